Source: an optimization exercise on an open RTL-to-GDS flow (aim: small area). Production flows keep margins and buffers that such runs may drop. The RTL was checked by simulation tests, not by an equivalence proof against the original design. The runs stand in the order in which they began. Some may have run side by side, so a run need not build on the results above it, and the first need not be the original design. The series may have gaps, and a smaller design here may also do less where the tests do not look. Power figures rest on the tool's default switching activity, not on a simulated workload.

File: flow/run.sh
#!/bin/bash
# synth_recipe.tcl (not shown) runs the flow's synth.tcl, then flattens the netlist and writes it again
# the make line also repeats each setting of config.mk as NAME=value (left out here)
make -C /OpenROAD-flow-scripts/flow DESIGN_CONFIG=/design/flow/config.mk WORK_HOME=/design/flow/orfs CLKGATE_MAP_FILE= SYNTH_SCRIPT=/design/flow/synth_recipe.tcl finish
File: flow/config.mk
export PLATFORM = sky130hd
export DESIGN_NAME = ATM_TOP
export DESIGN_NICKNAME = ATM_TOP
export VERILOG_FILES = /design/flow/design.v
export SDC_FILE = /design/flow/constraint.sdc
export NUM_CORES = 4
export LEC_CHECK = 0
export CAP_MARGIN = 20
export CORE_MARGIN = 2
export CORE_UTILIZATION = 40
export SLEW_MARGIN = 20
File: flow/constraint.sdc
create_clock -name core_clock -period 6.0 [get_ports {clk}]
set_input_delay 1.2000 -clock core_clock [delete_from_list [all_inputs] [get_ports {clk}]]
set_output_delay 1.2000 -clock core_clock [all_outputs]
set_load 0.01 [all_outputs]
File: flow/design.v
module timer (
    input wire           clk,
    input wire           rst,
    input wire           start,
    input wire           restart,
    input wire [31:0]    threshold,
    output reg           time_out
);
reg [31:0] counter;
always @(posedge clk or negedge rst) 
begin
    if (!rst) 
    begin
        counter  <= 'b0;
        time_out <= 1'b0;
    end 
    else if (start) 
    begin
        if(!restart)
        begin
            counter <= counter + 'b1;
        end
        else
        begin
            counter <= 'b0;
        end
        if (counter == threshold) 
        begin
            time_out <= 1'b1;
            counter  <= 'd0 ;
        end
        else
        begin
            time_out <= 1'b0;
        end
    end
    else
    begin
        counter <= 'd0;
    end
end
endmodule
module card_handling #(parameter    C_WIDTH   = 6,
                                    P_WIDTH   = 16,
                                    B_WIDTH   = 20,
                                    USERS_NUM = 10)
(
    input wire                  clk,
    input wire                  rst,
    input wire [C_WIDTH-1:0]    card_number,
    input wire                  card_in,
    input wire                  card_out,
    input wire                  operation_done,
    input wire [B_WIDTH-1:0]    updated_balance,
    output reg [P_WIDTH-1:0]    password,
    output reg [B_WIDTH-1:0]    balance,
    output reg                  pass_en     
);
reg [P_WIDTH-1:0] password_rom ;
always @(*)
begin
    case (card_number)
    'd0    : password_rom = 'b0011_0011_0111_0000 ;
    'd1    : password_rom = 'b0011_0101_0000_0110 ;
    'd2    : password_rom = 'b0100_0000_0111_0110 ;
    'd3    : password_rom = 'b0011_0011_0111_0000 ;
    'd4    : password_rom = 'b0101_0010_1001_1000 ;
    'd5    : password_rom = 'b0110_0110_0011_1001 ;
    'd6    : password_rom = 'b0010_0010_1000_0100 ;
    'd7    : password_rom = 'b1001_0001_0010_0101 ;
    'd8    : password_rom = 'b1000_0110_0101_0111 ;
    'd9    : password_rom = 'b0101_0111_1001_0001 ;
    default: password_rom = 'b0 ;
    endcase
end
reg [B_WIDTH*USERS_NUM-1:0] balance_memory ;
reg [B_WIDTH-1:0]           balance_rd ;
localparam [B_WIDTH*USERS_NUM-1:0] BALANCE_INIT = {
    20'd15000 , 20'd40000 , 20'd25000 , 20'd20000 , 20'd4000   ,
    20'd100000, 20'd200000, 20'd10000 , 20'd50000 , 20'd2200   } ;
genvar i ;
generate
for (i = 0 ; i < USERS_NUM ; i = i + 1)
begin : g_balance
    always @(posedge clk or negedge rst) 
    begin
        if (!rst) 
        begin
            balance_memory[i*B_WIDTH +: B_WIDTH] <= BALANCE_INIT[i*B_WIDTH +: B_WIDTH] ;
        end
        else if((card_number == i) && (card_out || operation_done))
        begin
            balance_memory[i*B_WIDTH +: B_WIDTH] <= updated_balance ;
        end
    end
end
endgenerate
integer k ;
always @(*)
begin
    balance_rd = 'b0 ;
    for (k = 0 ; k < USERS_NUM ; k = k + 1)
    begin
        if (card_number == k)
        begin
            balance_rd = balance_memory[k*B_WIDTH +: B_WIDTH] ;
        end
    end
end
always @(posedge clk or negedge rst) 
begin
    if (!rst) 
    begin
        password <= 'b0 ;
        balance  <= 'b0 ;
    end 
    else 
    begin
        if(card_number < USERS_NUM)
        begin
            if(card_in)
            begin
                password <= password_rom ;
                balance  <= balance_rd  ;
            end
        end
        else
        begin
            password <= 'b0 ;
            balance  <= 'b0 ;
        end
    end
end
always @(posedge clk or negedge rst) 
begin
    if(!rst)
    begin
        pass_en <= 1'b0 ;
    end
    else if(card_number < USERS_NUM)
    begin
        pass_en <= card_in ;
    end
    else begin
    end
end
endmodule
module user_interface #(parameter  	P_WIDTH = 16,
                            		B_WIDTH = 20 )
(
    input wire                      clk,
    input wire                      rst,
	input wire                      card_in,
    input wire                      button_0,
    input wire                      button_1,
    input wire                      button_2,
    input wire                      button_3,
    input wire                      button_4,
    input wire                      button_5,
    input wire                      button_6,
    input wire                      button_7,
    input wire                      button_8,
    input wire                      button_9,
    input wire                      enter_button,
    input wire                      cancel_button,
	input wire                      multiple_100_button,
    input wire                      multiple_1000_button,
    input wire                      withdraw_button,
    input wire                      deposit_button,
    input wire                      show_balance,
    input wire                      another_service,
    input wire                      English_button,
    input wire                      Arabic_button,
	output reg     [B_WIDTH-1:0]    entry_value,  
    output reg     [P_WIDTH-1:0]    in_password,  
	output reg     [1:0]            operation,
	output reg     [1:0]	        language
);
reg  [1:0]  count ; 
reg  [3:0]  temp1, temp2, temp3, temp4 ;
reg     [P_WIDTH-1:0]    in_password_temp;
reg     [B_WIDTH-1:0]    entry_value_temp;
reg                 withdraw_hold, withdraw_100_hold, withdraw_1000_hold ;
reg                 withdraw_hold_reg, withdraw_100_hold_reg, withdraw_1000_hold_reg ;
always @(posedge clk or negedge rst) 
begin
	if(!rst)
	begin
		withdraw_hold_reg      <= 1'b0;
		withdraw_100_hold_reg  <= 1'b0;
		withdraw_1000_hold_reg <= 1'b0;
	end
	else
	begin
		withdraw_hold_reg      <= withdraw_hold ;
		withdraw_100_hold_reg  <= withdraw_100_hold ;
		withdraw_1000_hold_reg <= withdraw_1000_hold ;
	end
end
always @(posedge clk or negedge rst) 
begin
	if(!rst)
	begin
		in_password     <= 'b0;
		entry_value  <= 'b0;
	end
	else
	begin
		in_password     <= in_password_temp ;
		entry_value     <= entry_value_temp ;
	end
end
always @(*) 
begin
	if(withdraw_button || deposit_button)
	begin
		entry_value_temp = entry_value ;
		withdraw_hold       = 1'b1; 
		withdraw_100_hold   = 1'b0;
		withdraw_1000_hold  = 1'b0;
	end
	else if(withdraw_hold_reg)
	begin
		entry_value_temp   = entry_value ;
		withdraw_hold      = withdraw_hold_reg ;
		withdraw_100_hold  = withdraw_100_hold_reg ;
		withdraw_1000_hold = withdraw_1000_hold_reg ;
		  if(multiple_100_button)
		begin
			entry_value_temp = entry_value ;
			withdraw_100_hold   = 1'b1;
			withdraw_hold       = 1'b1;
			withdraw_1000_hold  = 1'b0;
		end
		else if(withdraw_100_hold_reg)
		begin
			if(button_1)
			begin
				entry_value_temp = 'd100;
				withdraw_100_hold   = 1'b0;
				withdraw_hold       = 1'b0;
				withdraw_1000_hold  = 1'b0;
			end
			else if(button_2)
			begin
				entry_value_temp = 'd200 ;
				withdraw_100_hold   = 1'b0;
				withdraw_hold       = 1'b0;
				withdraw_1000_hold  = 1'b0;
			end
			else if(button_3)
			begin
				entry_value_temp = 'd300 ;
				withdraw_100_hold   = 1'b0;
				withdraw_hold       = 1'b0;
				withdraw_1000_hold  = 1'b0;
			end
			else if(button_4)
			begin
				entry_value_temp = 'd400 ;
				withdraw_100_hold   = 1'b0;
				withdraw_hold       = 1'b0;
				withdraw_1000_hold  = 1'b0;
			end
			else if(button_5)
			begin
				entry_value_temp      = 'd500 ;
				withdraw_100_hold   = 1'b0;
				withdraw_hold       = 1'b0;
				withdraw_1000_hold  = 1'b0;
			end
			else if(button_6)
			begin
				entry_value_temp      = 'd600 ;
				withdraw_100_hold   = 1'b0;
				withdraw_hold       = 1'b0;
				withdraw_1000_hold  = 1'b0;
			end
			else if(button_7)
			begin
				entry_value_temp      = 'd700 ;
				withdraw_100_hold   = 1'b0;
				withdraw_hold       = 1'b0;
				withdraw_1000_hold  = 1'b0;
			end
			else if(button_8)
			begin
				entry_value_temp      = 'd800 ;
				withdraw_100_hold   = 1'b0;
				withdraw_hold       = 1'b0;
				withdraw_1000_hold  = 1'b0;
			end
			else if(button_9)
			begin
				entry_value_temp      = 'd900 ;
				withdraw_100_hold   = 1'b0;
				withdraw_hold       = 1'b0;
				withdraw_1000_hold  = 1'b0;
			end
			else
			begin
				entry_value_temp = entry_value ;
				withdraw_100_hold   = 1'b1;
				withdraw_hold       = 1'b1;
				withdraw_1000_hold  = 1'b0;
			end
		end
		else if(multiple_1000_button)
		begin
			entry_value_temp = entry_value ;
			withdraw_hold      = 1'b1;
			withdraw_100_hold  = 1'b0;
			withdraw_1000_hold = 1'b1;
		end
		else if(withdraw_1000_hold_reg)
		begin
			if(button_1)
			begin
				entry_value_temp = 'd1000 ;
				withdraw_hold      = 1'b0;
				withdraw_100_hold  = 1'b0;
				withdraw_1000_hold = 1'b0;
			end
			else if(button_2)
			begin
				entry_value_temp = 'd2000 ;
				withdraw_hold      = 1'b0;
				withdraw_100_hold  = 1'b0;
				withdraw_1000_hold = 1'b0;
			end
			else if(button_3)
			begin
				entry_value_temp = 'd3000 ;
				withdraw_hold      = 1'b0;
				withdraw_100_hold  = 1'b0;
				withdraw_1000_hold = 1'b0;
			end
			else if(button_4)
			begin
				entry_value_temp = 'd4000 ;
				withdraw_hold      = 1'b0;
				withdraw_100_hold  = 1'b0;
				withdraw_1000_hold = 1'b0;
			end
			else if(button_5)
			begin
				entry_value_temp = 'd5000 ;
				withdraw_hold      = 1'b0;
				withdraw_100_hold  = 1'b0;
				withdraw_1000_hold = 1'b0;
			end
			else if(button_6)
			begin
				entry_value_temp = 'd6000 ;
				withdraw_hold      = 1'b0;
				withdraw_100_hold  = 1'b0;
				withdraw_1000_hold = 1'b0;
			end
			else if(button_7)
			begin
				entry_value_temp = 'd7000 ;
				withdraw_hold      = 1'b0;
				withdraw_100_hold  = 1'b0;
				withdraw_1000_hold = 1'b0;
			end
			else if(button_8)
			begin
				entry_value_temp = 'd8000 ;
				withdraw_hold      = 1'b0;
				withdraw_100_hold  = 1'b0;
				withdraw_1000_hold = 1'b0;
			end
			else if(button_9)
			begin
				entry_value_temp = 'd9000 ;
				withdraw_hold      = 1'b0;
				withdraw_100_hold  = 1'b0;
				withdraw_1000_hold = 1'b0;
			end
			else
			begin
				entry_value_temp = entry_value ;
				withdraw_hold      = 1'b1;
				withdraw_100_hold  = 1'b0;
				withdraw_1000_hold = 1'b1;
			end
		end 
	end
	else
	begin
		entry_value_temp = entry_value ;
		withdraw_hold      = 1'b0;
		withdraw_100_hold  = 1'b0;
		withdraw_1000_hold = 1'b0;
	end
end
always @(*) 
begin
	if(withdraw_button)
	begin
		operation = 2'b00 ;
	end
	else if(deposit_button)
	begin
		operation = 2'b01 ;
	end
	else if(show_balance)
	begin
		operation = 2'b10 ;
	end
	else
	begin
		operation = 2'b11 ;  
	end
end
always @(posedge clk or negedge rst) 
begin
    if(!rst)
    begin
        count <= 'b0;
		temp1 <= 'd0;
		temp2 <= 'd0;
		temp3 <= 'd0;
		temp4 <= 'd0;
    end
    else if(card_in)
	begin
		count <= 'b0 ;
	end
	else
    begin
        if(button_0)
        begin
		  if(count == 'd0)
		  begin
		   temp1 <= 'd0;
		   count <= count + 1'b1 ;
		  end
		  else if(count == 'd1)
		  begin
		   temp2 <= 'd0;
		   count <= count + 1'b1 ;
		  end
		  else if(count == 'd2)
		  begin
		   temp3 <= 'd0;
		   count <= count + 1'b1 ;
		  end
		  else
		  begin
		   temp4 <= 'd0;
		   count <= 1'b0 ;
		  end
        end
        else if (button_1) 
        begin
		  if(count == 'd0)
		  begin
		   temp1 <= 'd1;
		   count <= count + 1'b1 ;
		  end
		  else if(count == 'd1)
		  begin
		   temp2 <= 'd1;
		   count <= count + 1'b1 ;
		  end
		  else if(count == 'd2)
		  begin
		   temp3 <= 'd1;
		   count <= count + 1'b1 ;
		  end
		  else
		  begin
		   temp4 <= 'd1;
		   count <= 1'b0 ;
		  end
        end
        else if (button_2) 
        begin
		 if(count == 'd0)
		  begin
		   temp1 <= 'd2;
		   count <= count + 1'b1 ;
		  end
		  else if(count == 'd1)
		  begin
		   temp2 <= 'd2;
		   count <= count + 1'b1 ;
		  end
		  else if(count == 'd2)
		  begin
		   temp3 <= 'd2;
		   count <= count + 1'b1 ;
		  end
		  else
		  begin
		   temp4 <= 'd2;
		   count <= 1'b0 ;
		  end
        end
        else if (button_3) 
        begin
		 if(count == 'd0)
		  begin
		   temp1 <= 'd3;
		   count <= count + 1'b1 ;
		  end
		  else if(count == 'd1)
		  begin
		   temp2 <= 'd3;
		   count <= count + 1'b1 ;
		  end
		  else if(count == 'd2)
		  begin
		   temp3 <= 'd3;
		   count <= count + 1'b1 ;
		  end
		  else
		  begin
		   temp4 <= 'd3;
		   count <= 1'b0 ;
		  end
        end
        else if (button_4) 
        begin
		  if(count == 'd0)
		  begin
		   temp1 <= 'd4;
		   count <= count + 1'b1 ;
		  end
		  else if(count == 'd1)
		  begin
		   temp2 <= 'd4;
		   count <= count + 1'b1 ;
		  end
		  else if(count == 'd2)
		  begin
		   temp3 <= 'd4;
		   count <= count + 1'b1 ;
		  end
		  else
		  begin
		   temp4 <= 'd4;
		   count <= 1'b0 ;
		  end
        end
        else if (button_5) 
        begin
           if(count == 'd0)
		  begin
		   temp1 <= 'd5;
		   count <= count + 1'b1 ;
		  end
		  else if(count == 'd1)
		  begin
		   temp2 <= 'd5;
		   count <= count + 1'b1 ;
		  end
		  else if(count == 'd2)
		  begin
		   temp3 <= 'd5;
		   count <= count + 1'b1 ;
		  end
		  else
		  begin
		   temp4 <= 'd5;
		   count <= 1'b0 ;
		  end 
        end
        else if (button_6) 
        begin
		 if(count == 'd0)
		  begin
		   temp1 <= 'd6;
		   count <= count + 1'b1 ;
		  end
		  else if(count == 'd1)
		  begin
		   temp2 <= 'd6;
		   count <= count + 1'b1 ;
		  end
		  else if(count == 'd2)
		  begin
		   temp3 <= 'd6;
		   count <= count + 1'b1 ;
		  end
		  else
		  begin
		   temp4 <= 'd6;
		   count <= 1'b0 ;
		  end 
        end
        else if (button_7) 
        begin
            if(count == 'd0)
		  begin
		   temp1 <= 'd7;
		   count <= count + 1'b1 ;
		  end
		  else if(count == 'd1)
		  begin
		   temp2 <= 'd7;
		   count <= count + 1'b1 ;
		  end
		  else if(count == 'd2)
		  begin
		   temp3 <= 'd7;
		   count <= count + 1'b1 ;
		  end
		  else
		  begin
		   temp4 <= 'd7;
		   count <= 1'b0 ;
		  end 
        end
        else if (button_8) 
        begin
            if(count == 'd0)
		  begin
		   temp1 <= 'd8;
		   count <= count + 1'b1 ;
		  end
		  else if(count == 'd1)
		  begin
		   temp2 <= 'd8;
		   count <= count + 1'b1 ;
		  end
		  else if(count == 'd2)
		  begin
		   temp3 <= 'd8;
		   count <= count + 1'b1 ;
		  end
		  else
		  begin
		   temp4 <= 'd8;
		   count <= 1'b0 ;
		  end 
        end
        else if (button_9) 
        begin
            if(count == 'd0)
		  begin
		   temp1 <= 'd9;
		   count <= count + 1'b1 ;
		  end
		  else if(count == 'd1)
		  begin
		   temp2 <= 'd9;
		   count <= count + 1'b1 ;
		  end
		  else if(count == 'd2)
		  begin
		   temp3 <= 'd9;
		   count <= count + 1'b1 ;
		  end
		  else
		  begin
		   temp4 <= 'd9;
		   count <= 1'b0 ;
		  end 
        end
    end
end
always @(*) begin
    if(enter_button ) 
	begin
		in_password_temp = {temp1, temp2, temp3, temp4} ;
	end
	else
	begin
		in_password_temp = in_password ;
	end
end
always @(*) 
begin
	if(English_button)
	begin
		language = 2'b01;
	end	
	else if(Arabic_button)
	begin
		language = 2'b10;
	end
	else
	begin
		language = 2'b00;   
	end
end
endmodule
module ATM_FSM #(parameter  P_WIDTH = 16,
                            B_WIDTH = 20 )
(
    input wire              clk,
    input wire              rst,
    input wire                       time_out,
    input wire     [P_WIDTH-1:0]     user_password,
    input wire     [B_WIDTH-1:0]     current_balance,
    input wire                       pass_en,
    input wire     [P_WIDTH-1:0]     in_password,
    input wire                       enter_button,
    input wire                       cancel_button,
    input wire                       correction_button,
    input wire                       another_service,
    input wire     [1:0]             language,       
    input wire     [1:0]             operation,      
    input wire     [B_WIDTH-1:0]     actual_deposit_value,
    input wire     [B_WIDTH-1:0]     entry_value,
    output reg     [B_WIDTH-1:0]     updated_balance,
    output reg                       wrong_password,
    output reg                       operation_done,  
    output reg                       error,  
    output reg                       start_timer,  
    output wire                      restart_timer,  
    output reg                       card_out
);
localparam          IDLE             = 4'b0000 ,
                    LANGUAGE         = 4'b0001 ,
                    WRITE_PASS       = 4'b0010 ,
                    CHECK_PASS       = 4'b0011 ,
                    OPERATION        = 4'b0100 ,
                    WRITE_WITHDRAW   = 4'b0101 ,
                    WITHDRAW         = 4'b0110 ,
                    WRITE_DEPOSIT    = 4'b0111 ,
                    DEPOSIT          = 4'b1000 ,
                    BALANCE          = 4'b1001 ;
reg      [3:0]      current_state ,
                    next_state ;
reg      [B_WIDTH-1:0]     updated_balance_comb ;
reg      [1:0]    error_count ;
reg      [1:0]    error_count_reg ;
always @(posedge clk or negedge rst) 
begin
    if(!rst)
    begin
        error_count_reg <= 'b0 ;
    end
    else
    begin
        error_count_reg <= error_count ;
    end
end
reg                        op_done_reg ;
always @(posedge clk or negedge rst) 
begin
    if(!rst)
    begin
        op_done_reg <= 1'b0 ;
    end
    else
    begin
        op_done_reg <= operation_done && ((current_state == WITHDRAW) || (current_state == DEPOSIT)) ;
    end
end
always @(posedge clk or negedge rst) 
begin
    if(!rst)
    begin
        updated_balance <= 'b0 ;
    end
    else
    begin
        if(pass_en)
        begin
            updated_balance <= current_balance ;
        end
        else
        begin
            updated_balance <= updated_balance_comb ;
        end
    end   
end
always @ (posedge clk or negedge rst)
begin
    if(!rst)
    begin
        current_state <= IDLE ;
    end
    else
    begin
        current_state <= next_state ;
    end
end
always @ (*)
begin
    error_count = error_count_reg;
    case (current_state)
    IDLE : begin
        error_count = 'b0;
        if(pass_en)
        begin
            next_state = LANGUAGE ;
        end
        else
        begin
            next_state = IDLE ;
        end
    end
    LANGUAGE : begin
        if(time_out || cancel_button)  
        begin
            next_state = IDLE ;
        end
        else
        begin
            if(language == 2'b01 || language == 2'b10)
            begin
                next_state = WRITE_PASS ;
            end
            else
            begin
                next_state = LANGUAGE ;
            end
        end
    end
    WRITE_PASS : begin
        error_count = error_count_reg;
        if(time_out || cancel_button)
        begin
            next_state = IDLE ;
        end
        else if(enter_button)
        begin
            next_state = CHECK_PASS ;
        end
        else
        begin
            next_state = WRITE_PASS ;
        end
    end
    CHECK_PASS : begin
        if(wrong_password)  
        begin
            if(error_count_reg == 2'b10)
            begin
                error_count = 2'b0;
                next_state = IDLE ;
            end
            else
            begin
                error_count = error_count_reg + 'b1 ;
                next_state = WRITE_PASS ;
            end    
        end
        else
        begin
            error_count = 2'b0;
            next_state = OPERATION ;
        end
    end
    OPERATION : begin
        if(time_out || cancel_button)  
        begin
            next_state = IDLE ;
        end
        else
        begin
            if(operation == 2'b00)
            begin
                next_state = WRITE_WITHDRAW ;
            end
            else if(operation == 2'b01)
            begin
                next_state = WRITE_DEPOSIT ;
            end
            else if(operation == 2'b10)
            begin
                next_state = BALANCE ;
            end
            else
            begin
                next_state = OPERATION ;
            end
        end
    end
    WRITE_WITHDRAW : begin
         error_count = error_count_reg;
        if(time_out || cancel_button)
        begin
            next_state = IDLE ;
        end
        else
        begin
            if(enter_button)
            begin
                next_state = WITHDRAW ;
            end
            else 
            begin
                next_state = WRITE_WITHDRAW ;
            end
        end
    end
    WITHDRAW : begin
        if(operation_done)
        begin
            error_count = 2'b0;
            if(time_out || cancel_button)
            begin
                next_state = IDLE ;
            end
            else
            begin
                if(another_service)
                begin
                    next_state = OPERATION ;
                end
                else
                begin
                    next_state = WITHDRAW ;
                end
            end
        end
        else  
        begin
            if(error_count_reg == 2'b10)
            begin
                error_count = 2'b0;
                next_state = IDLE ;
            end
            else
            begin
                error_count = error_count_reg + 'b1 ;
                next_state = WRITE_WITHDRAW ;
            end
        end
    end
    WRITE_DEPOSIT : begin
         error_count = error_count_reg;
        if(time_out || cancel_button)
        begin
            next_state = IDLE ;
        end
        else
        begin
            if(enter_button)
            begin
                next_state = DEPOSIT ;
            end
            else
            begin
                next_state = WRITE_DEPOSIT ;
            end
        end
    end
    DEPOSIT : begin
        if(operation_done)
        begin
            error_count = 2'b0;
            if(time_out || cancel_button)
            begin
                next_state = IDLE ;
            end
            else
            begin
                if(another_service)
                begin
                    next_state = OPERATION ;
                end
                else
                begin
                    next_state = DEPOSIT ;
                end
            end 
        end
        else  
        begin
            if(error_count_reg == 2'b10)
            begin
                error_count = 2'b0;
                next_state = IDLE ;
            end
            else
            begin
                error_count = error_count_reg + 'b1 ;
                next_state = WRITE_DEPOSIT ;
            end
        end
    end
    BALANCE : begin
        if(time_out || cancel_button)
        begin
            next_state = IDLE ;
        end
        else
        begin
            if(another_service)
            begin
                next_state = OPERATION ;
            end
            else
            begin
                next_state = BALANCE ;
            end
        end
    end
    default : begin
        next_state = IDLE ;
    end
    endcase
end
always @ (*)
begin
    case (current_state)
    IDLE : begin
        wrong_password = 1'b0 ;
        operation_done = 1'b0 ;
        error = 1'b0 ;
        updated_balance_comb = updated_balance ; 
        start_timer = 1'b0 ;
        card_out = 1'b0 ;
    end
    LANGUAGE : begin
        wrong_password = 1'b0 ;
        operation_done = 1'b0 ;
        error = 1'b0 ;
        updated_balance_comb = updated_balance ; 
        start_timer = 1'b1 ;
        if(time_out || cancel_button) 
        begin
            card_out = 1'b1 ;
        end
        else
        begin
            card_out = 1'b0 ;
        end  
    end
    WRITE_PASS : begin
        wrong_password = 1'b0 ;
        operation_done = 1'b0 ;
        error = 1'b0 ;
        updated_balance_comb = updated_balance ; 
        start_timer = 1'b1 ;
        if(time_out || cancel_button) 
        begin
            card_out = 1'b1 ;
        end
        else
        begin
            card_out = 1'b0 ;
        end  
    end
    CHECK_PASS : begin
        operation_done = 1'b0 ;
        updated_balance_comb = updated_balance ; 
        start_timer = 1'b0 ;
        card_out = 1'b0 ;
        if(in_password == user_password)
        begin
            wrong_password = 1'b0 ;
            error = 1'b0 ;
        end
        else
        begin
            wrong_password = 1'b1 ;
            error = 1'b1 ;
        end
    end
    OPERATION : begin
        wrong_password = 1'b0 ;
        operation_done = 1'b0 ;
        error = 1'b0 ;
        updated_balance_comb = updated_balance ;
        start_timer = 1'b1 ;
        if(time_out || cancel_button) 
        begin
            card_out = 1'b1 ;
        end
        else
        begin
            card_out = 1'b0 ;
        end  
    end
    WRITE_WITHDRAW : begin
        wrong_password = 1'b0 ;
        operation_done = 1'b0 ;
        error = 1'b0 ;
        updated_balance_comb = updated_balance ; 
        start_timer = 1'b1 ;
        if(time_out || cancel_button) 
        begin
            card_out = 1'b1 ;
        end
        else
        begin
            card_out = 1'b0 ;
        end  
    end
    WITHDRAW : begin
        wrong_password = 1'b0 ;
        start_timer = 1'b1 ;
        if(!op_done_reg)  
        begin
            if(entry_value > current_balance)
            begin
                error = 1'b1 ;
                updated_balance_comb = updated_balance ;
                operation_done = 1'b0 ;
            end
            else
            begin
                error = 1'b0 ;
                updated_balance_comb = updated_balance - entry_value ;
                operation_done = 1'b1 ;
            end
        end
        else
        begin
            error = 1'b0 ;
            updated_balance_comb = updated_balance ;
            operation_done = 1'b1 ;
        end 
        if(time_out || cancel_button) 
        begin
            card_out = 1'b1 ;
        end
        else
        begin
            card_out = 1'b0 ;
        end  
    end
    WRITE_DEPOSIT : begin
        wrong_password = 1'b0 ;
        operation_done = 1'b0 ;
        error = 1'b0 ;
        updated_balance_comb = updated_balance ; 
        start_timer = 1'b1 ;
        if(time_out || cancel_button) 
        begin
            card_out = 1'b1 ;
        end
        else
        begin
            card_out = 1'b0 ;
        end  
    end
    DEPOSIT : begin
        wrong_password = 1'b0 ;
        start_timer = 1'b1 ;
        if(!op_done_reg)  
        begin
            if(entry_value == actual_deposit_value)
            begin
                error = 1'b0 ;
                updated_balance_comb = updated_balance + actual_deposit_value ;
                operation_done = 1'b1 ;
            end
            else
            begin
                error = 1'b1 ;
                updated_balance_comb = updated_balance ;
                operation_done = 1'b0 ;
            end
        end
        else
        begin
            error = 1'b0 ;
            updated_balance_comb = updated_balance ;
            operation_done = 1'b1 ;
        end
        if(time_out || cancel_button) 
        begin
            card_out = 1'b1 ;
        end
        else
        begin
            card_out = 1'b0 ;
        end   
    end
    BALANCE : begin
        wrong_password = 1'b0 ;
        operation_done = 1'b1 ;
        error = 1'b0 ;
        updated_balance_comb = updated_balance ; 
        start_timer = 1'b1 ;
        if(time_out || cancel_button) 
        begin
            card_out = 1'b1 ;
        end
        else
        begin
            card_out = 1'b0 ;
        end  
    end
    default : begin
        wrong_password = 1'b0 ;
        operation_done = 1'b0 ;
        error = 1'b0 ;
        updated_balance_comb = updated_balance ; 
        start_timer = 1'b0 ;
        card_out = 1'b0 ;
    end
    endcase
end
assign restart_timer = another_service || enter_button || (language == 2'b01) || (language == 2'b10) || (operation == 2'b00) || (operation == 2'b01) || (operation == 2'b10);
endmodule
module ATM_TOP #(parameter  P_WIDTH = 16,
                            B_WIDTH = 20, 
							C_WIDTH = 6)
( 
    input   wire                    clk,
    input   wire                    rst,
	input wire [C_WIDTH-1:0]         card_number,
	input wire                       card_in,
    input wire                      button_0,
    input wire                      button_1,
    input wire                      button_2,
    input wire                      button_3,
    input wire                      button_4,
    input wire                      button_5,
    input wire                      button_6,
    input wire                      button_7,
    input wire                      button_8,
    input wire                      button_9,
    input wire                      enter_button,
    input wire                      cancel_button,
    input wire                      withdraw_button,
    input wire                      deposit_button,
    input wire                      show_balance,
	input wire                      another_service,
    input wire                      English_button,
    input wire                      Arabic_button,
	input wire                      multiple_100_button,
    input wire                      multiple_1000_button,
    input wire     [B_WIDTH-1:0]     actual_deposit_value,
	input wire [31:0]                threshold,
	output wire	                         card_out,
	output wire  [B_WIDTH-1:0]     updated_balance,  
	output wire                    operation_done, 
	output wire                    error,
	output wire                    wrong_password
	);
wire  [B_WIDTH-1:0]         entry_value;
wire  [P_WIDTH-1:0]         password; 
wire  [B_WIDTH-1:0]         balance; 
wire                        pass_en; 
wire  [P_WIDTH-1:0]         in_password ;  
wire  [1:0]                 operation ;  
wire                         time_out ;  
wire                         start_timer ;  
wire                         restart_timer;  
wire     [1:0]               language ;
card_handling U0_card_handling (
    .clk(clk),
    .rst(rst),
    .card_number(card_number),
    .card_in(card_in),
	.card_out(card_out),
	.updated_balance(updated_balance),
    .password(password),
    .balance(balance),
	.operation_done(operation_done),
    .pass_en(pass_en)
);
user_interface U0_user_interface (
    .clk(clk),
    .rst(rst),
    .button_0(button_0),
	.button_1(button_1),
	.button_2(button_2),
	.button_3(button_3),
	.button_4(button_4),
	.button_5(button_5),
	.button_6(button_6),
	.button_7(button_7),
	.button_8(button_8),
	.button_9(button_9),
    .card_in(card_in),
	.multiple_100_button(multiple_100_button),
	.multiple_1000_button(multiple_1000_button),
    .enter_button(enter_button),
    .cancel_button(cancel_button),
    .withdraw_button(withdraw_button),
    .deposit_button(deposit_button),
	.show_balance(show_balance),
	.another_service(another_service),
	.English_button(English_button),
	.Arabic_button(Arabic_button),
	.entry_value(entry_value),
	.in_password(in_password),
	.operation(operation),
	.language(language)
);
timer U0_timer (
    .clk(clk),
    .rst(rst),
	.restart(restart_timer),
    .start(start_timer),
    .threshold(threshold),
    .time_out(time_out)
);
ATM_FSM U0_ATM_FSM (
    .clk(clk),
    .rst(rst),
    .time_out(time_out),
    .user_password(password),
    .current_balance(balance),
    .pass_en(pass_en),
	.card_out(card_out),
    .in_password(in_password),
    .enter_button(enter_button),
	.cancel_button(cancel_button),
	.correction_button(1'b0),
	.another_service(another_service),
	.language(language),
	.operation(operation),
	.entry_value(entry_value),
	.actual_deposit_value(actual_deposit_value),
	.updated_balance(updated_balance),
	.wrong_password(wrong_password),
	.operation_done(operation_done),
	.error(error),
	.start_timer(start_timer),
	.restart_timer(restart_timer)
);
endmodule
==> flow_metrics.tcl, run 1 <==
set metrics [dict create \
    synthCells 1750 \
    io_pins 105 \
    timing_worst_setup_path_type "in2out" \
    synth_ff_type "dfrtp_1" \
    antenna_left 0 \
    routedWlPerCell_microns 20.63 \
    grt_max_degree 118 \
    layout_setup_ws_ns 1.213 \
    tns_ns 0 \
    drive_above_1_share 0.1671 \
    h-tree-depth 2 \
    cts_buffer_depth 3 \
    worst_path_most_repeated_cell "clkdlybuf4s50_1" \
    syn_to_final_growth_pct 15.55 \
    drtIter0Drc 1103 \
    hold_path_class "reg2reg" \
    gr-total-overflow 0 \
    route.detailed.drc 0 \
    p_leak_nw 9.558 \
    cp.arrival_ns 3.59 \
    clock_latency_ns 0.58 \
    fp.dieW_microns 219.9 \
    synth_seq_area_share 0.4668 \
    cts_buffers 39 \
    yosysWarningCount 4 \
    core-area_sq_um 46260 \
    synth-async-reset-ratio 1.000 \
    dpl.hpwl_mm 35.41 \
    ir_drop_v 0.0002422 \
    finalCritPeriodShare 0.7978 \
    grt_pass1_vias 14231 \
    setup_viol 0 \
    path_max_fanout 4 \
    maxSlewViolCount 0 \
    vias 14051 \
    cp-end-kind "output port" \
    ys_types 83 \
    ctsResizeCount 0 \
    status "complete, no violations" \
    worst_slew_pin_slew_ns 1.065 \
    track_usage 0.2115 \
    post_cts_buffers 0 \
    drv_cap 0 \
    initial_core_util 0.4031 \
    synth_edf_count 0 \
    grt_pass1_wl_mm 80.73 \
    io_buffers 104 \
    max_stage_delay_ns 0.49 \
    rsz0062_at_grt "false" \
    antenna_found_initial 0 \
    place.gp.congestion 0.8818 \
    clk_pin_slew_ns 0.06 \
    synth_area_sq_um 18650 \
    clock_skew_ns 0.02537 \
    dp_slack_ns 1.266 \
    clock_sinks 345 \
    critPathBufInv 3 \
    cp_slowest_cell "clkdlybuf4s50_1" \
    crit_family "buffers and inverters" \
    fmax_ghz 0.2089 \
    antennaDiodeCount 0 \
    crit_chain "clkdlybuf4s50_1 -> nor4_1 -> nand2_1 -> nor4_4 -> nor2_1 -> a21o_1 -> a21oi_1 -> inv_1 -> clkdlybuf4s50_1" \
    slew_headroom 0.2902 \
    cp-start-kind "input pin" \
    finalHoldViolCount 0 \
    cts_root_buf "clkbuf_16" \
    synth_seq_cells 345 \
    powerDensity_nw_per_um2 305.6 \
    dr.pass1.iters 5 \
    min_period_ns 4.787 \
    regMostFlops "U0_card_handling.balance_memory" \
    avgSynthCellArea_sq_um 10.66 \
    routed_wl_mm 50.30 \
    die_area_sq_um 48360 \
    cp.required_ns 4.80 \
    cts_hold_buf 0 \
    largestRegisters "U0_card_handling.balance_memory: 200 flops, U0_timer.counter: 32 flops" \
    cts_tree "yes" \
    die_h_microns 219.9 \
    largest_reg_flops 200 \
    via_per_inst 5.763 \
    layout.nets 1927 \
    rows 79 \
]
-- power breakdown --
part | switching, mW | internal [mW] | total, mW
Clock | 0.999 | 1.62 | 2.62
Sequential | 0.265 | 2.57 | 2.83
Combinational | 0.604 | 0.533 | 1.14
Total | 1.87 | 4.72 | 6.59
-- stage by stage --
stage	power (mW)	instance area (sq um)	utilization	hold slack, ns	instances
2_1_floorplan	3.555	18650	-	0.4498	1750
3_3_place_gp	3.955	20120	0.4348	0.4679	2367
3_5_place_dp	4.000	20140	0.4354	0.4673	2368
4_1_cts	6.635	21540	0.4657	0.4882	2438
5_1_grt	6.897	21550	0.4658	0.5023	2438
6_report	6.585	21550	0.4658	0.4829	2438
-- kinds of logic after synthesis --
logic type | after synthesis | share of synthesized area
compound gates | 392 | 0.1428
xor+xnor | 104 | 0.04885
fa+ha+maj | 44 | 0.02993
buf+inv | 166 | 0.04033
flops | 345 | 0.4668
mux | 247 | 0.1522
simple gates | 452 | 0.1192
-- Yosys cell counts, types with 8 or more instances --
cell type,n,share of area
inv_1,45,0.0091
nor2b_1,10,0.0034
nor3_1,35,0.0094
ha_1,43,0.029
dfrtp_1,289,0.39
nor4_1,20,0.0067
dfstp_2,56,0.079
a21oi_1,78,0.021
a21o_1,8,0.0032
o21a_1,14,0.0056
and3_1,19,0.0064
buf_6,13,0.0079
mux2_2,105,0.063
a211o_1,8,0.0038
o22ai_1,22,0.0074
nand2_1,111,0.022
clkbuf_1,81,0.016
xor2_1,33,0.016
o21ai_0,85,0.023
mux2i_1,15,0.0081
o221ai_1,9,0.0042
o211ai_1,23,0.0093
a22oi_1,8,0.0032
o31ai_1,12,0.0048
mux2_1,107,0.065
a2111oi_0,10,0.0047
mux2_4,20,0.016
buf_2,19,0.0051
and2_1,10,0.0034
nor2_1,151,0.030
nand4_1,28,0.0094
a221oi_1,38,0.018
xnor2_1,71,0.033
nand3_1,23,0.0062
-- cell type report --
| type | count | area (sq um) |
|---|---|---|
| Sequential cell | 345 | 8703 |
| Clock buffer | 54 | 1082 |
| Inverter | 45 | 168.9 |
| Tap cell | 607 | 759.5 |
| Multi-Input combinational cell | 1239 | 9246 |
| Fill cell | 4314 | 24710 |
| Clock inverter | 16 | 317.8 |
| Timing Repair Buffer | 132 | 1267 |
-- final timing paths --
kind                                                  start  depth (start not counted)  slack (ns)                                   to
worst max-delay path               actual_deposit_value[18]                          9        1.21                                error
worst min-delay path             U0_user_interface.temp3[2]                          1        0.48           U0_user_interface.temp3[2]
worst max register to register  U0_ATM_FSM.current_state[1]                         13        1.58       U0_ATM_FSM.updated_balance[18]
worst min register to register   U0_user_interface.temp3[2]                          1        0.48           U0_user_interface.temp3[2]
max in group asynchronous                               rst                          2        4.23  U0_card_handling.balance_memory[31]
min in group asynchronous                               rst                          1        0.61           U0_user_interface.temp2[1]
-- routing by layer --
| metal | track usage | vias to the layer above | share of wire |
|---|---|---|---|
| li1 | - | 6470 | - |
| met4 | 0.05123 | 0 | 0.019 |
| met3 | 0.03271 | 76 | 0.058 |
| met5 | 0 | - | 0 |
| met2 | 0.3463 | 405 | 0.47 |
| met1 | 0.2937 | 7100 | 0.46 |
-- cells in the final DEF (no fill, tap or decap), drive strengths merged, types with 22 or more instances in the layout --
| master | instances |
|---|---|
| dfrtp | 289 |
| mux2 | 232 |
| nor2 | 151 |
| nand2 | 111 |
| clkdlybuf4s50 | 102 |
| o21ai | 95 |
| a21oi | 79 |
| xnor2 | 71 |
| dfstp | 56 |
| clkbuf | 54 |
| inv | 46 |
| ha | 43 |
| a221oi | 38 |
| nor3 | 35 |
| xor2 | 33 |
| buf | 30 |
| nand4 | 28 |
| nand3 | 23 |
| o211ai | 23 |
| o22ai | 22 |
| nor4 | 22 |
==> inputs of run 2 (changes only) <==
==> flow/design.v (replaced) <==
module timer (
    input  wire          clk,
    input  wire          rst,
    input  wire          start,
    input  wire          restart,
    input  wire [31:0]   threshold,
    output reg           time_out
);
reg  [31:0] counter;
wire        hit = (counter == threshold);
always @(posedge clk)
    counter <= (start && !restart && !hit) ? counter + 32'd1 : 32'd0;
always @(posedge clk or negedge rst)
    if (!rst)
        time_out <= 1'b0;
    else if (start)
        time_out <= hit;
endmodule
module card_handling (
    input  wire          clk,
    input  wire          rst,
    input  wire [5:0]    card_number,
    input  wire          card_in,
    input  wire          write_en,           
    input  wire [19:2]   updated_balance,
    output reg  [15:0]   password_next,      
    output reg  [19:2]   balance,
    output reg           pass_en
);
wire valid = (card_number < 6'd10);
reg  [3:0] pin_idx;
wire [3:0] pin_idx_next = valid ? (card_in ? card_number[3:0] : pin_idx) : 4'd15;
always @(posedge clk)
    pin_idx <= pin_idx_next;
always @(*)
begin
    case (pin_idx_next)
    4'd0   : password_next = 16'h3370;
    4'd1   : password_next = 16'h3506;
    4'd2   : password_next = 16'h4076;
    4'd3   : password_next = 16'h3370;
    4'd4   : password_next = 16'h5298;
    4'd5   : password_next = 16'h6639;
    4'd6   : password_next = 16'h2284;
    4'd7   : password_next = 16'h9125;
    4'd8   : password_next = 16'h8657;
    4'd9   : password_next = 16'h5791;
    default: password_next = 16'h0000;
    endcase
end
localparam [20*10-1:0] BALANCE_INIT = {
    20'd15000 , 20'd40000 , 20'd25000 , 20'd20000 , 20'd4000   ,
    20'd100000, 20'd200000, 20'd10000 , 20'd50000 , 20'd2200   } ;
reg [19:2] mem [0:9];
genvar i;
generate
for (i = 0; i < 10; i = i + 1)
begin : g_balance
    always @(posedge clk or negedge rst)
        if (!rst)
            mem[i] <= BALANCE_INIT[i*20+2 +: 18];
        else if ((card_number == i) && write_en)
            mem[i] <= updated_balance;
end
endgenerate
wire [19:2] balance_rd = card_number[3] ? (card_number[0] ? mem[9] : mem[8])
                                        : mem[card_number[2:0]];
always @(posedge clk)
    if (!valid)
        balance <= 18'd0;
    else if (card_in)
        balance <= balance_rd;
always @(posedge clk or negedge rst)
    if (!rst)
        pass_en <= 1'b0;
    else if (valid)
        pass_en <= card_in;
endmodule
module user_interface (
    input  wire          clk,
    input  wire          rst,
    input  wire          card_in,
    input  wire [9:0]    digit,
    input  wire          withdraw_button,
    input  wire          deposit_button,
    input  wire          multiple_100_button,
    input  wire          multiple_1000_button,
    input  wire [15:0]   password_next,
    output reg           pin_ok,            
    output reg           entry_big,         
    output reg  [3:0]    entry_digit
);
reg [3:0] pin_digit;
integer k;
always @(*)
begin
    pin_digit = 4'd0;
    for (k = 9; k >= 0; k = k - 1)
        if (digit[k]) pin_digit = k;
end
reg [3:0] amt_digit;
always @(*)
begin
    amt_digit = 4'd0;
    for (k = 9; k >= 1; k = k - 1)
        if (digit[k]) amt_digit = k;
end
wire amt_any = |digit[9:1];
reg [1:0] count;
reg [3:0] temp1, temp2, temp3, temp4;
always @(posedge clk or negedge rst)
begin
    if (!rst) begin
        count <= 2'd0;
        temp1 <= 4'd0; temp2 <= 4'd0; temp3 <= 4'd0; temp4 <= 4'd0;
    end
    else if (card_in)
        count <= 2'd0;
    else if (|digit) begin
        case (count)
        2'd0: temp1 <= pin_digit;
        2'd1: temp2 <= pin_digit;
        2'd2: temp3 <= pin_digit;
        2'd3: temp4 <= pin_digit;
        endcase
        count <= count + 2'd1;
    end
end
always @(posedge clk)
    pin_ok <= ({temp1, temp2, temp3, temp4} == password_next);
localparam H_NONE = 2'd0, H_WAIT = 2'd1, H_100 = 2'd2, H_1000 = 2'd3;
reg [1:0] hold;
always @(posedge clk or negedge rst)
begin
    if (!rst) begin
        hold        <= H_NONE;
        entry_big   <= 1'b0;
        entry_digit <= 4'd0;
    end
    else if (withdraw_button || deposit_button)
        hold <= H_WAIT;
    else if (hold != H_NONE) begin
        if (multiple_100_button)
            hold <= H_100;
        else if (hold == H_100) begin
            if (amt_any) begin
                hold        <= H_NONE;
                entry_big   <= 1'b0;
                entry_digit <= amt_digit;
            end
        end
        else if (multiple_1000_button)
            hold <= H_1000;
        else if (hold == H_1000) begin
            if (amt_any) begin
                hold        <= H_NONE;
                entry_big   <= 1'b1;
                entry_digit <= amt_digit;
            end
        end
    end
end
endmodule
module ATM_FSM (
    input  wire          clk,
    input  wire          rst,
    input  wire          time_out,
    input  wire [19:2]   current_balance,
    input  wire          pass_en,
    input  wire          pin_ok,
    input  wire          enter_button,
    input  wire          cancel_button,
    input  wire          another_service,
    input  wire          language_key,       
    input  wire          withdraw_button,
    input  wire          deposit_button,
    input  wire          show_balance,
    input  wire          entry_big,
    input  wire [3:0]    entry_digit,
    input  wire [19:0]   actual_deposit_value,
    output reg  [19:2]   updated_balance,
    output wire          wrong_password,
    output wire          operation_done,
    output wire          error,
    output wire          start_timer,
    output wire          card_out
);
localparam [3:0]    IDLE             = 4'd0 ,
                    LANGUAGE         = 4'd1 ,
                    WRITE_PASS       = 4'd2 ,
                    CHECK_PASS       = 4'd3 ,
                    OPERATION        = 4'd4 ,
                    WRITE_WITHDRAW   = 4'd5 ,
                    WITHDRAW         = 4'd6 ,
                    WRITE_DEPOSIT    = 4'd7 ,
                    DEPOSIT          = 4'd8 ,
                    BALANCE          = 4'd9 ;
reg [3:0] state, next_state;
reg [1:0] error_count, error_count_next;
reg       op_done_reg;
reg [13:2] entry;
always @(*)
begin
    case ({entry_big, entry_digit})
    5'h01: entry = 100  >> 2;
    5'h02: entry = 200  >> 2;
    5'h03: entry = 300  >> 2;
    5'h04: entry = 400  >> 2;
    5'h05: entry = 500  >> 2;
    5'h06: entry = 600  >> 2;
    5'h07: entry = 700  >> 2;
    5'h08: entry = 800  >> 2;
    5'h09: entry = 900  >> 2;
    5'h11: entry = 1000 >> 2;
    5'h12: entry = 2000 >> 2;
    5'h13: entry = 3000 >> 2;
    5'h14: entry = 4000 >> 2;
    5'h15: entry = 5000 >> 2;
    5'h16: entry = 6000 >> 2;
    5'h17: entry = 7000 >> 2;
    5'h18: entry = 8000 >> 2;
    5'h19: entry = 9000 >> 2;
    default: entry = 12'd0;
    endcase
end
wire st_withdraw = (state == WITHDRAW);
wire st_deposit  = (state == DEPOSIT);
wire st_check    = (state == CHECK_PASS);
wire st_balance  = (state == BALANCE);
wire over = (current_balance[19:14] != 6'd0) ? 1'b0 : (entry > current_balance[13:2]);
wire dep_ok = (actual_deposit_value == {6'd0, entry, 2'b00});
wire op_ok = st_withdraw ? !over : dep_ok;
wire op_fresh = (st_withdraw || st_deposit) && !op_done_reg;
assign operation_done = st_balance || ((st_withdraw || st_deposit) && (op_done_reg || op_ok));
assign error          = (st_check && !pin_ok) || (op_fresh && !op_ok);
assign wrong_password = st_check && !pin_ok;
assign start_timer = (state != IDLE) && (state != CHECK_PASS) && (state <= BALANCE);
wire   abort       = time_out || cancel_button;
assign card_out    = start_timer && abort;
wire        do_op  = op_fresh && op_ok;
wire        sub    = st_withdraw;
wire [19:2] addend = do_op ? (sub ? ~{6'd0, entry} : {6'd0, entry}) : 18'd0;
wire [19:2] sum    = updated_balance + addend + {17'd0, do_op && sub};
always @(posedge clk or negedge rst)
    if (!rst)
        updated_balance <= 18'd0;
    else if (pass_en)
        updated_balance <= current_balance;
    else
        updated_balance <= sum;
always @(posedge clk or negedge rst)
    if (!rst) begin
        state       <= IDLE;
        error_count <= 2'd0;
        op_done_reg <= 1'b0;
    end
    else begin
        state       <= next_state;
        error_count <= error_count_next;
        op_done_reg <= operation_done && (st_withdraw || st_deposit);
    end
always @(*)
begin
    next_state       = state;
    error_count_next = error_count;
    case (state)
    IDLE: begin
        error_count_next = 2'd0;
        if (pass_en) next_state = LANGUAGE;
    end
    LANGUAGE: begin
        if (abort) next_state = IDLE;
        else if (language_key) next_state = WRITE_PASS;
    end
    WRITE_PASS: begin
        if (abort) next_state = IDLE;
        else if (enter_button) next_state = CHECK_PASS;
    end
    CHECK_PASS: begin
        if (!pin_ok) begin
            if (error_count == 2'd2) begin
                error_count_next = 2'd0;
                next_state = IDLE;
            end
            else begin
                error_count_next = error_count + 2'd1;
                next_state = WRITE_PASS;
            end
        end
        else begin
            error_count_next = 2'd0;
            next_state = OPERATION;
        end
    end
    OPERATION: begin
        if (abort) next_state = IDLE;
        else if (withdraw_button) next_state = WRITE_WITHDRAW;
        else if (deposit_button) next_state = WRITE_DEPOSIT;
        else if (show_balance) next_state = BALANCE;
    end
    WRITE_WITHDRAW: begin
        if (abort) next_state = IDLE;
        else if (enter_button) next_state = WITHDRAW;
    end
    WRITE_DEPOSIT: begin
        if (abort) next_state = IDLE;
        else if (enter_button) next_state = DEPOSIT;
    end
    WITHDRAW, DEPOSIT: begin
        if (operation_done) begin
            error_count_next = 2'd0;
            if (abort) next_state = IDLE;
            else if (another_service) next_state = OPERATION;
        end
        else begin
            if (error_count == 2'd2) begin
                error_count_next = 2'd0;
                next_state = IDLE;
            end
            else begin
                error_count_next = error_count + 2'd1;
                next_state = st_withdraw ? WRITE_WITHDRAW : WRITE_DEPOSIT;
            end
        end
    end
    BALANCE: begin
        if (abort) next_state = IDLE;
        else if (another_service) next_state = OPERATION;
    end
    default: next_state = IDLE;
    endcase
end
endmodule
module ATM_TOP #(parameter  P_WIDTH = 16,
                            B_WIDTH = 20,
                            C_WIDTH = 6)
(
    input  wire                     clk,
    input  wire                     rst,
    input  wire [C_WIDTH-1:0]       card_number,
    input  wire                     card_in,
    input  wire                     button_0,
    input  wire                     button_1,
    input  wire                     button_2,
    input  wire                     button_3,
    input  wire                     button_4,
    input  wire                     button_5,
    input  wire                     button_6,
    input  wire                     button_7,
    input  wire                     button_8,
    input  wire                     button_9,
    input  wire                     enter_button,
    input  wire                     cancel_button,
    input  wire                     withdraw_button,
    input  wire                     deposit_button,
    input  wire                     show_balance,
    input  wire                     another_service,
    input  wire                     English_button,
    input  wire                     Arabic_button,
    input  wire                     multiple_100_button,
    input  wire                     multiple_1000_button,
    input  wire [B_WIDTH-1:0]       actual_deposit_value,
    input  wire [31:0]              threshold,
    output wire                     card_out,
    output wire [B_WIDTH-1:0]       updated_balance,
    output wire                     operation_done,
    output wire                     error,
    output wire                     wrong_password
);
wire [19:2] ub;
wire [19:2] balance;
wire [15:0] password_next;
wire        pass_en, pin_ok, entry_big, time_out, start_timer;
wire [3:0]  entry_digit;
assign updated_balance = {ub, 2'b00};
wire restart_timer = another_service || enter_button || English_button || Arabic_button ||
                     withdraw_button || deposit_button || show_balance;
card_handling U0_card_handling (
    .clk(clk), .rst(rst),
    .card_number(card_number), .card_in(card_in),
    .write_en(card_out || operation_done),
    .updated_balance(ub),
    .password_next(password_next),
    .balance(balance),
    .pass_en(pass_en)
);
user_interface U0_user_interface (
    .clk(clk), .rst(rst),
    .card_in(card_in),
    .digit({button_9, button_8, button_7, button_6, button_5,
            button_4, button_3, button_2, button_1, button_0}),
    .withdraw_button(withdraw_button),
    .deposit_button(deposit_button),
    .multiple_100_button(multiple_100_button),
    .multiple_1000_button(multiple_1000_button),
    .password_next(password_next),
    .pin_ok(pin_ok),
    .entry_big(entry_big),
    .entry_digit(entry_digit)
);
timer U0_timer (
    .clk(clk), .rst(rst),
    .start(start_timer),
    .restart(restart_timer),
    .threshold(threshold),
    .time_out(time_out)
);
ATM_FSM U0_ATM_FSM (
    .clk(clk), .rst(rst),
    .time_out(time_out),
    .current_balance(balance),
    .pass_en(pass_en),
    .pin_ok(pin_ok),
    .enter_button(enter_button),
    .cancel_button(cancel_button),
    .another_service(another_service),
    .language_key(English_button || Arabic_button),
    .withdraw_button(withdraw_button),
    .deposit_button(deposit_button),
    .show_balance(show_balance),
    .entry_big(entry_big),
    .entry_digit(entry_digit),
    .actual_deposit_value(actual_deposit_value),
    .updated_balance(ub),
    .wrong_password(wrong_password),
    .operation_done(operation_done),
    .error(error),
    .start_timer(start_timer),
    .card_out(card_out)
);
endmodule
==> run 2 against run 1 <==
Against the previous run: final area shrank 12%; sequential power fell by 19%; first-iteration DRC count down 29%; critical endpoint is now U0_ATM_FSM.updated_balance[18].
==> flow_metrics.tcl, run 2 <==
set metrics [dict create \
    busiest_layer "met2" \
    grt_util_met3 0.03579 \
    cts_root_buf "clkbuf_16" \
    placed_cell_area_sq_um 17860 \
    drv_cap 0 \
    via_per_inst 5.503 \
    synth_seq_cells 287 \
    fin_util 0.4658 \
    powerDensity_nw_per_um2 289.2 \
    clock_sinks 287 \
    critPathCapture "U0_ATM_FSM.updated_balance[18]" \
    dr.pass1.iters 5 \
    cp-end-kind "flop" \
    cts_buffer_depth 3 \
    post_cts_buffers 0 \
    final_cells 2190 \
    slew_headroom 0.3804 \
    track_usage 0.2021 \
    maxSlewViolCount 0 \
    finalCritPeriodShare 0.9300 \
    grt_use_met2 0.3338 \
    fmax_ghz 0.1792 \
    grt_pass1_wl_mm 68.10 \
    vias 12051 \
    finalInstanceArea_sq_um 18970 \
    synth_edf_count 0 \
    cp.required_ns 6.45 \
    route.detailed.drc 0 \
    synth_ff_type "dfrtp_1" \
    status "complete, no violations" \
    routed_wl_mm 42.13 \
    power.switching_mw 1.624 \
    io_pins 105 \
    r2r_end "U0_ATM_FSM.updated_balance[18]" \
    seq_power_share 0.417 \
    cts_hold_buf 0 \
    initial_core_util 0.4040 \
    clk_pin_slew_ns 0.06 \
    cts_tree "yes" \
    setup_viol 0 \
    rows 74 \
    place_inst 2126 \
    synth-async-reset-ratio 0.8084 \
    h-tree-depth 2 \
    io_buffers 102 \
    synth_mux_area_frac 0.1979 \
    avgSynthCellArea_sq_um 10.61 \
    clock_latency_ns 0.53 \
    layout_commonest_cell "dfrtp_1" \
    die_h_microns 206.8 \
    cp.arrival_ns 6.03 \
    gr-total-overflow 0 \
    grt_pass1_vias 12312 \
    min_period_ns 5.580 \
    hold_path_class "reg2reg" \
    grt_max_degree 141 \
    netlist.area_leader.share 0.2676 \
    synth_top_family_by_area "multiplexers" \
    drtIter0Drc 779 \
    synth_seq_area_share 0.4239 \
    seqCellArea_sq_um 6978 \
    p_int_mw 3.863 \
    p_leak_nw 8.270 \
    drive_above_1_share 0.1996 \
    regMostFlops "U0_card_handling.mem" \
    rsz0062_at_grt "false" \
    synth_compound_area_frac 0.1124 \
    post-synth-top-count-cell "dfrtp_1" \
    comb_power_share 0.213 \
    synthCells 1551 \
    routedWlPerCell_microns 19.24 \
    synth.largest_area_cell "dfrtp_1" \
    die_area_sq_um 42780 \
    synth_simple_gate_area_share 0.1263 \
    antenna_left 0 \
    core-area_sq_um 40740 \
    fp.dieW_microns 206.8 \
    switching_share 0.2960 \
    multi_input_area_sq_um 8743 \
    synth_xor_area_frac 0.05588 \
    layout.nets 1760 \
    crit_path_start "U0_user_interface.entry_digit[1]" \
    dpl.hpwl_mm 29.10 \
    syn_to_final_growth_pct 15.29 \
    rr_startpoint "U0_user_interface.entry_digit[1]" \
    place.gp.congestion 0.8700 \
    synth_adder_area_share 0.03740 \
    antennaDiodeCount 0 \
    worst-r2r-cell-count 24 \
    antenna_found_initial 4 \
    finalHoldViolCount 0 \
    timing_worst_setup_path_type "reg2reg" \
    cp-start-kind "flop" \
    path_max_fanout 5 \
    clock_skew_ns 0.03204 \
    largestRegisters "U0_card_handling.mem: 180 flops, U0_timer.counter: 32 flops" \
    tns_ns 0 \
    synth_area_leaders "dfrtp_1 27%, dfstp_2 8.9%, mux2_2 8.3%" \
    worst_slew_pin_slew_ns 0.9209 \
    groute.layer.met1.usage 0.2721 \
    p_clk_frac 0.370 \
    synth_area_sq_um 16460 \
    cts_buffers 35 \
    largest_reg_flops 180 \
    reg2reg_slack_ns 0.42 \
    ir_drop_v 0.0001791 \
    yosysWarningCount 5 \
    fillers 3776 \
    layout_common_cells "175 x dfrtp_1, 121 x mux2_2, 117 x nor2_1" \
    ys_types 89 \
    synth_common_cells "176 x dfrtp_1, 121 x mux2_2, 118 x nor2_1, 94 x nand2_1, 88 x o21ai_0" \
]
==> run 2: cell types whose count changed after synthesis, moves of 33 or more <==
cell      delta
nor2_1      -33
clkbuf_1    -41
dfrtp_1    -113
dfxtp_1     +55
xnor2_1     -35
mux2_1      -37
xor2_1      +36
==> run 2: cell type report <==
class	instances	area share
clock buffer	61	0.05618
clock inverter	3	0.001846
inverter	54	0.01068
multi-input combinational	1116	0.4608
sequential	287	0.3678
tap	532	0.03508
timing repair buffer	137	0.06766
==> run 2: per-layer routing <==
metal	share of wire	vias to the layer above
li1	-	5715
met1	0.45	6013
met3	0.045	70
met5	0.00057	-
met4	0.024	4
met2	0.48	249
==> run 2: repair_timing <==
item,CTS,global route
endpoints found under the hold margin,0,0
endpoints found under the setup margin,0,1
gates resized for setup,0,6
==> run 2: worst min path at each step <==
stage                                     endpoint  cells past startpoint  slack, ns                         start
global route           U0_card_handling.mem[4][18]                      1       0.50   U0_card_handling.mem[4][18]
CTS                  U0_ATM_FSM.updated_balance[9]                      2       0.48   U0_card_handling.balance[9]
detailed placement     U0_card_handling.mem[0][16]                      1       0.47   U0_card_handling.mem[0][16]
global placement    U0_ATM_FSM.updated_balance[13]                      2       0.46  U0_card_handling.balance[13]
finish              U0_ATM_FSM.updated_balance[11]                      2       0.48  U0_card_handling.balance[11]
floorplan            U0_ATM_FSM.updated_balance[2]                      2       0.44   U0_card_handling.balance[2]
==> run 2: worst max-delay path, cell delays in order, from the launching register on <==
cell      delay (ns)
dfrtp_1         0.37
inv_1           0.18
ha_1            0.28
nand2b_1        0.18
a21oi_1         0.16
nor2_1          0.06
nor2_2          0.14
ha_1            0.27
a21oi_1         0.19
o21ai_0         0.10
a2111o_1        0.40
o21a_1          0.22
o21a_1          0.20
or3_1           0.36
fa_1            0.42
inv_1           0.08
fa_1            0.20
a21o_1          0.13
a21oi_1         0.09
o21ai_1         0.22
o211ai_1        0.19
a41oi_2         0.24
a21oi_1         0.12
or4b_2          0.61
nand3_1         0.09
==> run 2: kinds of logic after synthesis <==
group                    Yosys count
adder cells (fa/ha/maj)           48
AO/OA/AOI/OAI                    283
flip-flops                       287
buffers and inverters            149
multiplexers                     274
XOR/XNOR                         105
other                              1
AND/OR/NAND/NOR                  404
==> run 2: power groups by stage <==
stage	clock, mW	combinational [mW]	sequential [mW]
after floorplan	0	0.872	2.21
after global placement	0	1.16	2.31
after detailed placement	0	1.17	2.32
after CTS	2.08	1.17	2.28
after global routing	2.18	1.30	2.31
final	2.03	1.17	2.29
==> run 2: stage by stage <==
step	hold WS [ns]	setup WS (ns)	power, mW
final	0.4776	0.4200	5.487
after global routing	0.5007	0.02354	5.788
after global placement	0.4616	0.05008	3.468
after detailed placement	0.4695	0.009691	3.484
after floorplan	0.4404	0.6596	3.082
after CTS	0.4776	0.2039	5.533
==> inputs of run 3 (changes only) <==
--- a/flow/config.mk
+++ b/flow/config.mk
@@ -7,5 +7,8 @@
 export LEC_CHECK = 0
+export ABC_AREA = 1
 export CAP_MARGIN = 20
 export CORE_MARGIN = 2
-export CORE_UTILIZATION = 40
+export CORE_UTILIZATION = 65
+export CTS_BUF_LIST = sky130_fd_sc_hd__clkbuf_4 sky130_fd_sc_hd__clkbuf_8
+export CTS_CLUSTER_SIZE = 30
 export SLEW_MARGIN = 20
==> run 3 against run 2 <==
Against the previous run: still clean; combinational power shrank 9%; sequential power is 2% lower; final cell count is 18% higher; worst hold slack worse by 0.017 ns; sequential share of layout area is 1.1 points higher; largest cell class unchanged; largest power group unchanged.
==> flow_metrics.tcl, run 3 <==
set metrics [dict create \
    io_buffers 102 \
    dpl.hpwl_mm 31.23 \
    dr.pass1.iters 6 \
    ir_drop_v 0.0002620 \
    cp-end-kind "output port" \
    cts_hold_buf 0 \
    synth_simple_gate_area_share 0.3220 \
    netlist.area_leader.share 0.2710 \
    synth_area_sq_um 16250 \
    synth_adder_area_share 0.03788 \
    clk_pin_slew_ns 0.06 \
    antenna_left 0 \
    cts_root_buf "clkbuf_8" \
    drtIter0Drc 1347 \
    route.detailed.drc 0 \
    synth_common_cells "689 x nand2_1, 216 x nand3_1, 176 x dfrtp_1, 157 x inv_1, 154 x nor2_1" \
    routedWlPerCell_microns 18.05 \
    synth.largest_area_cell "dfrtp_1" \
    grt_util_met3 0.09270 \
    finalPower_mw 5.264 \
    largest_reg_flops 180 \
    largestRegisters "U0_card_handling.mem: 180 flops, U0_timer.counter: 32 flops" \
    layout_commonest_cell "nand2_1" \
    vias 15245 \
    timing_worst_setup_path_type "reg2out" \
    cts_tree "yes" \
    min_period_ns 5.146 \
    max_stage_delay_ns 0.61 \
    syn_to_final_growth_pct 13.44 \
    cp.arrival_ns 3.95 \
    ctsResizeCount 0 \
    layout_common_cells "689 x nand2_1, 216 x nand3_1, 176 x dfrtp_1" \
    busiest_layer "met2" \
    ys_types 60 \
    h-tree-depth 2 \
    grt_pass1_vias 14403 \
    place.gp.congestion 0.9096 \
    synth_mux_area_frac 0 \
    regMostFlops "U0_card_handling.mem" \
    cp.required_ns 4.80 \
    cts_buffer_depth 3 \
    track_usage 0.3550 \
    grt_use_met2 0.5559 \
    routed_wl_mm 46.75 \
    cts_buffers 48 \
    cp_slowest_cell "clkdlybuf4s50_1" \
    initial_core_util 0.6643 \
    hp-start "U0_card_handling.mem[9][12]" \
    crit_family "simple AND/OR/NAND/NOR gates" \
    finalHoldViolCount 0 \
    fmax_ghz 0.1943 \
    finalInstanceArea_sq_um 18430 \
    io_pins 105 \
    layout_setup_ws_ns 0.8540 \
    maxSlewViolCount 0 \
    status "complete, no violations" \
    tns_ns 0 \
    grt_max_degree 132 \
    clock_skew_ns 0.03132 \
    crit_path_start "U0_user_interface.entry_digit[1]" \
    setup_viol 0 \
    worst_slew_pin_slew_ns 1.040 \
    drive_above_1_share 0.1130 \
    path_max_fanout 9 \
    rr_startpoint "U0_user_interface.entry_digit[1]" \
    rows 57 \
    post-synth-top-count-cell "nand2_1" \
    cp-start-kind "flop" \
    antenna_found_initial 0 \
    dp_slack_ns 0.8646 \
    place_inst 2498 \
    die_area_sq_um 26280 \
    synth_edf_count 0 \
    p_leak_nw 8.754 \
    crit_chain "inv_1 -> ha_1 -> nand2_1 -> nand2_1 -> nand2_1 -> nand2_1 -> inv_1 -> ha_1 -> nand4_1 -> nor3_1 -> nand2_1 -> nand4_1 -> nand3_1 -> nand2_1 -> nand3_2 -> o22ai_1 -> clkdlybuf4s50_1" \
    gr-total-overflow 0 \
    layout.nets 2354 \
    clock_sinks 287 \
    rsz0062_at_grt "false" \
    drv_cap 0 \
    synth_area_leaders "dfrtp_1 27%, nand2_1 16%, dfstp_2 9.1%" \
    hold_path_class "reg2reg" \
    synth_xor_area_frac 0.02425 \
    critPathBufInv 3 \
    synth_seq_area_share 0.4293 \
    powerDensity_nw_per_um2 285.5 \
    holdWs_ns 0.4603 \
    post_cts_buffers 0 \
    yosysWarningCount 5 \
    synth_compound_area_frac 0.1101 \
    clock_latency_ns 0.60 \
    synth_seq_cells 287 \
    worst_path_most_repeated_cell "nand2_1" \
    groute.layer.met1.usage 0.4844 \
    synthCells 2149 \
    grt_pass1_wl_mm 74.03 \
    reg2reg_slack_ns 0.98 \
    finalCritPeriodShare 0.8577 \
    placed_cell_area_sq_um 17310 \
    die_h_microns 162.1 \
    fp.dieW_microns 162.1 \
    slew_headroom 0.3051 \
    synth-async-reset-ratio 0.8084 \
    final_cells 2590 \
    core-area_sq_um 24460 \
    avgSynthCellArea_sq_um 7.562 \
    synth_ff_type "dfrtp_1" \
    via_per_inst 5.886 \
    synth_top_family_by_area "simple AND/OR/NAND/NOR gates" \
    fin_util 0.7536 \
]
==> run 3: cell families (layout without fill, tap and decap cells) <==
kind of cell,after synthesis,in the layout
other,1,3
buffers and inverters,272,387
and+or+nand+nor,1198,1198
xor gates and xnor gates,45,45
DFF,287,287
AOI/OAI and AO/OA,298,298
adders and majority gates,48,48
==> run 3: area by class of cell <==
cell class / count / area [sq um]
inverter: 169 / 634.4
clock inverter: 8 / 88.84
sequential: 287 / 6977
tap: 324 / 405.4
antenna: 1 / 2.502
multi-input combinational: 1591 / 8069
clock buffer: 82 / 1003
fill: 1893 / 6028
timing repair buffer: 128 / 1254
==> run 3: where the power goes <==
part           switching (mW)  internal [mW]  leakage, nW  total (mW)
clock                   0.833           1.11        0.582        1.94
sequential              0.158           2.10         3.43        2.25
combinational           0.717          0.356         4.74        1.07
total                    1.71           3.56         8.75        5.26
==> run 3: worst min-delay path: cells and delay by family, from the launching register on <==
family | cells | cell delay (ns)
and+or+nand+nor | 2 | 0.09
DFF | 1 | 0.37
==> run 3: worst paths after layout <==
kind	end	depth (start not counted)
worst max-delay path	error	17
worst min-delay path	U0_card_handling.mem[9][12]	2
worst max register to register	U0_ATM_FSM.updated_balance[16]	29
worst min register to register	U0_card_handling.mem[9][12]	2
max in group asynchronous	U0_card_handling.mem[0][5]	2
min in group asynchronous	U0_user_interface.entry_big	1
==> run 3: routing by layer <==
metal / vias up / wire length, microns
met1: 7112 / 19400
li1: 7233 / -
met4: 0 / 1410
met2: 778 / 20850
met3: 122 / 5083
met5: - / 0
==> inputs of run 4 (changes only) <==
--- a/flow/design.v
+++ b/flow/design.v
@@ -10,4 +10,21 @@
 wire        hit = (counter == threshold);
+wire [8:0]  group_carry;
+wire [31:0] carry;
+wire [31:0] inc;
+assign group_carry[0] = 1'b1;
+genvar g;
+generate
+for (g = 0; g < 8; g = g + 1)
+begin : g_inc
+    assign group_carry[g+1] = group_carry[g] & (&counter[4*g+3:4*g]);
+    assign carry[4*g]   = group_carry[g];
+    assign carry[4*g+1] = group_carry[g] & counter[4*g];
+    assign carry[4*g+2] = group_carry[g] & (&counter[4*g+1:4*g]);
+    assign carry[4*g+3] = group_carry[g] & (&counter[4*g+2:4*g]);
+end
+endgenerate
+assign inc = counter ^ carry;
+wire run = start && !restart && !hit;
 always @(posedge clk)
-    counter <= (start && !restart && !hit) ? counter + 32'd1 : 32'd0;
+    counter <= run ? inc : 32'd0;
 always @(posedge clk or negedge rst)
@@ -54,2 +71,6 @@
 reg [19:2] mem [0:9];
+wire [9:0] sel;
+wire       hi_zero = (card_number[5:4] == 2'd0);
+wire       load    = valid && card_in;
+wire       keep    = valid && !card_in;
 genvar i;
@@ -58,2 +79,3 @@
 begin : g_balance
+    assign sel[i] = (card_number[3:0] == i);
     always @(posedge clk or negedge rst)
@@ -61,3 +83,3 @@
             mem[i] <= BALANCE_INIT[i*20+2 +: 18];
-        else if ((card_number == i) && write_en)
+        else if (sel[i] && hi_zero && write_en)
             mem[i] <= updated_balance;
@@ -65,9 +87,12 @@
 endgenerate
-wire [19:2] balance_rd = card_number[3] ? (card_number[0] ? mem[9] : mem[8])
-                                        : mem[card_number[2:0]];
+reg [19:2] balance_next;
+integer k;
+always @(*)
+begin
+    balance_next = keep ? balance : 18'd0;
+    for (k = 0; k < 10; k = k + 1)
+        balance_next = balance_next | ({18{sel[k] && load}} & mem[k]);
+end
 always @(posedge clk)
-    if (!valid)
-        balance <= 18'd0;
-    else if (card_in)
-        balance <= balance_rd;
+    balance <= balance_next;
 always @(posedge clk or negedge rst)
@@ -229,3 +254,12 @@
 wire st_balance  = (state == BALANCE);
-wire over = (current_balance[19:14] != 6'd0) ? 1'b0 : (entry > current_balance[13:2]);
+wire [14:2] gt_c;
+assign gt_c[2] = 1'b0;
+genvar gi;
+generate
+for (gi = 2; gi < 14; gi = gi + 1)
+begin : g_gt
+    assign gt_c[gi+1] = (entry[gi] & ~current_balance[gi]) | ((entry[gi] | ~current_balance[gi]) & gt_c[gi]);
+end
+endgenerate
+wire over = (current_balance[19:14] == 6'd0) && gt_c[14];
 wire dep_ok = (actual_deposit_value == {6'd0, entry, 2'b00});
@@ -241,4 +275,4 @@
 wire        sub    = st_withdraw;
-wire [19:2] addend = do_op ? (sub ? ~{6'd0, entry} : {6'd0, entry}) : 18'd0;
-wire [19:2] sum    = updated_balance + addend + {17'd0, do_op && sub};
+wire [19:2] addend = sub ? ~{6'd0, entry} : {6'd0, entry};
+wire [19:2] sum    = updated_balance + addend + {17'd0, sub};
 always @(posedge clk or negedge rst)
@@ -248,3 +282,3 @@
         updated_balance <= current_balance;
-    else
+    else if (do_op)
         updated_balance <= sum;
--- a/flow/config.mk
+++ b/flow/config.mk
@@ -11,4 +11,2 @@
 export CORE_UTILIZATION = 65
-export CTS_BUF_LIST = sky130_fd_sc_hd__clkbuf_4 sky130_fd_sc_hd__clkbuf_8
-export CTS_CLUSTER_SIZE = 30
 export SLEW_MARGIN = 20
==> run 4 against run 3 <==
Against the previous run: worst hold slack better by 0.0028 ns; register-to-register slack gained 0.71 ns; final area shrank 3.8%; critical path type unchanged.
==> flow_metrics.tcl, run 4 <==
set metrics [dict create \
    status "complete, no violations" \
    rsz0062_at_grt "false" \
    multi_input_area_sq_um 7481 \
    routed_wl_mm 43.45 \
    layout_commonest_cell "nand2_1" \
    min_period_ns 5.044 \
    ctsResizeCount 0 \
    synth_xor_area_frac 0.04036 \
    post-synth-top-count-cell "nand2_1" \
    dp_slack_ns 0.9559 \
    drtIter0Drc 1319 \
    clock_latency_ns 0.57 \
    finalCritPeriodShare 0.8407 \
    setup_viol 0 \
    regMostFlops "U0_card_handling.mem" \
    place_inst 2316 \
    post_cts_buffers 0 \
    cts_hold_buf 0 \
    via_per_inst 5.906 \
    antennaDiodeCount 0 \
    ir_drop_v 0.0002508 \
    antenna_found_initial 0 \
    synth_area_sq_um 15620 \
    seqCellArea_sq_um 6977 \
    synth_simple_gate_area_share 0.3023 \
    clock_sinks 287 \
    worst_slew_pin_slew_ns 1.161 \
    grt_pass1_vias 13636 \
    ys_types 67 \
    placed_cell_area_sq_um 16670 \
    holdWs_ns 0.4631 \
    layout_setup_ws_ns 0.9557 \
    clk_pin_slew_ns 0.06 \
    io_buffers 102 \
    netlist.area_leader.share 0.2819 \
    dr.pass1.iters 5 \
    tns_ns 0 \
    power.switching_mw 1.381 \
    maxSlewViolCount 0 \
    largest_reg_flops 180 \
    layout_common_cells "610 x nand2_1, 212 x nand3_1, 176 x dfrtp_1" \
    p_leak_nw 8.361 \
    die_h_microns 159.0 \
    cp.arrival_ns 3.84 \
    final_cells 2373 \
    timing_worst_setup_path_type "reg2out" \
    initial_core_util 0.6637 \
    synth_top_family_by_area "simple AND/OR/NAND/NOR gates" \
    cts_buffers 30 \
    synthCells 1959 \
    cts_buffer_depth 3 \
    synth_ff_type "dfrtp_1" \
    cts_tree "yes" \
    finalInstanceArea_sq_um 17740 \
    routedWlPerCell_microns 18.31 \
    layout.nets 2153 \
    synth_edf_count 0 \
    synth_seq_area_share 0.4465 \
    synth_adder_area_share 0.03411 \
    synth_seq_cells 287 \
    synth_mux_area_frac 0 \
    clock_skew_ns 0.02470 \
    powerDensity_nw_per_um2 272.1 \
    synth_area_leaders "dfrtp_1 28%, nand2_1 15%, dfstp_2 9.4%" \
    synth_compound_area_frac 0.09962 \
    die_area_sq_um 25300 \
    avgSynthCellArea_sq_um 7.976 \
    finalPower_mw 4.828 \
    yosysWarningCount 5 \
    fin_util 0.7536 \
    fp.dieW_microns 159.0 \
    core-area_sq_um 23540 \
    seq_power_share 0.428 \
    cp-start-kind "flop" \
    cts_root_buf "clkbuf_16" \
    p_clk_frac 0.403 \
    synth-async-reset-ratio 0.8084 \
    io_pins 105 \
    syn_to_final_growth_pct 13.55 \
    cp.required_ns 4.80 \
    fmax_ghz 0.1982 \
    route.detailed.drc 0 \
    hold_path_class "reg2reg" \
    fillers 1828 \
    place.gp.congestion 0.9115 \
    track_usage 0.3439 \
    drive_above_1_share 0.1071 \
    slew_headroom 0.2250 \
    synth_common_cells "610 x nand2_1, 212 x nand3_1, 176 x dfrtp_1, 147 x inv_1, 129 x nor2_1" \
    antenna_left 0 \
    vias 14014 \
    finalHoldViolCount 0 \
    cp-end-kind "output port" \
    comb_power_share 0.168 \
    dpl.hpwl_mm 29.24 \
    p_int_mw 3.447 \
    path_max_fanout 13 \
    gr-total-overflow 0 \
    rows 56 \
    drv_cap 0 \
    grt_pass1_wl_mm 70.61 \
    largestRegisters "U0_card_handling.mem: 180 flops, U0_timer.counter: 32 flops" \
    synth.largest_area_cell "dfrtp_1" \
    switching_share 0.2860 \
    h-tree-depth 1 \
    grt_max_degree 133 \
]
run 4: cell count changes in the layout (fill, tap and decap cells not counted), sizes merged, moves of 20 or more:
cell,before,now
a221oi,13,33
o21ai,136,97
nand2,703,642
clkbuf,82,43
nor2,168,137
a21oi,64,43
run 4: power by group through the flow:
stage	sequential [mW]	clock [mW]	combinational, mW
finish	2.07	1.95	0.813
global route	2.08	2.04	0.901
CTS	2.07	1.95	0.802
detailed placement	2.10	0	0.798
global placement	2.10	0	0.787
floorplan	2.08	0	0.636
run 4: worst paths after layout:
kind	startpoint	endpoint	slack [ns]	cells past startpoint
max in group asynchronous	rst	U0_ATM_FSM.state[1]	4.32	2
worst max register to register	U0_user_interface.entry_digit[3]	U0_card_handling.mem[1][16]	1.69	24
worst min-delay path	U0_card_handling.mem[1][15]	U0_card_handling.mem[1][15]	0.46	2
worst min register to register	U0_card_handling.mem[1][15]	U0_card_handling.mem[1][15]	0.46	2
min in group asynchronous	rst	U0_ATM_FSM.updated_balance[19]	0.56	1
worst max-delay path	U0_user_interface.entry_digit[3]	operation_done	0.96	22
run 4: routing by layer:
metal	vias to the layer above	GRT usage	wire length [microns]	part of all wire
met2	644	0.5729	20350	0.47
met3	144	0.04741	3327	0.077
met4	0	0.1463	2126	0.049
met5	-	0	0	0
li1	6592	-	-	-
met1	6634	0.4545	17640	0.41
run 4: final cells by class:
| class | count | share of cell area |
|---|---|---|
| clock inverters | 13 | 0.01044 |
| repair buffers | 129 | 0.07038 |
| clock buffers | 43 | 0.04845 |
| flip-flops and latches | 287 | 0.3932 |
| inverters | 157 | 0.03336 |
| well taps | 319 | 0.02250 |
| multi-input cells | 1425 | 0.4217 |
run 4: worst max-delay path, cell delays in order (launching register included):
cell and delay [ns]:
dfrtp_1 0.67, inv_1 0.27, nand2_1 0.20, nand3_2 0.16
nor2_1 0.18, nand2_1 0.07, nand3_1 0.07, nand2_1 0.06
nand2_1 0.05, nand2_1 0.04, nand2_1 0.06, nand2_1 0.05
nand2_1 0.05, nand3_1 0.07, nand3_1 0.08, nand2_1 0.05
nand2_1 0.05, nand2_1 0.11, nand2_2 0.15, nand3_2 0.08
nand2_2 0.11, nand2_1 0.15, clkdlybuf4s50_1 0.52
run 4: kinds of logic after synthesis:
family / Yosys count
compound gates: 236
xor+xnor: 72
fa+ha+maj: 42
buf+inv: 248
flops: 287
other cells: 1
simple gates: 1073
==> inputs of run 5 (changes only) <==
==> flow/flow/run.sh (new file) <==
#!/bin/bash
# Standard layout (standard.sh, standard synthesis unchanged), with
# buf_1 port buffers and a clock tree built without dummy loads.
set -euo pipefail
cat >> config.mk <<'EOC'
export BUFFER_PORTS_ARGS = -buffer_cell sky130_fd_sc_hd__buf_1
export CTS_ARGS = -sink_clustering_enable -repair_clock_nets -dont_use_dummy_load
EOC
bash standard.sh > standard.log 2>&1
==> flow/standard.sh (new file) <==
#!/bin/bash
# synth_recipe.tcl (not shown) runs the flow's synth.tcl, then flattens the netlist and writes it again
# the make line also repeats each setting of config.mk as NAME=value (left out here)
make -C /OpenROAD-flow-scripts/flow DESIGN_CONFIG=/design/flow/config.mk WORK_HOME=/design/flow/orfs CLKGATE_MAP_FILE= SYNTH_SCRIPT=/design/flow/synth_recipe.tcl "${@:-finish}"
--- a/flow/config.mk
+++ b/flow/config.mk
@@ -12 +12,3 @@
 export SLEW_MARGIN = 20
+export BUFFER_PORTS_ARGS = -buffer_cell sky130_fd_sc_hd__buf_1
+export CTS_ARGS = -sink_clustering_enable -repair_clock_nets -dont_use_dummy_load
removed: flow/run.sh
==> run 5 against run 4 <==
Against the previous run: sequential share of layout area rose by 2.2 points; clock skew rose by 0.023 ns; final area fell by 5.3%; sequential power barely moved; non-clock buffer count fell by 2; global-route usage fell by 0.85 points; flip-flop and latch count did not move; critical endpoint unchanged.
==> flow_metrics.tcl, run 5 <==
set metrics [dict create \
    fp.dieW_microns 159.0 \
    tns_ns 0 \
    crit_chain "inv_1 -> nor3_1 -> xor2_1 -> nor4_1 -> nand3b_1 -> nor2_1 -> nand4_1 -> nand3_2 -> nand2_2 -> nand2_1 -> buf_1" \
    synthCells 1959 \
    critPathBufInv 2 \
    fin_util 0.7134 \
    cp-end-kind "output port" \
    placed_cell_area_sq_um 16040 \
    timing_worst_setup_path_type "reg2out" \
    finalPower_mw 4.407 \
    track_usage 0.3354 \
    comb_power_share 0.175 \
    post-synth-top-count-cell "nand2_1" \
    final_cells 2345 \
    switching_share 0.2958 \
    reg2reg_slack_ns 1.59 \
    cp-start-kind "flop" \
    maxSlewViolCount 0 \
    slew_headroom 0.2350 \
    p_clk_frac 0.356 \
    syn_to_final_growth_pct 7.495 \
    ctsResizeCount 0 \
    layout_common_cells "610 x nand2_1, 212 x nand3_1, 176 x dfrtp_1" \
    die_h_microns 159.0 \
    cts_hold_buf 0 \
    seq_power_share 0.469 \
    synth_seq_cells 287 \
    p_int_mw 3.104 \
    ir_drop_v 0.0002021 \
    vias 13878 \
    cts_buffer_depth 3 \
    r2r_end "U0_card_handling.mem[7][19]" \
    fillers 1984 \
    cp_slowest_cell "nor3_1" \
    dpl.hpwl_mm 29.31 \
    setup_viol 0 \
    hp-start "U0_card_handling.mem[9][9]" \
    layout.nets 2151 \
    finalCritPeriodShare 0.8281 \
    antenna_found_initial 0 \
    clock_sinks 287 \
    place_inst 2315 \
    grt_max_degree 92 \
    whs_endpoint "U0_card_handling.mem[9][9]" \
    die_area_sq_um 25300 \
    power.switching_mw 1.304 \
    min_period_ns 4.969 \
    rr_startpoint "U0_user_interface.entry_digit[3]" \
    netlist.area_leader.share 0.2819 \
    clk_pin_slew_ns 0.06 \
    routed_wl_mm 42.66 \
    hold_path_class "reg2reg" \
    synth_area_leaders "dfrtp_1 28%, nand2_1 15%, dfstp_2 9.4%" \
    avgSynthCellArea_sq_um 7.976 \
    cts_tree "yes" \
    antenna_left 0 \
    ys_types 67 \
    synth_seq_area_share 0.4465 \
    clock_latency_ns 0.56 \
    gr-total-overflow 0 \
    drv_cap 0 \
    clock_skew_ns 0.04779 \
    yosysWarningCount 5 \
    path_max_fanout 13 \
    rsz0062_at_grt "false" \
    synth_edf_count 0 \
    max_stage_delay_ns 0.74 \
    status "complete, no violations" \
    largest_reg_flops 180 \
    synth.largest_area_cell "dfrtp_1" \
    cp.required_ns 4.80 \
    worst_slew_pin_slew_ns 1.146 \
    io_pins 105 \
    powerDensity_nw_per_um2 262.4 \
    synth-async-reset-ratio 0.8084 \
    place.gp.congestion 0.9331 \
    grt_pass1_vias 13353 \
    io_buffers 102 \
    dr.pass1.iters 5 \
    routedWlPerCell_microns 18.19 \
    worst-r2r-cell-count 13 \
    crit_family "simple AND/OR/NAND/NOR gates" \
    hold_depth 2 \
    layout_commonest_cell "nand2_1" \
    core-area_sq_um 23540 \
    largestRegisters "U0_card_handling.mem: 180 flops, U0_timer.counter: 32 flops" \
    p_leak_nw 7.945 \
    cp.arrival_ns 3.77 \
    via_per_inst 5.918 \
    cts_buffers 30 \
    synth_area_sq_um 15620 \
    fmax_ghz 0.2013 \
    h-tree-depth 1 \
    drive_above_1_share 0.09773 \
    finalInstanceArea_sq_um 16800 \
    synth_common_cells "610 x nand2_1, 212 x nand3_1, 176 x dfrtp_1, 147 x inv_1, 129 x nor2_1" \
    rows 56 \
    grt_pass1_wl_mm 68.90 \
    post_cts_buffers 0 \
    route.detailed.drc 0 \
    regMostFlops "U0_card_handling.mem" \
    finalHoldViolCount 0 \
    cts_root_buf "clkbuf_16" \
    antennaDiodeCount 0 \
    initial_core_util 0.6637 \
    drtIter0Drc 1258 \
    synth_ff_type "dfrtp_1" \
]
[run 5: cells by family (layout without fill, tap and decap cells)]
group,count (synthesis),in the layout,synth area share
and+or+nand+nor,1073,1073,0.3023
DFF,287,287,0.4465
buffers and inverters,248,314,0.07687
AOI/OAI and AO/OA,236,236,0.09962
xor gates and xnor gates,72,72,0.04036
adders and majority gates,42,42,0.03411
other,1,2,0.0002400
[run 5: worst min-delay path, stage by stage (launching register included)]
cell and delay, ns:
dfstp_2 0.37, nand2_1 0.05, nand2_1 0.04
[run 5: final cells by class]
cell class              count  area (sq um)  share of cell area
clock buffers              30         750.7             0.04470
inverters                 157         591.8             0.03524
multi-input cells        1425          7478              0.4452
flip-flops and latches    287          6977              0.4154
well taps                 319         399.1             0.02376
repair buffers            127         599.3             0.03568
[run 5: power by group through the flow]
stage	registers (mW)	clock network, mW	logic [mW]
after floorplan	2.08	0	0.636
after global placement	2.10	0	0.749
after detailed placement	2.10	0	0.759
after CTS	2.07	1.58	0.763
after global routing	2.08	1.64	0.858
final	2.07	1.57	0.771
[run 5: worst max path at each step]
stage                                           from  cells after the start  slack [ns]                        to
floorplan                             card_number[5]                     16        2.20  U0_user_interface.pin_ok
global route        U0_user_interface.entry_digit[3]                     11        0.77            operation_done
global placement                      card_number[1]                     16        1.56  U0_user_interface.pin_ok
CTS                 U0_user_interface.entry_digit[3]                     11        1.08            operation_done
finish              U0_user_interface.entry_digit[3]                     11        1.03            operation_done
detailed placement                    card_number[1]                     16        1.32  U0_user_interface.pin_ok
[run 5: layer usage]
metal,vias up,global-route usage,wire length (microns)
li1,6546,-,-
met1,6652,0.4539,17950
met2,573,0.5579,20100
met3,107,0.03725,2979
met4,0,0.1331,1637
met5,-,0,0
[run 5: stage by stage]
step | worst slack [ns] | hold WS, ns
2_1_floorplan | 2.200 | 0.4297
3_3_place_gp | 1.564 | 0.4501
3_5_place_dp | 1.320 | 0.4534
4_1_cts | 1.076 | 0.4629
5_1_grt | 0.7664 | 0.4720
6_report | 1.031 | 0.4624
==> inputs of run 6 (changes only) <==
==> flow/flow/run.sh (replaced) <==
#!/bin/bash
set -euo pipefail
cat >> config.mk <<'EOC'
export BUFFER_PORTS_ARGS = -buffer_cell sky130_fd_sc_hd__buf_1
export CTS_ARGS = -sink_clustering_enable -repair_clock_nets -dont_use_dummy_load -buf_list sky130_fd_sc_hd__clkbuf_16 -sink_clustering_size 30 -sink_clustering_max_diameter 120
EOC
bash standard.sh > standard.log 2>&1
--- a/flow/config.mk
+++ b/flow/config.mk
@@ -13,2 +13,2 @@
 export BUFFER_PORTS_ARGS = -buffer_cell sky130_fd_sc_hd__buf_1
-export CTS_ARGS = -sink_clustering_enable -repair_clock_nets -dont_use_dummy_load
+export CTS_ARGS = -sink_clustering_enable -repair_clock_nets -dont_use_dummy_load -buf_list sky130_fd_sc_hd__clkbuf_16 -sink_clustering_size 30 -sink_clustering_max_diameter 120
==> run 6 against run 5 <==
Against the previous run: power fell by 13%; count of clock-buffer cells in the layout down 17; critical path type unchanged; still clean on timing, DRC and antenna; largest cell class unchanged; worst setup slack improved by 0.052 ns; final cell count fell by 0.72%.
==> flow_metrics.tcl, run 6 <==
set metrics [dict create \
    yosysWarningCount 5 \
    powerDensity_nw_per_um2 233.4 \
    cp.arrival_ns 3.72 \
    maxSlewViolCount 0 \
    synth_edf_count 0 \
    io_buffers 102 \
    io_pins 105 \
    grt_pass1_wl_mm 67.70 \
    gr-total-overflow 0 \
    ys_types 67 \
    cts_buffers 13 \
    via_per_inst 5.851 \
    core-area_sq_um 23540 \
    track_usage 0.3298 \
    slew_headroom 0.2525 \
    hold_path_class "reg2reg" \
    grt_max_degree 92 \
    syn_to_final_growth_pct 4.773 \
    synth-async-reset-ratio 0.8084 \
    clk_pin_slew_ns 0.11 \
    largest_reg_flops 180 \
    path_max_fanout 13 \
    die_h_microns 159.0 \
    drive_above_1_share 0.09009 \
    finalInstanceArea_sq_um 16370 \
    antenna_found_initial 0 \
    layout_common_cells "610 x nand2_1, 212 x nand3_1, 176 x dfrtp_1" \
    cp_slowest_cell "nor3_1" \
    netlist.area_leader.share 0.2819 \
    clock_skew_ns 0.03974 \
    p_leak_nw 7.736 \
    post-synth-top-count-cell "nand2_1" \
    worst_slew_pin_slew_ns 1.120 \
    drtIter0Drc 1208 \
    cts_root_buf "clkbuf_16" \
    finalHoldViolCount 0 \
    fp.dieW_microns 159.0 \
    routed_wl_mm 41.87 \
    vias 13622 \
    cts_tree "yes" \
    synth_common_cells "610 x nand2_1, 212 x nand3_1, 176 x dfrtp_1, 147 x inv_1, 129 x nor2_1" \
    synth_area_sq_um 15620 \
    place.gp.congestion 0.9331 \
    drv_cap 0 \
    h-tree-depth 1 \
    layout_setup_ws_ns 1.083 \
    dpl.hpwl_mm 29.31 \
    die_area_sq_um 25300 \
    dp_slack_ns 1.320 \
    status "complete, no violations" \
    layout_commonest_cell "nand2_1" \
    cp-end-kind "output port" \
    dr.pass1.iters 5 \
    rsz0062_at_grt "false" \
    routedWlPerCell_microns 17.99 \
    synth_ff_type "dfrtp_1" \
    min_period_ns 4.917 \
    clock_sinks 287 \
    initial_core_util 0.6637 \
    antenna_left 0 \
    finalPower_mw 3.821 \
    synth_seq_area_share 0.4465 \
    cts_buffer_depth 3 \
    fmax_ghz 0.2034 \
    synth_seq_cells 287 \
    layout.nets 2134 \
    timing_worst_setup_path_type "reg2out" \
    avgSynthCellArea_sq_um 7.976 \
    finalCritPeriodShare 0.8195 \
    largestRegisters "U0_card_handling.mem: 180 flops, U0_timer.counter: 32 flops" \
    cp-start-kind "flop" \
    ir_drop_v 0.0001981 \
    post_cts_buffers 0 \
    synth.largest_area_cell "dfrtp_1" \
    antennaDiodeCount 0 \
    ctsResizeCount 0 \
    max_stage_delay_ns 0.76 \
    tns_ns 0 \
    regMostFlops "U0_card_handling.mem" \
    fin_util 0.6954 \
    placed_cell_area_sq_um 16040 \
    grt_pass1_vias 13028 \
    setup_viol 0 \
    synth_area_leaders "dfrtp_1 28%, nand2_1 15%, dfstp_2 9.4%" \
    route.detailed.drc 0 \
    crit_chain "inv_1 -> nor3_1 -> xor2_1 -> nor4_1 -> nand3b_1 -> nor2_1 -> nand4_1 -> nand3_2 -> nand2_2 -> nand2_1 -> buf_1" \
    clock_latency_ns 0.50 \
    cts_hold_buf 0 \
    cp.required_ns 4.80 \
    rows 56 \
    synthCells 1959 \
]
run 6: cell counts after synthesis:
Identical to the previous run, type by type.
run 6: routing by layer:
layer | vias to the layer above | GRT usage | part of all wire
met5 | - | 0 | 0
met4 | 0 | 0.1260 | 0.037
met3 | 83 | 0.03490 | 0.073
met2 | 517 | 0.5470 | 0.47
met1 | 6509 | 0.4507 | 0.42
li1 | 6513 | - | -
run 6: final cells by class:
| cell class | instances | area, sq um |
|---|---|---|
| Multi-Input combinational cell | 1425 | 7478 |
| Fill cell | 2037 | 7172 |
| Timing Repair Buffer | 127 | 599.3 |
| Tap cell | 319 | 399.1 |
| Clock buffer | 13 | 325.3 |
| Inverter | 157 | 591.8 |
| Sequential cell | 287 | 6977 |
run 6: worst paths after layout:
kind,startpoint,to,slack [ns],cells past startpoint
max in group asynchronous,rst,U0_card_handling.mem[6][8],4.12,2
setup reg to reg,U0_user_interface.entry_digit[3],U0_card_handling.mem[7][19],1.57,12
hold / removal,U0_card_handling.mem[7][14],U0_card_handling.mem[7][14],0.47,2
min in group asynchronous,rst,U0_ATM_FSM.updated_balance[9],0.72,1
setup / recovery,U0_user_interface.entry_digit[3],operation_done,1.08,11
hold reg to reg,U0_card_handling.mem[7][14],U0_card_handling.mem[7][14],0.47,2
run 6: per-stage QoR:
step | cells | hold WS [ns]
final | 2328 | 0.4696
after global routing | 2328 | 0.4813
after global placement | 2315 | 0.4501
after floorplan | 1960 | 0.4297
after CTS | 2328 | 0.4703
after detailed placement | 2315 | 0.4534
run 6: critical path, delay by kind of cell (launching register included):
family	cells	cell delay, ns
buffers and inverters	2	0.44
xor gates and xnor gates	1	0.14
and+or+nand+nor	8	2.01
DFF	1	0.67
run 6: where the power goes:
group / leakage, nW / switching [mW] / internal [mW]
Combinational: 4.14 / 0.541 / 0.230
Clock: 0.160 / 0.591 / 0.395
Sequential: 3.44 / 0.0633 / 2.00
run 6: cell families after synthesis:
kind of cell               Yosys count  synth area share
AOI/OAI and AO/OA                  236           0.09962
xor gates and xnor gates            72           0.04036
adders and majority gates           42           0.03411
buffers and inverters              248           0.07687
DFF                                287            0.4465
other                                1         0.0002400
and+or+nand+nor                   1073            0.3023

==> separate check: timing with driven ports <==
Ports are ideal in the flow. The routed layouts listed here were re-timed in OpenROAD. Step 1, drivers: a clkbuf_16 drives clk and a buf_2 each remaining input, both assumed. Step 2 adds t to the input delays and takes it off the output delays; t is the mean of the earliest and latest rising clock arrival at the registers after step 1. Input paths then give back, and output paths get back, about the clock's delay inside the block. Three values: ideal ports, drivers, drivers and shift; two values: the first two.
run | shift t [ns] | setup slack, ns | hold slack, ns | cell pins on the clock port's net
run 1 | 0.617 | 1.213 / 1.185 / 1.185 | 0.483 / 0.483 / 0.483 | 1
run 2 | 0.568 | 0.420 / 0.420 / 0.175 | 0.478 / 0.478 / 0.478 | 1
run 3 | 0.638 | 0.854 / 0.804 / 0.822 | 0.460 / 0.460 / 0.460 | 1
run 4 | 0.604 | 0.956 / 0.905 / 0.817 | 0.463 / 0.463 / 0.463 | 1
run 5 | 0.588 | 1.031 / 0.980 / 1.194 | 0.462 / 0.462 / 0.462 | 1
run 6 | 0.532 | 1.083 / 1.036 / 1.284 | 0.470 / 0.470 / 0.470 | 1
After both steps every run listed still meets setup and hold. The setup slack of run 2, which loses most, moves by 0.000 ns with the drivers and by -0.245 ns with both steps.
